Background: an optimization exercise with open tools, aiming at a short achievable clock period and few clock cycles. Do not read the settings as production practice. At most, simulation tests tie the RTL to the original design; equivalence was not proved. Runs are listed by start time; runs that overlapped did not see each other's results, and the first one shown may already differ from the original design. Some runs may be left out. An edit can pass the tests and still lose a function that they never use. Only the layout flow was run in runs 2 and 3; the RTL was not checked for function there.

**flow/run.sh**
```bash
#!/bin/bash
# synth_recipe.tcl (not shown) runs the flow's synth.tcl, then flattens the netlist and writes it again
# the make line also repeats each setting of config.mk as NAME=value (left out here)
make -C /OpenROAD-flow-scripts/flow DESIGN_CONFIG=/design/flow/config.mk WORK_HOME=/design/flow/orfs CLKGATE_MAP_FILE= SYNTH_SCRIPT=/design/flow/synth_recipe.tcl finish
```
**flow/config.mk**
```make
export PLATFORM = sky130hd
export DESIGN_NAME = myCPU
export DESIGN_NICKNAME = myCPU
export VERILOG_FILES = /design/flow/design.v
export SDC_FILE = /design/flow/constraint.sdc
export NUM_CORES = 4
export LEC_CHECK = 0
export CAP_MARGIN = 20
export CORE_MARGIN = 2
export CORE_UTILIZATION = 30
export PLACE_DENSITY = 0.5
export SLEW_MARGIN = 20
```
**flow/constraint.sdc**
```tcl
create_clock -name core_clock -period 7.5 [get_ports {cpu_clk}]
set_input_delay 1.5000 -clock core_clock [delete_from_list [all_inputs] [get_ports {cpu_clk}]]
set_output_delay 1.5000 -clock core_clock [all_outputs]
set_load 0.01 [all_outputs]
```
**flow/design.v**
```verilog
`timescale 1ns / 1ps
module PC(
    input  wire        rst,
    input  wire        clk,
    input  wire [31:0] din,
    input  wire        stop,
    output reg  [31:0] pc
);
    wire rst_n = ~rst;
    always @(posedge clk or posedge rst) begin
        if(rst) begin
            pc <= 32'h0;
        end else if (stop)begin
            pc <= pc;
        end else begin
            pc <= din;            
        end
    end
endmodule
`timescale 1ns / 1ps
module NPC(
    input  wire [31:0] PC,
    input  wire [31:0] pc_jump,
    input  wire   op,
    output wire [31:0] npc,
    output wire [31:0] pc4
);
    assign pc4 = PC + 4;
    assign npc = op ? pc_jump : PC + 32'd4;
endmodule
`timescale 1ns / 1ps
module REG_IF_ID(
    input wire clk,
    input wire rst,
    input wire [31:0] inst_in,
    input wire [31:0] pc_in,
    input wire [31:0] pc4_in,
    input wire pipeline_stop,
    input wire flush,
    output reg [31:0] pc_out,
    output reg [31:0] pc4_out,
    output reg [31:0] inst_out
    );
    wire rst_n = ~rst;
    always @(posedge clk or posedge rst) begin
        if(rst)          pc_out <= 32'b0;
        else if (flush)     pc_out <= 32'b0;
        else if (pipeline_stop) pc_out <= pc_out;
        else                pc_out <= pc_in;
    end
    always @(posedge clk or posedge rst) begin
        if(rst)          pc4_out <= 32'b0;
        else if (flush)     pc4_out <= 32'b0;
        else if (pipeline_stop) pc4_out <= pc4_out;
        else                pc4_out <= pc4_in;
    end
    always @(posedge clk or posedge rst) begin
        if(rst)          inst_out <= 32'b0;
        else if (flush)     inst_out <= 32'b0;
        else if (pipeline_stop) inst_out <= inst_out;
        else                inst_out <= inst_in;
    end
endmodule
`timescale 1ns / 1ps
module SEXT(
    input  wire [24:0] imm,
    input  wire [2:0] op,
    output reg [31:0] ext
);
    always @(*) begin
        case (op)
            3'b000: ext = {{20{imm[24]}}, imm[24:13]};
            3'b001: ext = {{20{imm[24]}}, imm[24:18], imm[4:0]};
            3'b011: ext = {imm[24:5], 12'b0};
            3'b010: ext = {{20{imm[24]}},imm[0],imm[23:18],imm[4:1],1'b0};
            3'b100: ext = {{12{imm[24]}}, imm[12:5], imm[13], imm[23:14], 1'b0};
            default: ext = 32'b0;
        endcase
    end
endmodule
`timescale 1ns / 1ps
module RF(
    input  wire        clk,
    input  wire        rst,
    input  wire [4:0] rR1,
    output wire  [31:0] rD1,
    input  wire [4:0] rR2,
    output wire  [31:0] rD2,
    input  wire        we,
    input  wire [4:0] wR,
    input  wire [31:0] wD
);
    reg [31:0] rf[31:0];
    wire rst_n = ~rst;
    assign rD1 = rf[rR1];
    assign rD2 = rf[rR2];
    always @(posedge clk or posedge rst) begin
        if (rst) begin
            rf[0]  <= 32'b0;
            rf[1]  <= 32'b0;
            rf[2]  <= 32'b0;
            rf[3]  <= 32'b0;
            rf[4]  <= 32'b0;
            rf[5]  <= 32'b0;
            rf[6]  <= 32'b0;
            rf[7]  <= 32'b0;
            rf[8]  <= 32'b0;
            rf[9]  <= 32'b0;
            rf[10] <= 32'b0;
            rf[11] <= 32'b0;
            rf[12] <= 32'b0;
            rf[13] <= 32'b0;
            rf[14] <= 32'b0;
            rf[15] <= 32'b0;
            rf[16] <= 32'b0;
            rf[17] <= 32'b0;
            rf[18] <= 32'b0;
            rf[19] <= 32'b0;
            rf[20] <= 32'b0;
            rf[21] <= 32'b0;
            rf[22] <= 32'b0;
            rf[23] <= 32'b0;
            rf[24] <= 32'b0;
            rf[25] <= 32'b0;
            rf[26] <= 32'b0;
            rf[27] <= 32'b0;
            rf[28] <= 32'b0;
            rf[29] <= 32'b0;
            rf[30] <= 32'b0;
            rf[31] <= 32'b0;
        end else if(we && wR) begin
            rf[wR] <= wD;
        end else begin
            rf[0] <= 32'b0;
        end
    end
endmodule
`timescale 1ns / 1ps
module Ctrl(
    input  wire [6:0] opcode,
    input  wire [6:0] funct7,
    input  wire [2:0] funct3,
    output wire read_rD1,
    output wire read_rD2,
    output wire [2:0] branch,
    output reg have_inst,
    output reg       rf_we,
    output reg  [3:0] alu_op,
    output reg       alub_sel,
    output reg       ram_we,
    output reg [2:0] sext_op,
    output reg [1:0] rf_wsel
);
    assign read_rD1 = (opcode == 7'b0110011) | (opcode == 7'b0000011) | (opcode == 7'b1100111) | (opcode == 7'b0010011) | (opcode == 7'b0100011) | (opcode == 7'b1100011);
    assign read_rD2 = (opcode == 7'b0110011) | (opcode == 7'b0000011) | (opcode == 7'b1100111) | (opcode == 7'b0100011) | (opcode == 7'b1100011);
    wire is_B = (opcode == 7'b1100011)? 1'b1 : 1'b0;
    wire is_JAL = (opcode == 7'b1101111)? 1'b1 : 1'b0;
    wire is_JALR = (opcode == 7'b1100111)? 1'b1 : 1'b0;
    assign branch = {is_B, is_JAL, is_JALR};
    always @(*) begin
        case (opcode)
            7'b0110011,7'b0010011,7'b0000011,7'b0100011,7'b0110111,7'b1100011,7'b1101111,7'b1100111: 
                have_inst = 1'b1;
            default: have_inst = 1'b0;
        endcase
    end
    always @(*) begin
        case (opcode)
            7'b0110011,7'b0010011,7'b0000011,7'b0110111,7'b1101111,7'b1100111:
                rf_we = 1'b1;
            7'b0100011,7'b1100011: rf_we = 1'b0;
            default: rf_we = 1'b0;
        endcase
    end
    always @(*) begin
        case (opcode)
            7'b0110011,7'b0010011: rf_wsel = 2'b00;
            7'b0000011: rf_wsel = 2'b11;
            7'b0100011,7'b0110111: rf_wsel = 2'b01;
            7'b1101111,7'b1100111: rf_wsel = 2'b10;
            default: rf_wsel = 2'b00;
        endcase
    end
    always @(*) begin
        case (opcode)
            7'b0110011: sext_op = 3'b111;
            7'b0010011,7'b0000011,7'b1100111: sext_op = 3'b000;
            7'b0100011: sext_op = 3'b001;
            7'b1100011: sext_op = 3'b010;
            7'b0110111: sext_op = 3'b011;
            7'b1101111: sext_op = 3'b100;
            default: sext_op = 3'b111;
        endcase
    end
    always @(*) begin
        case (opcode)
            7'b0110011: begin
                case (funct3)
                    3'b000: alu_op = funct7[5] ? 4'b0001 : 4'b0000;
                    3'b001: alu_op = 4'b0101;
                    3'b100: alu_op = 4'b0100;
                    3'b101: alu_op = funct7[5] ? 4'b0111 : 4'b0110;
                    3'b110: alu_op = 4'b0011;
                    3'b111: alu_op = 4'b0010;
                    default: alu_op = 4'b0010;
                endcase
            end
            7'b0010011: begin
                case (funct3)
                    3'b000: alu_op = 4'b0000;
                    3'b001: alu_op = 4'b0101;
                    3'b100: alu_op = 4'b0100;
                    3'b101: alu_op = funct7[5] ? 4'b0111 : 4'b0110;
                    3'b110: alu_op = 4'b0011;
                    3'b111: alu_op = 4'b0010;
                    default: alu_op = 4'b0010;
                endcase
            end
            7'b0000011,7'b1100111,7'b0100011: alu_op = 4'b0000;
            7'b1100011: begin
                case (funct3)
                    3'b000: alu_op = 4'b1000;
                    3'b001: alu_op = 4'b1001;
                    3'b100: alu_op = 4'b1010;
                    3'b101: alu_op = 4'b1011;
                    default: alu_op = 4'b1000;
                endcase
            end
            default: alu_op = 4'b0010;
        endcase
    end
    always @(*) begin
        case (opcode)
            7'b0110011,7'b1100011: alub_sel = 1'b0;
            7'b0010011,7'b0000011,7'b1100111,7'b0100011: alub_sel = 1'b1;
            default: alub_sel = 1'b0;
        endcase
    end
    always @(*) begin
        if (opcode == 7'b0100011) begin
            ram_we = 1'b1;
        end else begin
            ram_we = 1'b0;
        end
    end
endmodule
`timescale 1ns / 1ps
module REG_ID_EX(
    input wire        clk,
    input wire        rst,  
    input wire [31:0] rD1_in,
    input wire [31:0] rD2_in,
    input wire [4 :0] wR_in,
    input wire [31:0] pc_in,
    input wire [31:0] pc4_in,
    input wire [31:0] imm_in,
    input wire        have_inst_in,
    output reg [31:0] rD1_out,
    output reg [31:0] rD2_out,
    output reg [4 :0] wR_out,
    output reg [31:0] pc_out,
    output reg [31:0] pc4_out,
    output reg [31:0] imm_out,
    output reg        have_inst_out,
    input wire        forward_op1,
    input wire        forward_op2,
    input wire [31:0] rD1_forward,
    input wire [31:0] rD2_forward,
    input wire        flush,
    input wire [1 :0] rf_wsel_in,
    input wire [2 :0] branch_in,
    input wire        rf_we_in,
    input wire [3 :0] alu_op_in,
    input wire        alub_sel_in,
    input wire        ram_we_in,
    output reg [1 :0] rf_wsel_out,
    output reg [2 :0] branch_out,
    output reg        rf_we_out,
    output reg [3 :0] alu_op_out,
    output reg        alub_sel_out,
    output reg        ram_we_out
    );
    wire rst_n = ~rst;
    always @(posedge clk or posedge rst) begin
        if(rst)         wR_out <= 5'b0;
        else if(flush)  wR_out <= 5'b0;
        else            wR_out <= wR_in;
    end
    always @(posedge clk or posedge rst) begin
        if(rst)         pc_out <= 32'b0;
        else if(flush)  pc_out <= 32'b0;
        else            pc_out <= pc_in;
    end
    always @(posedge clk or posedge rst) begin
        if(rst)         pc4_out <= 32'b0;
        else if(flush)  pc4_out <= 32'b0;
        else            pc4_out <= pc4_in;
    end
    always @(posedge clk or posedge rst) begin
        if(rst)         have_inst_out <= 1'b0;
        else if(flush)  have_inst_out <= 1'b0;
        else            have_inst_out <= have_inst_in;
    end
    always @(posedge clk or posedge rst) begin
        if(rst)         imm_out <= 32'b0;
        else if(flush)  imm_out <= 32'b0;
        else            imm_out <= imm_in;
    end
    always @(posedge clk or posedge rst) begin
        if(rst)         rD1_out <= 32'b0;
        else if(forward_op1)  rD1_out <= rD1_forward;
        else            rD1_out <= rD1_in;
    end
    always @(posedge clk or posedge rst) begin
        if(rst)         rD2_out <= 32'b0;
        else if(forward_op2)  rD2_out <= rD2_forward;
        else            rD2_out <= rD2_in;
    end
    always @(posedge clk or posedge rst) begin
        if(rst)         rf_wsel_out <= 2'b0;
        else if(flush)  rf_wsel_out <= 2'b0;
        else            rf_wsel_out <= rf_wsel_in;
    end
    always @(posedge clk or posedge rst) begin
        if(rst)         branch_out <= 3'b0;
        else if(flush)  branch_out <= 3'b0;
        else            branch_out <= branch_in;
    end
    always @(posedge clk or posedge rst) begin
        if(rst)         rf_we_out <= 1'b0;
        else if(flush)  rf_we_out <= 1'b0;
        else            rf_we_out <= rf_we_in;
    end
    always @(posedge clk or posedge rst) begin
        if(rst)         alu_op_out <= 4'b0;
        else if(flush)  alu_op_out <= 4'b0;
        else            alu_op_out <= alu_op_in;
    end
    always @(posedge clk or posedge rst) begin
        if(rst)         alub_sel_out <= 1'b0;
        else if(flush)  alub_sel_out <= 1'b0;
        else            alub_sel_out <= alub_sel_in;
    end
    always @(posedge clk or posedge rst) begin
        if(rst)         ram_we_out <= 1'b0;
        else if(flush)  ram_we_out <= 1'b0;
        else            ram_we_out <= ram_we_in;
    end
endmodule
`timescale 1ns / 1ps
module ALU(
    input  wire alub_sel,
    input  wire [3:0] alu_op,       
    input  wire [31:0] rD1,
    input  wire [31:0] rD2,
    input  wire [31:0] imm,
    output reg [31:0] C,
    output reg        f
);
    reg [31:0] B;
    wire [31:0] A = rD1;
    always @ (*) begin
        case (alub_sel)
            1'b0  : B = rD2;
            1'b1: B = imm;
            default        : B = rD2;
        endcase
    end
    wire [4 :0]shamt = B[4:0];
    always @(*) begin
        C = 32'b0;
        f = 1'b0;
        case (alu_op)
            4'b0000: C = A+B;
            4'b0010: C = A&B;
            4'b0011: C = A|B;
            4'b0100: C = A^B;
            4'b0101: C = A<<shamt;
            4'b0110: C = A>>shamt;
            4'b0111: C = $signed(A)>>>shamt;
            4'b0001: C = A-B;
            4'b1000: f = (A==B)? 1'b1 : 1'b0;
            4'b1001: f = (A!=B)? 1'b1 : 1'b0;
            4'b1010: begin
                C = A+(~B)+1;
                f = ($signed(A) < $signed(B))?  1'b1 : 1'b0;
            end
            4'b1011: begin
                C = A+(~B)+1;
                f = ($signed(A) >= $signed(B))?  1'b1 : 1'b0;
            end
            default: C = 32'b0;
        endcase
    end
endmodule
`timescale 1ns / 1ps
module Judge_Jump(
    input wire [2:0] branch,
    input wire bf,
    input wire [31:0] imm,
    input wire [31:0] PC,
    input wire [31:0] PC4,
    input wire [31:0] aluc,
    output reg npc_op,
    output reg [31:0] pc_jump
    );
    always @(*) begin
        if(branch[2] & bf)      pc_jump = PC+imm;       
        else if(branch[1])      pc_jump = PC+imm;       
        else if(branch[0])      pc_jump = aluc;         
        else                    pc_jump = PC+32'd4;
    end
    always @(*) begin
        if(branch[2] & bf)          npc_op = 1'b1;           
        else if(branch[2] & !bf)    npc_op = 1'b0;           
        else if(branch[1])          npc_op = 1'b1;           
        else if(branch[0])          npc_op = 1'b1;           
        else                        npc_op = 1'b0; 
    end
endmodule
`timescale 1ns / 1ps
module REG_EX_MEM(
    input wire clk,
    input wire rst,
    input wire [4:0] wR_in,
    input wire [31:0] rD2_in,
    input wire [31:0] aluc_in,
    input wire [31:0] wD_in,
    input wire [31:0] pc_in,
    input wire       have_inst_in,
    output reg [4:0] wR_out,
    output reg [31:0] rD2_out,
    output reg [31:0] aluc_out,
    output reg [31:0] wD_out,
    output reg [31:0] pc_out,
    output reg       have_inst_out,
    input wire [1 :0] rf_wsel_in,
    input wire        rf_we_in,
    input wire        ram_we_in,
    output reg [1 :0] rf_wsel_out,
    output reg        rf_we_out,
    output reg        ram_we_out
    );
    wire rst_n = ~rst;
    always @(posedge clk or posedge rst) begin
        if(rst)           wD_out <= 32'b0;
        else              wD_out <= wD_in;
    end
    always @(posedge clk or posedge rst) begin
        if(rst)           wR_out <= 5'b0;
        else              wR_out <= wR_in;
    end
    always @(posedge clk or posedge rst) begin
        if(rst)           rD2_out <= 32'b0;
        else              rD2_out <= rD2_in;
    end
    always @(posedge clk or posedge rst) begin
        if(rst)           pc_out <= 32'b0;
        else              pc_out <= pc_in;
    end
    always @(posedge clk or posedge rst) begin
        if(rst)           aluc_out <= 32'b0;
        else              aluc_out <= aluc_in;
    end
    always @(posedge clk or posedge rst) begin
        if(rst)           have_inst_out <= 1'b0;
        else              have_inst_out <= have_inst_in;
    end
    always @(posedge clk or posedge rst) begin
        if(rst)           rf_wsel_out <= 2'b0;
        else              rf_wsel_out <= rf_wsel_in;
    end
    always @(posedge clk or posedge rst) begin
        if(rst)           rf_we_out <= 1'b0;
        else              rf_we_out <= rf_we_in;
    end
    always @(posedge clk or posedge rst) begin
        if(rst)           ram_we_out <= 1'b0;
        else              ram_we_out <= ram_we_in;
    end
endmodule
`timescale 1ns / 1ps
module REG_MEM_WB(
    input wire        clk,
    input wire        rst,  
    input wire [4 :0] wR_in,
    input wire [31:0] wD_in,
    input wire [31:0] pc_in,
    input wire        have_inst_in,
    input wire        rf_we_in,
    output reg [4 :0] wR_out,
    output reg [31:0] wD_out,
    output reg [31:0] pc_out,
    output reg        have_inst_out,
    output reg        rf_we_out
    );
    wire rst_n = ~rst;
    always @ (posedge clk or posedge rst) begin
        if(rst)      wR_out <= 5'b0;
        else         wR_out <= wR_in;
    end
    always @ (posedge clk or posedge rst) begin
        if(rst)      wD_out <= 32'b0;
        else         wD_out <= wD_in;
    end
    always @ (posedge clk or posedge rst) begin
        if(rst)      pc_out <= 32'b0;
        else         pc_out <= pc_in;
    end
    always @(posedge clk or posedge rst) begin
        if(rst)      have_inst_out <= 1'b0;
        else         have_inst_out <= have_inst_in;
    end
    always @ (posedge clk or posedge rst) begin
        if(rst)      rf_we_out <= 1'b0;
        else         rf_we_out <= rf_we_in;
    end
endmodule
`timescale 1ns / 1ps
module Control_HazardDetection(
    input wire        is_control_hazard,
    output wire       flush_REG_ID_EX,
    output wire       flush_REG_IF_ID
    );
    assign flush_REG_ID_EX = is_control_hazard? 1'b1 :1'b0;
    assign flush_REG_IF_ID = is_control_hazard? 1'b1 :1'b0;
endmodule
`timescale 1ns / 1ps
module Data_HazardDetection(
    input wire [4 :0] rR1_ID,
    input wire [4 :0] rR2_ID,
    input wire        read_rD1,
    input wire        read_rD2,
    input wire [1 :0] rf_wsel,
    input wire [4 :0] wR_EX,
    input wire [4 :0] wR_MEM,
    input wire [4 :0] wR_WB,
    input wire [31:0] wD_EX,
    input wire [31:0] wD_MEM,
    input wire [31:0] wD_WB,
    input wire        rf_we_EX,
    input wire        rf_we_MEM,
    input wire        rf_we_WB,
    output wire       forward_op1,
    output wire       forward_op2,
    output reg [31:0] rD1_forward,
    output reg [31:0] rD2_forward,
    output reg        pipeline_stop_PC,
    output reg        pipeline_stop_REG_IF_ID,
    output reg        flush_REG_ID_EX
    );
    wire RAW_A_rR1 = (wR_EX == rR1_ID) && rf_we_EX && read_rD1 && (wR_EX != 5'b0);
    wire RAW_A_rR2 = (wR_EX == rR2_ID) && rf_we_EX && read_rD2 && (wR_EX != 5'b0);
    wire RAW_B_rR1 = (wR_MEM == rR1_ID) && rf_we_MEM && read_rD1 && (wR_MEM != 5'b0);
    wire RAW_B_rR2 = (wR_MEM == rR2_ID) && rf_we_MEM && read_rD2 && (wR_MEM != 5'b0);
    wire RAW_C_rR1 = (wR_WB == rR1_ID) && rf_we_WB && read_rD1 && (wR_WB != 5'b0);
    wire RAW_C_rR2 = (wR_WB == rR2_ID) && rf_we_WB && read_rD2 && (wR_WB != 5'b0);
    assign forward_op1 = RAW_A_rR1 | RAW_B_rR1 | RAW_C_rR1;
    assign forward_op2 = RAW_A_rR2 | RAW_B_rR2 | RAW_C_rR2;
    always @ (*) begin
        if (RAW_A_rR1)      rD1_forward = wD_EX;
        else if (RAW_B_rR1) rD1_forward = wD_MEM;
        else if (RAW_C_rR1) rD1_forward = wD_WB;
        else                rD1_forward = 32'b0;
    end
    always @ (*) begin
        if (RAW_A_rR2)      rD2_forward = wD_EX;
        else if (RAW_B_rR2) rD2_forward = wD_MEM;
        else if (RAW_C_rR2) rD2_forward = wD_WB;
        else                rD2_forward = 32'b0;
    end
    wire load_hazard = (RAW_A_rR1 || RAW_A_rR2) && (rf_wsel == 2'b11);
    always @ (*) begin
        if(load_hazard)  begin
            pipeline_stop_PC = 1'b1;
            pipeline_stop_REG_IF_ID = 1'b1;
            flush_REG_ID_EX = 1'b1;
        end
        else begin
            pipeline_stop_PC = 1'b0;
            pipeline_stop_REG_IF_ID = 1'b0;
            flush_REG_ID_EX = 1'b0;
        end
    end
endmodule
`timescale 1ns / 1ps
module myCPU (
    input  wire         cpu_rst,
    input  wire         cpu_clk,
    output wire [15:0]  inst_addr,
    input  wire [31:0]  inst,
    output wire [31:0]  Bus_addr,
    input  wire [31:0]  Bus_rdata,
    output wire         Bus_we,
    output wire [31:0]  Bus_wdata
    , 
    output wire         debug_wb_have_inst,
    output wire [31:0]  debug_wb_pc,
    output              debug_wb_ena,
    output wire [ 4:0]  debug_wb_reg,
    output wire [31:0]  debug_wb_value
);
    wire [31:0] PC4_IF;
    wire [31:0] PC_IF;
    wire [31:0] npc;
    wire [31:0] pc_jump;
    wire        npc_op;
    wire pipeline_stop_PC;
    wire pipeline_stop_REG_IF_ID;
    wire flush_REG_IF_ID;
    wire [31:0] PC4_ID;
    wire [31:0] PC_ID;
    wire [31:0] inst_ID;
    wire [31:0] imm_ID;
    wire [31:0] rD1_ID;
    wire [31:0] rD2_ID;
    wire have_inst_ID;
    wire        rf_we_ID;
    wire [3:0] alu_op_ID;
    wire        alub_sel_ID;
    wire        ram_we_ID;
    wire [2:0]    sext_op_ID;
    wire [1:0]    rf_wsel_ID;
    wire [2:0] branch_ID;
    wire read_rD1;
    wire read_rD2;
    wire [31:0] PC4_EX;
    wire [31:0] PC_EX;
    wire [31:0] imm_EX;
    wire [31:0] rD1_EX;
    wire [31:0] rD2_EX;
    wire [4:0] wR_EX;
    wire have_inst_EX;
    wire        rf_we_EX;
    wire [3:0] alu_op_EX;
    wire        alub_sel_EX;
    wire        ram_we_EX;
    wire [2:0]    sext_op_EX;
    wire [1:0]    rf_wsel_EX;
    wire [2:0] branch_EX;
    wire forward_op1;
    wire forward_op2;
    wire [31:0] rD1_forward;
    wire [31:0] rD2_forward;
    wire flush_REG_ID_EX;
    wire [31:0] aluc_EX;
    wire bf_EX ;
    reg [31:0] wD_EX;
    wire [4:0] wR_MEM;
    wire [31:0] rD2_MEM;
    wire [31:0] aluc_MEM;
    wire [31:0] wD_MEM;
    wire [31:0] PC_MEM;
    wire have_inst_MEM;
    wire        rf_we_MEM;
    wire        ram_we_MEM;
    wire [1:0]    rf_wsel_MEM;
    reg [31:0] wD;
    wire [31:0] DRAM_rdo;
    wire [4:0] wR_WB;
    wire [31:0] wD_WB;
    wire [31:0] PC_WB;
    wire have_inst_WB;
    wire        rf_we_WB;
    wire flush_REG_ID_EX_Control;
    wire flush_REG_ID_EX_Data;
    PC U_PC (
        .rst        (cpu_rst),               
        .clk        (cpu_clk),               
        .din        (npc),               
        .stop       (pipeline_stop_PC),
        .pc         (PC_IF)                  
    );
    NPC U_NPC (
        .PC         (PC_IF),                 
        .pc_jump     (pc_jump),                  
        .op         (npc_op),              
        .npc        (npc),                
        .pc4        (PC4_IF)                
    );
    REG_IF_ID U_REG_IF_ID (
        .clk    (cpu_clk),
        .rst    (cpu_rst),
        .inst_in   (inst),
        .pc_in      (PC_IF),
        .pc4_in     (PC4_IF),
        .pipeline_stop(pipeline_stop_REG_IF_ID),
        .flush(flush_REG_IF_ID),
        .pc_out(PC_ID),
        .pc4_out(PC4_ID),
        .inst_out(inst_ID)
    );
    SEXT U_SEXT (
        .op         (sext_op_ID),              
        .imm        (inst_ID[31:7]),   
        .ext        (imm_ID)               
    );
    RF U_RF (
        .clk        (cpu_clk),               
        .rst        (cpu_rst),               
        .rR1        (inst_ID[19:15]),      
        .rD1        (rD1_ID),                
        .rR2        (inst_ID[24:20]),      
        .rD2        (rD2_ID),                
        .we         (rf_we_WB),            
        .wR         (wR_WB),       
        .wD         (wD_WB)                  
    );
    Ctrl U_Ctrl (
        .opcode     (inst_ID[6:0]),        
        .funct7     (inst_ID[31:25]),      
        .funct3     (inst_ID[14:12]),      
        .read_rD1   (read_rD1),
        .read_rD2   (read_rD2),
        .rf_we      (rf_we_ID),            
        .alu_op     (alu_op_ID),           
        .alub_sel   (alub_sel_ID),         
        .ram_we     (ram_we_ID),            
        .sext_op    (sext_op_ID),      
        .rf_wsel    (rf_wsel_ID),        
        .have_inst  (have_inst_ID),
        .branch     (branch_ID)
    );
    REG_ID_EX U_REG_ID_EX (
        .clk    (cpu_clk),
        .rst    (cpu_rst),
        .rD1_in (rD1_ID),
        .rD2_in (rD2_ID),
        .wR_in  (inst_ID[11:7]),
        .pc_in      (PC_ID),
        .pc4_in     (PC4_ID),
        .imm_in     (imm_ID),
        .have_inst_in(have_inst_ID),
        .rD1_out(rD1_EX),
        .rD2_out(rD2_EX),
        .wR_out(wR_EX),
        .pc_out(PC_EX),
        .pc4_out(PC4_EX),
        .imm_out(imm_EX),
        .have_inst_out(have_inst_EX),
        .rf_wsel_in(rf_wsel_ID),
        .branch_in(branch_ID),
        .rf_we_in(rf_we_ID),
        .alu_op_in(alu_op_ID),
        .alub_sel_in(alub_sel_ID),
        .ram_we_in(ram_we_ID),
        .rf_wsel_out(rf_wsel_EX),
        .branch_out(branch_EX),
        .rf_we_out(rf_we_EX),
        .alu_op_out(alu_op_EX),
        .alub_sel_out(alub_sel_EX),
        .ram_we_out(ram_we_EX),
        .forward_op1(forward_op1),
        .forward_op2(forward_op2),
        .rD1_forward(rD1_forward),
        .rD2_forward(rD2_forward),
        .flush(flush_REG_ID_EX)
    );
    ALU U_ALU (
        .alub_sel   (alub_sel_EX),
        .alu_op         (alu_op_EX),           
        .rD1          (rD1_EX),                
        .rD2          (rD2_EX),      
        .imm          (imm_EX),      
        .C          (aluc_EX),                  
        .f          (bf_EX)                  
    );
    Judge_Jump U_Judge_Jump (
        .branch(branch_EX),
        .bf(bf_EX),
        .imm(imm_EX),
        .PC(PC_EX),
        .PC4(PC4_EX),
        .aluc(aluc_EX),
        .npc_op(npc_op),
        .pc_jump(pc_jump)
    );
    always @ (*) begin
        case (rf_wsel_EX)
            2'b00   : wD_EX = aluc_EX;
            2'b10 : wD_EX = PC4_EX;
            2'b01: wD_EX = imm_EX;
            default  : wD_EX = aluc_EX;
        endcase
    end
    REG_EX_MEM U_REG_EX_MEM (
        .clk    (cpu_clk),
        .rst    (cpu_rst),
        .wR_in  (wR_EX),
        .rD2_in (rD2_EX),
        .aluc_in(aluc_EX),
        .wD_in  (wD_EX),
        .pc_in  (PC_EX),
        .have_inst_in(have_inst_EX),
        .wR_out  (wR_MEM),
        .rD2_out (rD2_MEM),
        .aluc_out(aluc_MEM),
        .wD_out  (wD_MEM),
        .pc_out     (PC_MEM),
        .have_inst_out(have_inst_MEM),
        .ram_we_in  (ram_we_EX),
        .rf_wsel_in (rf_wsel_EX),
        .rf_we_in   (rf_we_EX),
        .ram_we_out  (ram_we_MEM),
        .rf_wsel_out (rf_wsel_MEM),
        .rf_we_out   (rf_we_MEM)
    );
    always @ (*) begin
        case (rf_wsel_MEM)
            2'b00   : wD = wD_MEM;
            2'b11 : wD = DRAM_rdo;
            2'b10 : wD = wD_MEM;
            2'b01: wD = wD_MEM;
            default  : wD = 32'h0;
        endcase
    end
    REG_MEM_WB U_REG_MEM_WB(
        .clk(cpu_clk),
        .rst(cpu_rst),
        .wR_in(wR_MEM),
        .wD_in(wD),
        .pc_in(PC_MEM),
        .have_inst_in(have_inst_MEM),
        .rf_we_in(rf_we_MEM),
        .wR_out(wR_WB),
        .wD_out(wD_WB),
        .pc_out(PC_WB),
        .have_inst_out(have_inst_WB),
        .rf_we_out(rf_we_WB)
    );
    assign inst_addr = PC_IF[17:2];
    assign Bus_addr = aluc_MEM;
    assign Bus_we = ram_we_MEM;
    assign Bus_wdata = rD2_MEM;
    assign DRAM_rdo = Bus_rdata;
    assign flush_REG_ID_EX = flush_REG_ID_EX_Control | flush_REG_ID_EX_Data;
    Control_HazardDetection U_Control_HazardDetection(
        .is_control_hazard(npc_op),       
        .flush_REG_ID_EX(flush_REG_ID_EX_Control),
        .flush_REG_IF_ID(flush_REG_IF_ID)
    );
    Data_HazardDetection U_Data_HazardDetection(
        .rR1_ID(inst_ID[19:15]),
        .rR2_ID(inst_ID[24:20]),
        .read_rD1(read_rD1),
        .read_rD2(read_rD2),
        .rf_wsel(rf_wsel_EX),
        .wR_EX(wR_EX),
        .wR_MEM(wR_MEM),
        .wR_WB(wR_WB),
        .wD_EX(wD_EX),
        .wD_MEM(wD),
        .wD_WB(wD_WB),
        .rf_we_EX(rf_we_EX),
        .rf_we_MEM(rf_we_MEM),
        .rf_we_WB(rf_we_WB),
        .forward_op1(forward_op1),
        .forward_op2(forward_op2),
        .rD1_forward(rD1_forward),
        .rD2_forward(rD2_forward),
        .pipeline_stop_PC(pipeline_stop_PC),
        .pipeline_stop_REG_IF_ID(pipeline_stop_REG_IF_ID),
        .flush_REG_ID_EX(flush_REG_ID_EX_Data)
    );
    assign debug_wb_have_inst = have_inst_WB ;
    assign debug_wb_pc        = PC_WB ;
    assign debug_wb_ena       = rf_we_WB ;
    assign debug_wb_reg       = wR_WB ;
    assign debug_wb_value     = wD_WB ;
endmodule
```
==> results.cfg, run 1 <==
[critical_path]
cp.required_ns = 8.19
path_class = reg -> reg
crit_path_frequent_cell = mux2i_1
r2r-end = U_PC.pc[11]$_DFFE_PP0N_
slowest_stage = nor4_1
arrival_ns = 6.45
cp_max_fo = 28
worstReg2RegStart = U_REG_ID_EX.alub_sel_out$_DFF_PP0_
path_cells = buf_4, mux2i_1, ha_1, nor4_1, nand4_1, nor4_2, mux2i_1, clkinv_1, and3_1, o21ai_4, nand2_1, a211oi_1, a311oi_1
r2r_setup_slack_ns = 1.74
crit_path_max_incr_delay_ns = 0.94
r2r_cells = 13
endpoint_kind = flip-flop
worstSetupStartpointType = flip-flop

[die]
initial_core_util = 0.302
die_x_um = 524
io_pins = 218
core.rowCount = 190
core_mm2 = 0.268
die_h_um = 524
dieArea_mm2 = 0.274

[global_routing]
grt_pass1_wl_um = 589000
top_usage_layer = met2
grt_pass1_vias = 69900
grt_start_max_net_pins = 164
antenna_found_initial = 35
grt_usage = 0.306
grt-ovfl-total = 0
use_met2 = 0.452
use_met3 = 0.101
grtUsageMet1 = 0.386

[yosys]
yosysUniqueCellTypes = 110
synth_async_sr_flop_share = 1.00
yosysWarnings = 13
netlist.area_leader.share = 0.474
syn_nets = 7634
synth_top_area_cell = dfrtp_1
synth_edf_count = 0
avgSynthCellArea_um2 = 10.9
syn_area_mm2 = 0.0810
synthesis.instances = 7429
yosysSeqAreaShare = 0.474
ys_seq_elements = 1535
synth_ff_type = dfrtp_1
synth_area_leaders = dfrtp_1 (47%), mux2_2 (14%), a22oi_1 (4.4%), a221oi_1 (3.3%), a22o_1 (2.9%)

[timing]
rsz0062_at_grt = no
finalSetupTns_ns = 0
max-slew-margin-rel = 0.162
report.final.slew_viol_count = 0
hold_violations = 0
finalCritPeriodShare = 0.768
fin_crit_ns = 5.76
skew_ns = 0.0537
setup_violations = 0
worstMarginPinSlew_ns = 1.25
worst_hold_slack_ns = 0.318
fmaxAchievable_mhz = 174

[hold_path]
hold_path_class = reg -> reg
holdPathEnd = U_REG_MEM_WB.pc_out[29]$_DFF_PP0_
hp-start = U_REG_EX_MEM.pc_out[29]$_DFF_PP0_
hold_depth = 0

[placed_design]
hpwl_um = 275000
gp_congestion = 1.01
port_buffers = 217

[route]
drtPass1Iterations = 8
drtAntennaViolNets = 0
drc = 0
via_count = 72300
post_drt_wl_per_cell_um = 38.6
routed_via_density = 6.47
drt_iter0_drc = 10300
wl_um = 431000

[clock_network]
cts_buffers = 173
cts_root_buf = clkbuf_16
holdBufCountCts = 0
clkSinkCount = 1535
postCtsSetupBuffers = 0
cts_buffer_depth = 3
clk_pin_slew_ns = 0.06
htreeDepth = 4
cts_tree = built
insertion_delay_ns = 0.87
post_cts_resized = 0

[layout]
final_nets = 7663
final_common_cell = dfrtp_1
flow.area_growth_from_synthesis_pct = 16.4
drive_gt1_frac = 0.239
mostFrequentLayoutCells = dfrtp_1 (1,532), mux2_2 (1,001), a22oi_1 (480)

[run]
maxCapViolCount = 0

[run_status]
outcome = timing/DRC/antenna clean
==> cells by family after synthesis <==
| kind of cell | share of synthesized area |
|---|---|
| buffers and inverters | 0.0414 |
| and+or+nand+nor | 0.0903 |
| adders and majority gates | 0.0217 |
| muxes | 0.171 |
| DFF | 0.474 |
| xor gates and xnor gates | 0.0120 |
| AOI/OAI and AO/OA | 0.190 |
==> sequential cells by signal, indices dropped and copies added, names as in the netlist, 32 cells and up <==
register / count
U_PC.pc: 32
U_REG_EX_MEM.aluc_out: 32
U_REG_MEM_WB.wD_out: 32
U_REG_ID_EX.rD1_out: 32
U_REG_IF_ID.pc_out: 32
U_REG_ID_EX.imm_out: 32
U_REG_MEM_WB.pc_out: 32
U_REG_EX_MEM.pc_out: 32
U_RF.rf: 1024
U_REG_ID_EX.rD2_out: 32
U_REG_EX_MEM.wD_out: 32
U_REG_EX_MEM.rD2_out: 32
U_REG_ID_EX.pc_out: 32
U_REG_IF_ID.inst_out: 32
==> final cells by class <==
class | instances | area, um^2
multi-input combinational | 5053 | 40100
sequential | 1535 | 38400
antenna | 10 | 25.0
inverter | 190 | 722
timing repair buffer | 505 | 4540
clock inverter | 71 | 961
clock buffer | 248 | 5080
tap | 3552 | 4440
fill | 26600 | 174000
==> worst max-delay path: cells and delay by family, from the launching register on <==
kind	cells	cell delay [ns]
muxes	2	0.58
DFF	1	0.74
adders and majority gates	1	0.47
and+or+nand+nor	5	2.15
AOI/OAI and AO/OA	3	1.11
buffers and inverters	2	0.54
==> cells in the mapped netlist, types with 19 or more instances <==
library cell and instances:
nor2_1 352, mux4_2 48, a221oi_1 307, nand3_1 192, nor3_1 107, o31ai_1 24
nand4_1 132, a21o_1 38, or4_1 26, o21ai_0 227, buf_1 91, a221o_1 19
nand2_1 393, a31oi_1 26, o211ai_1 57, dfrtp_1 1535, mux2i_1 120, a21oi_1 387
o221ai_1 25, buf_2 36, a22o_1 271, nand2b_1 24, ha_1 136, buf_4 22
xor2_1 45, xnor2_1 66, mux2_2 1001, nor4_1 21, clkbuf_1 491, a22oi_1 480
nor2b_1 22, o22ai_1 29, and3_1 30, a211oi_1 66, inv_1 180, and2_1 113
==> per-layer routing <==
metal,vias up,wire (um)
li1,28100,-
met1,37000,165000
met2,5414,182000
met3,1680,50200
met4,32,33400
met5,-,322
==> per-stage QoR <==
step,util,setup slack (ns),std cells,instance area (um^2)
after CTS,0.351,1.80,11200,94300
after detailed placement,0.329,1.81,10800,88200
final,0.351,1.74,11200,94300
after global placement,0.328,1.76,10800,88200
after global routing,0.351,1.54,11200,94300
after floorplan,-,-15.26,7429,81000
==> worst max path at each step <==
stage | start | endpoint | slack [ns] | cells after the start
final | U_REG_ID_EX.alub_sel_out$_DFF_PP0_ | U_PC.pc[11]$_DFFE_PP0N_ | 1.74 | 13
after floorplan | cpu_rst | U_PC.pc[0]$_DFFE_PP0P_ | -15.26 | 1
after CTS | U_REG_ID_EX.alub_sel_out$_DFF_PP0_ | U_PC.pc[11]$_DFFE_PP0N_ | 1.80 | 13
after global routing | U_REG_ID_EX.alub_sel_out$_DFF_PP0_ | U_PC.pc[11]$_DFFE_PP0N_ | 1.54 | 13
after detailed placement | U_REG_ID_EX.alub_sel_out$_DFF_PP0_ | U_PC.pc[11]$_DFFE_PP0N_ | 1.81 | 13
after global placement | U_REG_ID_EX.alub_sel_out$_DFF_PP0_ | U_PC.pc[11]$_DFFE_PP0N_ | 1.76 | 13
Testbench counts, summed over its fixed seeds: cycles 31,139.
Power of run 1 is not shown: the default activity estimate is doubtful for this run.
==> inputs of run 2 (changes only) <==
==> flow/design.v (replaced) <==
`timescale 1ns / 1ps
module myCPU (
    input  wire         cpu_rst,
    input  wire         cpu_clk,
    output wire [15:0]  inst_addr,
    input  wire [31:0]  inst,
    output wire [31:0]  Bus_addr,
    input  wire [31:0]  Bus_rdata,
    output wire         Bus_we,
    output wire [31:0]  Bus_wdata,
    output wire         debug_wb_have_inst,
    output wire [31:0]  debug_wb_pc,
    output wire         debug_wb_ena,
    output wire [ 4:0]  debug_wb_reg,
    output wire [31:0]  debug_wb_value
);
    localparam BTB_N = 16;
    reg  [31:0] pc_f;
    reg         e_valid;         
    reg         e_have;          
    reg  [31:0] e_pc, e_pc4, e_imm;
    reg  [31:0] e_a_rf, e_b_rf;
    reg         e_aM, e_aW, e_aX, e_bM, e_bW, e_bX;
    reg         e_ld_dep;
    reg         e_wen, e_is_ld, e_is_st, e_is_br, e_is_jal, e_is_jalr;
    reg  [4:0]  e_rd;
    reg         e_use_imm;
    reg         e_r_add, e_r_sub, e_r_sll, e_r_srl, e_r_sra, e_r_xor, e_r_or, e_r_and, e_r_imm, e_r_link;
    reg         e_beq, e_bne, e_blt, e_bge;
    reg         e_pred;
    reg         m_have, m_wen, m_is_ld, m_st;
    reg  [4:0]  m_rd;
    reg  [31:0] m_res, m_sdata, m_pc;
    reg         w_have, w_wen;
    reg  [4:0]  w_rd;
    reg  [31:0] w_val, w_pc;
    reg  [31:0] x_val;
    reg  [31:0] rf [1:31];
    reg         btb_v   [0:BTB_N-1];
    reg  [1:0]  btb_c   [0:BTB_N-1];
    reg  [25:0] btb_tag [0:BTB_N-1];
    reg  [31:0] btb_tgt [0:BTB_N-1];
    wire [6:0] op  = inst[6:0];
    wire [2:0] f3  = inst[14:12];
    wire [4:0] rd  = inst[11:7];
    wire [4:0] rs1 = inst[19:15];
    wire [4:0] rs2 = inst[24:20];
    wire is_r    = (op == 7'b0110011);
    wire is_i    = (op == 7'b0010011);
    wire is_ld   = (op == 7'b0000011);
    wire is_st   = (op == 7'b0100011);
    wire is_br   = (op == 7'b1100011);
    wire is_lui  = (op == 7'b0110111);
    wire is_jal  = (op == 7'b1101111);
    wire is_jalr = (op == 7'b1100111);
    wire known   = is_r | is_i | is_ld | is_st | is_br | is_lui | is_jal | is_jalr;
    wire use1 = is_r | is_i | is_ld | is_st | is_br | is_jalr;
    wire use2 = is_r | is_st | is_br;
    wire wen  = is_r | is_i | is_ld | is_lui | is_jal | is_jalr;
    wire [31:0] imm_i = {{20{inst[31]}}, inst[31:20]};
    wire [31:0] imm_s = {{20{inst[31]}}, inst[31:25], inst[11:7]};
    wire [31:0] imm_b = {{20{inst[31]}}, inst[7], inst[30:25], inst[11:8], 1'b0};
    wire [31:0] imm_u = {inst[31:12], 12'b0};
    wire [31:0] imm_j = {{12{inst[31]}}, inst[19:12], inst[20], inst[30:21], 1'b0};
    wire [31:0] imm   = ({32{is_i | is_ld | is_jalr}} & imm_i) |
                        ({32{is_st}}  & imm_s) |
                        ({32{is_br}}  & imm_b) |
                        ({32{is_lui}} & imm_u) |
                        ({32{is_jal}} & imm_j);
    wire ri   = is_r | is_i;
    wire f_add = (ri & f3 == 3'b000 & ~(is_r & inst[30])) | is_ld | is_st;
    wire f_sub = is_r & f3 == 3'b000 & inst[30];
    wire f_sll = ri & f3 == 3'b001;
    wire f_srl = ri & f3 == 3'b101 & ~inst[30];
    wire f_sra = ri & f3 == 3'b101 & inst[30];
    wire f_xor = ri & f3 == 3'b100;
    wire f_or  = ri & f3 == 3'b110;
    wire f_and = ri & (f3 == 3'b111 | f3 == 3'b010 | f3 == 3'b011);
    wire f_bne = f3 == 3'b001;
    wire f_blt = f3 == 3'b100;
    wire f_bge = f3 == 3'b101;
    wire f_beq = ~(f_bne | f_blt | f_bge);
    wire [31:0] rf_a = (rs1 == 5'd0) ? 32'd0 : rf[rs1];
    wire [31:0] rf_b = (rs2 == 5'd0) ? 32'd0 : rf[rs2];
    wire e_w = e_valid & e_wen & (e_rd != 5'd0);
    wire m_w = m_wen & (m_rd != 5'd0);
    wire hitE_a = e_w & (e_rd == rs1);
    wire hitE_b = e_w & (e_rd == rs2);
    wire hitM_a = m_w & (m_rd == rs1);
    wire hitM_b = m_w & (m_rd == rs2);
    wire ld_dep = e_is_ld & ((hitE_a & use1) | (hitE_b & use2));
    wire [3:0]  fi = pc_f[5:2];
    wire        f_pred = btb_v[fi] & (btb_tag[fi] == pc_f[31:6]) & btb_c[fi][1];
    wire [31:0] pc_f4 = pc_f + 32'd4;
    wire [31:0] srcA = ({32{e_aM}} & m_res) | ({32{e_aW}} & w_val) | ({32{e_aX}} & x_val) |
                       ({32{~(e_aM | e_aW | e_aX)}} & e_a_rf);
    wire [31:0] srcB = ({32{e_bM}} & m_res) | ({32{e_bW}} & w_val) | ({32{e_bX}} & x_val) |
                       ({32{~(e_bM | e_bW | e_bX)}} & e_b_rf);
    wire [31:0] opB  = e_use_imm ? e_imm : srcB;
    wire [4:0]  sh   = opB[4:0];
    wire [31:0] sra_v = $signed(srcA) >>> sh;
    wire [31:0] sum  = srcA + opB;
    wire [31:0] dif  = srcA - srcB;
    wire [31:0] res  = ({32{e_r_add}}  & sum) |
                       ({32{e_r_sub}}  & dif) |
                       ({32{e_r_sll}}  & (srcA << sh)) |
                       ({32{e_r_srl}}  & (srcA >> sh)) |
                       ({32{e_r_sra}}  & sra_v) |
                       ({32{e_r_xor}}  & (srcA ^ opB)) |
                       ({32{e_r_or}}   & (srcA | opB)) |
                       ({32{e_r_and}}  & (srcA & opB)) |
                       ({32{e_r_imm}}  & e_imm) |
                       ({32{e_r_link}} & e_pc4);
    wire eq = (srcA == srcB);
    wire lt = ($signed(srcA) < $signed(srcB));
    wire br_taken = (e_beq & eq) | (e_bne & ~eq) | (e_blt & lt) | (e_bge & ~lt);
    wire stall = e_valid & e_ld_dep;
    wire go    = e_valid & ~e_ld_dep;
    wire taken = e_is_jal | e_is_jalr | (e_is_br & br_taken);
    wire mispredict = go & (e_is_jalr | (taken ^ e_pred));
    wire [31:0] btgt = e_pc + e_imm;
    wire [31:0] redirect_pc = e_is_jalr ? sum : (taken ? btgt : e_pc4);
    wire [31:0] npc = mispredict ? redirect_pc :
                      stall      ? pc_f :
                      f_pred     ? btb_tgt[fi] : pc_f4;
    wire [3:0] ei = e_pc[5:2];
    wire       e_btb_hit = btb_v[ei] & (btb_tag[ei] == e_pc[31:6]);
    wire [1:0] e_c = btb_c[ei];
    wire [31:0] m_val = m_is_ld ? Bus_rdata : m_res;
    always @(posedge cpu_clk or posedge cpu_rst) begin
        if (cpu_rst) pc_f <= 32'd0;
        else         pc_f <= npc;
    end
    always @(posedge cpu_clk or posedge cpu_rst) begin
        if (cpu_rst) begin
            e_valid <= 1'b0; e_have <= 1'b0; e_wen <= 1'b0; e_pred <= 1'b0;
            e_is_ld <= 1'b0; e_is_st <= 1'b0; e_is_br <= 1'b0; e_is_jal <= 1'b0; e_is_jalr <= 1'b0;
            e_ld_dep <= 1'b0;
            e_aM <= 1'b0; e_aW <= 1'b0; e_aX <= 1'b0;
            e_bM <= 1'b0; e_bW <= 1'b0; e_bX <= 1'b0;
        end else if (mispredict) begin
            e_valid <= 1'b0; e_have <= 1'b0; e_wen <= 1'b0; e_pred <= 1'b0;
            e_is_ld <= 1'b0; e_is_st <= 1'b0; e_is_br <= 1'b0; e_is_jal <= 1'b0; e_is_jalr <= 1'b0;
            e_ld_dep <= 1'b0;
        end else if (stall) begin
            e_ld_dep <= 1'b0;
            e_aM <= 1'b0; e_aW <= e_aM; e_aX <= e_aW;
            e_bM <= 1'b0; e_bW <= e_bM; e_bX <= e_bW;
        end else begin
            e_valid   <= 1'b1;
            e_have    <= known;
            e_wen     <= wen;
            e_pred    <= f_pred;
            e_is_ld   <= is_ld;
            e_is_st   <= is_st;
            e_is_br   <= is_br;
            e_is_jal  <= is_jal;
            e_is_jalr <= is_jalr;
            e_ld_dep  <= ld_dep;
            e_aM <= hitE_a; e_aW <= ~hitE_a & hitM_a; e_aX <= 1'b0;
            e_bM <= hitE_b; e_bW <= ~hitE_b & hitM_b; e_bX <= 1'b0;
        end
    end
    always @(posedge cpu_clk) begin
        if (~stall) begin
            e_pc      <= pc_f;
            e_pc4     <= pc_f4;
            e_imm     <= imm;
            e_a_rf    <= rf_a;
            e_b_rf    <= rf_b;
            e_rd      <= rd;
            e_use_imm <= is_i | is_ld | is_st | is_jalr;
            e_r_add   <= f_add;
            e_r_sub   <= f_sub;
            e_r_sll   <= f_sll;
            e_r_srl   <= f_srl;
            e_r_sra   <= f_sra;
            e_r_xor   <= f_xor;
            e_r_or    <= f_or;
            e_r_and   <= f_and;
            e_r_imm   <= is_lui;
            e_r_link  <= is_jal | is_jalr;
            e_beq     <= f_beq;
            e_bne     <= f_bne;
            e_blt     <= f_blt;
            e_bge     <= f_bge;
        end
    end
    always @(posedge cpu_clk or posedge cpu_rst) begin
        if (cpu_rst) begin
            m_have <= 1'b0; m_wen <= 1'b0; m_is_ld <= 1'b0; m_st <= 1'b0;
        end else begin
            m_have  <= go & e_have;
            m_wen   <= go & e_wen;
            m_is_ld <= e_is_ld;
            m_st    <= go & e_is_st;
        end
    end
    always @(posedge cpu_clk) begin
        m_rd    <= e_rd;
        m_res   <= res;
        m_sdata <= srcB;
        m_pc    <= e_pc;
    end
    always @(posedge cpu_clk or posedge cpu_rst) begin
        if (cpu_rst) begin
            w_have <= 1'b0; w_wen <= 1'b0;
        end else begin
            w_have <= m_have;
            w_wen  <= m_wen;
        end
    end
    always @(posedge cpu_clk) begin
        w_rd  <= m_rd;
        w_val <= m_val;
        w_pc  <= m_pc;
        x_val <= w_val;
    end
    integer i;
    always @(posedge cpu_clk or posedge cpu_rst) begin
        if (cpu_rst) begin
            for (i = 1; i < 32; i = i + 1) rf[i] <= 32'd0;
        end else if (m_w) begin
            rf[m_rd] <= m_val;
        end
    end
    integer j;
    always @(posedge cpu_clk or posedge cpu_rst) begin
        if (cpu_rst) begin
            for (j = 0; j < BTB_N; j = j + 1) btb_v[j] <= 1'b0;
        end else if (go & taken & ~e_is_jalr) begin
            btb_v[ei] <= 1'b1;
        end
    end
    always @(posedge cpu_clk) begin
        if (go & (e_is_br | e_is_jal)) begin
            if (taken) begin
                btb_tag[ei] <= e_pc[31:6];
                btb_tgt[ei] <= btgt;
                btb_c[ei]   <= ~e_btb_hit ? 2'b10 : (e_c == 2'b11 ? 2'b11 : e_c + 2'b01);
            end else if (e_btb_hit) begin
                btb_c[ei]   <= (e_c == 2'b00) ? 2'b00 : e_c - 2'b01;
            end
        end
    end
    assign inst_addr = pc_f[17:2];
    assign Bus_addr  = m_res;
    assign Bus_we    = m_st;
    assign Bus_wdata = m_sdata;
    assign debug_wb_have_inst = w_have;
    assign debug_wb_pc        = w_pc;
    assign debug_wb_ena       = w_wen;
    assign debug_wb_reg       = w_rd;
    assign debug_wb_value     = w_val;
endmodule
==> results.cfg, run 2 <==
[yosys]
synth_async_sr_flop_share = 0.441
synth_compound_area_frac = 0.169
synth_edf_count = 1138
syn_nets = 9782
synth.most_common_cell = edfxtp_1
yosys-top-cells-count = edfxtp_1 (1,138), dfrtp_1 (1,062), a21oi_1 (912), nor2_1 (874), nand2_1 (813)
synthMuxAreaShare = 0.108
yosysUniqueCellTypes = 86
synthesis.instances = 9581
synthAdderAreaFrac = 0.0151
ys_seq_elements = 2406
syn_area_mm2 = 0.113
yosysWarnings = 3
synth_area_leaders = edfxtp_1 (30%), dfrtp_1 (23%), mux4_2 (8.4%), a21oi_1 (4.0%), dfxtp_1 (3.6%)
synth_top_area_cell = edfxtp_1
synth_xor_area_frac = 0.0145
avgSynthCellArea_um2 = 11.8
netlist.area_leader.share = 0.301
synth_ff_type = edfxtp_1
yosysSeqAreaShare = 0.572
synth_top_family_by_area = compound AO/OA/AOI/OAI gates
yosys.area_share.simple = 0.0873

[clock_network]
clkSinkCount = 2406
insertion_delay_ns = 0.94
cts_buffers = 275
cts_buffer_depth = 4
clk_pin_slew_ns = 0.06
htreeDepth = 5
cts_root_buf = clkbuf_16
post_cts_resized = 0
holdBufCountCts = 0
cts_tree = built
postCtsSetupBuffers = 0

[route]
post_drt_wl_per_cell_um = 35.8
drc = 0
drtPass1Iterations = 11
wl_um = 533000
drt_iter0_drc = 14800
drtAntennaViolNets = 0
via_count = 90900
routed_via_density = 6.12

[critical_path]
worstReg2RegStart = e_bM$_DFFE_PP0P_
path_class = reg -> reg
cp.required_ns = 8.01
crit_path_max_incr_delay_ns = 0.97
arrival_ns = 7.18
setup.worst_path.start = e_bM$_DFFE_PP0P_
cp_max_fo = 39
endpoint_kind = flip-flop
r2r_cells = 12
slowest_stage = nor2_4
crit_buf_inv = 1
worstSetupStartpointType = flip-flop
path_cells = or4b_2, and2_1, fa_1, nand3_1, a21oi_1, o31a_1, o311a_1, o221a_1, nor3_2, nand2_1, nor2_4, buf_4
critPathTopFamily = simple AND/OR/NAND/NOR gates
critical_path_depth = 12

[timing]
fmaxAchievable_mhz = 150
skew_ns = 0.0658
finalWorstSetupSlack_ns = 0.828
worstMarginPinSlew_ns = 1.32
rsz0062_at_grt = no
finalCritPeriodShare = 0.890
fin_crit_ns = 6.67
hold_violations = 0
setup_violations = 0
max-slew-margin-rel = 0.112
report.final.slew_viol_count = 0

[placed_design]
port_buffers = 217
hpwl_um = 352000
pre_cts_ws_ns = 0.884
placed_cells = 14300
gp_congestion = 0.970

[global_routing]
grt-ovfl-total = 0
grt_pass1_wl_um = 730000
use_met2 = 0.434
grt_start_max_net_pins = 168
grtUsageMet1 = 0.325
use_met3 = 0.0667
grt_pass1_vias = 87800
top_usage_layer = met2
antenna_found_initial = 32
grt_usage = 0.271

[hold_path]
hold_path_class = reg -> reg
hp-start = m_pc[8]$_DFF_P_
hold_depth = 0

[layout]
mostFrequentLayoutCells = edfxtp_1 (1,138), dfrtp_1 (1,054), a21oi_1 (912)
largest_register_ffs = 992
final_common_cell = edfxtp_1
regArea_mm2 = 0.0649
final_nets = 9841
fin_cells = 14900
fillers = 37000
flow.area_growth_from_synthesis_pct = 16.9
multiInputGateArea_mm2 = 0.0461
reg.largest.list = rf x992, btb_tgt x512, btb_tag x416
max_flop_register = rf
drive_gt1_frac = 0.148

[run]
maxCapViolCount = 0

[die]
core.rowCount = 225
die_x_um = 619
core_mm2 = 0.376
dieArea_mm2 = 0.383
initial_core_util = 0.302
io_pins = 218
die_h_um = 619

[run_status]
outcome = timing/DRC/antenna clean
run 2: logic make-up (layout without fill, tap and decap cells):
logic type | after synthesis | after routing
xor+xnor | 188 | 188
flops | 2406 | 2406
fa+ha+maj | 135 | 135
compound gates | 2875 | 2875
mux | 690 | 690
buf+inv | 987 | 1260
simple gates | 2300 | 2300
other cells | 0 | 14
run 2: path summary, 6_finish.rpt:
check	to	slack [ns]
max	btb_tgt[7][30]$_DFFE_PP_	0.83
max reg2reg	btb_tgt[7][30]$_DFFE_PP_	0.83
min in group asynchronous	rf[12][18]$_DFFE_PP0P_	1.12
min	w_pc[8]$_DFF_P_	0.32
min reg2reg	w_pc[8]$_DFF_P_	0.32
max in group asynchronous	rf[21][22]$_DFFE_PP0P_	4.68
run 2: layer usage:
layer	wire length (um)	share of wire
met3	52700	0.099
met4	42000	0.079
met2	244000	0.46
met5	148	0.00028
met1	194000	0.36
run 2: through the flow:
stage | area, um^2 | util | TNS, ns | hold slack, ns
2_1_floorplan | 113000 | - | -9181.48 | 0.310
3_3_place_gp | 123000 | 0.327 | 0 | 0.310
3_5_place_dp | 123000 | 0.328 | 0 | 0.312
4_1_cts | 132000 | 0.352 | 0 | 0.325
5_1_grt | 133000 | 0.353 | 0 | 0.329
6_report | 133000 | 0.353 | 0 | 0.325
run 2: worst register-to-register path, delay by kind of cell, from the launching register on:
kind	cells	cell delay (ns)
AO/OA/AOI/OAI	4	1.18
adder cells (fa/ha/maj)	1	0.47
buffers and inverters	1	0.77
flip-flops	1	0.82
AND/OR/NAND/NOR	6	2.97
run 2: layout make-up:
cell class | count | area share
Sequential cell | 2406 | 0.489
Multi-Input combinational cell | 6188 | 0.347
Clock buffer | 378 | 0.0585
Tap cell | 4994 | 0.0471
Timing Repair Buffer | 593 | 0.0441
Clock inverter | 113 | 0.00841
Inverter | 176 | 0.00508
Antenna cell | 14 | 0.000264
Power of run 2 is not shown: the default activity estimate is doubtful for this run.
==> inputs of run 3 (changes only) <==
--- a/flow/config.mk
+++ b/flow/config.mk
@@ -7,2 +7,3 @@
 export LEC_CHECK = 0
+export ABC_CLOCK_PERIOD_IN_PS = 3000
 export CAP_MARGIN = 20
@@ -11,2 +12,3 @@
 export PLACE_DENSITY = 0.5
+export SETUP_SLACK_MARGIN = 4.5
 export SLEW_MARGIN = 20
==> results.cfg, run 3 <==
[clock_network]
insertion_delay_ns = 0.95
clkSinkCount = 2406
clk_pin_slew_ns = 0.06
cts_root_buf = clkbuf_16
cts_buffer_depth = 4
htreeDepth = 5
cts_tree = built
cts_buffers = 274

[yosys]
yosys-top-cells-count = edfxtp_1 (1,138), dfrtp_1 (1,062), a21oi_1 (912), nor2_1 (874), nand2_1 (813)
yosysWarnings = 3
synth_async_sr_flop_share = 0.441
synth_compound_area_frac = 0.169
avgSynthCellArea_um2 = 11.8
netlist.area_leader.share = 0.301
synthAdderAreaFrac = 0.0151
synth_edf_count = 1138
syn_nets = 9782
yosysUniqueCellTypes = 86
synth.most_common_cell = edfxtp_1
synthMuxAreaShare = 0.108
synth_top_family_by_area = compound AO/OA/AOI/OAI gates
synth_ff_type = edfxtp_1
syn_area_mm2 = 0.113
synth_xor_area_frac = 0.0145
synth_top_area_cell = edfxtp_1
yosys.area_share.simple = 0.0873
yosysSeqAreaShare = 0.572
synth_area_leaders = edfxtp_1 (30%), dfrtp_1 (23%), mux4_2 (8.4%), a21oi_1 (4.0%), dfxtp_1 (3.6%)
ys_seq_elements = 2406
synthesis.instances = 9581

[critical_path]
worstReg2RegStart = e_bM$_DFFE_PP0P_
path_class = reg -> reg
critPathTopFamily = buffers and inverters
r2r_setup_slack_ns = 2.61
slowest_stage = dfrtp_4
crit_buf_inv = 11
cp_max_fo = 6
crit_path_max_incr_delay_ns = 0.55
r2r_cells = 22
worstSetupStartpointType = flip-flop
endpoint_kind = flip-flop
arrival_ns = 5.57
r2r-end = btb_tgt[14][14]$_DFFE_PP_
path_cells = buf_12, buf_6, or4b_4, and2_4, buf_4, ha_4, nand4_1, nor3_4, a31o_2, nand3_1, a2111oi_4, buf_4, nor3_4, buf_12, nand2_8, buf_12, buf_8, nor2_4, buf_12, buf_12, buf_12, buf_16
cp.required_ns = 8.18
crit_path_frequent_cell = buf_12
critical_path_depth = 22

[die]
core.rowCount = 225
initial_core_util = 0.302
io_pins = 218
core_mm2 = 0.376
die_h_um = 619
dieArea_mm2 = 0.383
die_x_um = 619

[global_routing]
grt_pass1_wl_um = 792000
grt_usage = 0.297
grt_pass1_vias = 93300
grt_start_max_net_pins = 134
grt-ovfl-total = 0
antenna_found_initial = 33

[run]
maxCapViolCount = 0

[route]
post_drt_wl_per_cell_um = 38.2
routed_via_density = 6.26
drt_iter0_drc = 17100
wl_um = 601000
via_count = 98500
drc = 0
drtPass1Iterations = 13
drtAntennaViolNets = 0

[placed_design]
placed_cells = 14400
gp_congestion = 0.967
port_buffers = 217
hpwl_um = 349000

[layout]
final_nets = 10700
mostFrequentLayoutCells = edfxtp_1 (1,138), dfrtp_1 (1,040), a21oi_1 (874)
largest_register_ffs = 992
flow.area_growth_from_synthesis_pct = 31.2
drive_gt1_frac = 0.285
max_flop_register = rf
final_common_cell = edfxtp_1
fin_cells = 15700
reg.largest.list = rf x992, btb_tgt x512, btb_tag x416

[timing]
hold_violations = 0
worstMarginPinSlew_ns = 1.26
fmaxAchievable_mhz = 205
max-slew-margin-rel = 0.159
fin_crit_ns = 4.89
finalCritPeriodShare = 0.652
worst_hold_slack_ns = 0.324
rsz0062_at_grt = yes
setup_violations = 0
skew_ns = 0.0564
report.final.slew_viol_count = 0

[hold_path]
hold_path_class = reg -> reg
holdPathEnd = w_pc[31]$_DFF_P_
hp-start = m_pc[31]$_DFF_P_
hold_depth = 0

[run_status]
outcome = timing/DRC/antenna clean
==> run 3: cell counts after synthesis <==
No cell type changed its count.
==> run 3: kinds of logic (layout without fill, tap and decap cells) <==
| logic type | Yosys count | count (layout) |
|---|---|---|
| AO/OA/AOI/OAI | 2875 | 2875 |
| adder cells (fa/ha/maj) | 135 | 135 |
| flip-flops | 2406 | 2406 |
| AND/OR/NAND/NOR | 2300 | 2314 |
| multiplexers | 690 | 699 |
| other | 0 | 23 |
| XOR/XNOR | 188 | 188 |
| buffers and inverters | 987 | 2096 |
==> run 3: layout make-up <==
| class | instances | area (um^2) |
|---|---|---|
| Inverter | 176 | 698 |
| Sequential cell | 2406 | 65300 |
| Tap cell | 4994 | 6250 |
| Clock inverter | 125 | 1550 |
| Timing Repair Buffer | 1430 | 17500 |
| Multi-Input combinational cell | 6211 | 49900 |
| Timing Repair inverter | 3 | 47.5 |
| Clock buffer | 362 | 7580 |
| Fill cell | 35300 | 227000 |
| Antenna cell | 23 | 57.6 |
==> run 3: worst reg2reg max path, delay by kind of cell, from the launching register on <==
family                     cells  cell delay, ns
and+or+nand+nor                8            1.55
adders and majority gates      1            0.25
AOI/OAI and AO/OA              2            0.64
DFF                            1            0.55
buffers and inverters         11            1.62
==> run 3: through the flow <==
step / setup TNS, ns / utilization / cell area [um^2] / setup WS (ns)
global route: 0 / 0.396 / 149000 / 2.56
finish: 0 / 0.396 / 149000 / 2.61
global placement: 0 / 0.328 / 123000 / 1.42
CTS: 0 / 0.382 / 144000 / 2.70
floorplan: -9181.48 / - / 114000 / -8.65
detailed placement: 0 / 0.329 / 124000 / 1.34
==> run 3: layer usage <==
metal / global-route usage / wire length (um) / vias up
met1: 0.353 / 208000 / 49500
met3: 0.0905 / 70000 / 2461
met5: 0.00303 / 271 / -
met4: 0.200 / 55800 / 20
met2: 0.463 / 267000 / 7951
li1: - / - / 38600
==> run 3: how the worst max path moves through the flow <==
stage                                 from                         to
after floorplan                    cpu_rst       btb_v[0]$_DFFE_PP0P_
after global placement    e_bX$_DFFE_PP0P_   btb_tgt[0][31]$_DFFE_PP_
after detailed placement  e_bX$_DFFE_PP0P_   btb_tgt[0][25]$_DFFE_PP_
after CTS                 e_bM$_DFFE_PP0P_   btb_tgt[3][27]$_DFFE_PP_
after global routing      e_bM$_DFFE_PP0P_    btb_tgt[4][9]$_DFFE_PP_
final                     e_bM$_DFFE_PP0P_  btb_tgt[14][14]$_DFFE_PP_
==> run 3: repair_timing <==
action                                   CTS  global route
resized for setup                       1756           504
endpoints found under the setup margin  2113          1780
pin swaps                                212           207
hold buffers                               0             0
setup buffers                            489           208
cloned                                   109            45
Power of run 3 is not shown: the default activity estimate is doubtful for this run.
==> inputs of run 4 (changes only) <==
--- a/flow/design.v
+++ b/flow/design.v
@@ -16,3 +16,3 @@
 );
-    localparam BTB_N = 16;
+    localparam BHT_N = 64;
     reg  [31:0] pc_f;
@@ -20,3 +20,3 @@
     reg         e_have;          
-    reg  [31:0] e_pc, e_pc4, e_imm;
+    reg  [31:0] e_pc, e_pc4, e_imm, e_alt;
     reg  [31:0] e_a_rf, e_b_rf;
@@ -24,3 +24,3 @@
     reg         e_ld_dep;
-    reg         e_wen, e_is_ld, e_is_st, e_is_br, e_is_jal, e_is_jalr;
+    reg         e_wen, e_is_ld, e_is_st, e_is_br, e_is_jalr;
     reg  [4:0]  e_rd;
@@ -38,6 +38,7 @@
     reg  [31:0] rf [1:31];
-    reg         btb_v   [0:BTB_N-1];
-    reg  [1:0]  btb_c   [0:BTB_N-1];
-    reg  [25:0] btb_tag [0:BTB_N-1];
-    reg  [31:0] btb_tgt [0:BTB_N-1];
+    reg         bht_v   [0:BHT_N-1];
+    reg  [1:0]  bht_c   [0:BHT_N-1];
+    reg  [3:0]  bht_tag [0:BHT_N-1];
+    reg         u_en, u_taken;
+    reg  [9:0]  u_pc;
     wire [6:0] op  = inst[6:0];
@@ -66,5 +67,3 @@
                         ({32{is_st}}  & imm_s) |
-                        ({32{is_br}}  & imm_b) |
-                        ({32{is_lui}} & imm_u) |
-                        ({32{is_jal}} & imm_j);
+                        ({32{is_lui}} & imm_u);
     wire ri   = is_r | is_i;
@@ -82,2 +81,4 @@
     wire f_beq = ~(f_bne | f_blt | f_bge);
+    wire br_eff  = is_br & (imm_b != 32'd4);
+    wire br_same = (rs1 == rs2);
     wire [31:0] rf_a = (rs1 == 5'd0) ? 32'd0 : rf[rs1];
@@ -91,5 +92,12 @@
     wire ld_dep = e_is_ld & ((hitE_a & use1) | (hitE_b & use2));
-    wire [3:0]  fi = pc_f[5:2];
-    wire        f_pred = btb_v[fi] & (btb_tag[fi] == pc_f[31:6]) & btb_c[fi][1];
-    wire [31:0] pc_f4 = pc_f + 32'd4;
+    wire [5:0]  fi = pc_f[7:2];
+    wire        bht_hit = bht_v[fi] & (bht_tag[fi] == pc_f[11:8]);
+    wire        bht_taken = bht_c[fi][1];
+    wire        br_pred = br_same ? (f_beq | f_bge) :
+                          bht_hit ? bht_taken : inst[31];      
+    wire        f_pred = is_jal | (br_eff & br_pred);
+    wire [31:0] pc_f4  = pc_f + 32'd4;
+    wire [31:0] tgt_b  = pc_f + imm_b;
+    wire [31:0] tgt_j  = pc_f + imm_j;
+    wire [31:0] f_tgt  = is_jal ? tgt_j : tgt_b;
     wire [31:0] srcA = ({32{e_aM}} & m_res) | ({32{e_aW}} & w_val) | ({32{e_aX}} & x_val) |
@@ -118,12 +126,7 @@
     wire go    = e_valid & ~e_ld_dep;
-    wire taken = e_is_jal | e_is_jalr | (e_is_br & br_taken);
-    wire mispredict = go & (e_is_jalr | (taken ^ e_pred));
-    wire [31:0] btgt = e_pc + e_imm;
-    wire [31:0] redirect_pc = e_is_jalr ? sum : (taken ? btgt : e_pc4);
+    wire mispredict = go & (e_is_jalr | (e_is_br & (br_taken ^ e_pred)));
+    wire [31:0] redirect_pc = e_is_jalr ? sum : e_alt;
     wire [31:0] npc = mispredict ? redirect_pc :
                       stall      ? pc_f :
-                      f_pred     ? btb_tgt[fi] : pc_f4;
-    wire [3:0] ei = e_pc[5:2];
-    wire       e_btb_hit = btb_v[ei] & (btb_tag[ei] == e_pc[31:6]);
-    wire [1:0] e_c = btb_c[ei];
+                      f_pred     ? f_tgt : pc_f4;
     wire [31:0] m_val = m_is_ld ? Bus_rdata : m_res;
@@ -136,3 +139,3 @@
             e_valid <= 1'b0; e_have <= 1'b0; e_wen <= 1'b0; e_pred <= 1'b0;
-            e_is_ld <= 1'b0; e_is_st <= 1'b0; e_is_br <= 1'b0; e_is_jal <= 1'b0; e_is_jalr <= 1'b0;
+            e_is_ld <= 1'b0; e_is_st <= 1'b0; e_is_br <= 1'b0; e_is_jalr <= 1'b0;
             e_ld_dep <= 1'b0;
@@ -142,3 +145,3 @@
             e_valid <= 1'b0; e_have <= 1'b0; e_wen <= 1'b0; e_pred <= 1'b0;
-            e_is_ld <= 1'b0; e_is_st <= 1'b0; e_is_br <= 1'b0; e_is_jal <= 1'b0; e_is_jalr <= 1'b0;
+            e_is_ld <= 1'b0; e_is_st <= 1'b0; e_is_br <= 1'b0; e_is_jalr <= 1'b0;
             e_ld_dep <= 1'b0;
@@ -155,4 +158,3 @@
             e_is_st   <= is_st;
-            e_is_br   <= is_br;
-            e_is_jal  <= is_jal;
+            e_is_br   <= br_eff;
             e_is_jalr <= is_jalr;
@@ -168,2 +170,3 @@
             e_imm     <= imm;
+            e_alt     <= f_pred ? pc_f4 : f_tgt;
             e_a_rf    <= rf_a;
@@ -226,2 +229,16 @@
     end
+    always @(posedge cpu_clk or posedge cpu_rst) begin
+        if (cpu_rst) begin
+            u_en <= 1'b0;
+        end else begin
+            u_en <= go & e_is_br;
+        end
+    end
+    always @(posedge cpu_clk) begin
+        u_taken <= br_taken;
+        u_pc    <= e_pc[11:2];
+    end
+    wire [5:0] ui = u_pc[5:0];
+    wire       u_hit = bht_v[ui] & (bht_tag[ui] == u_pc[9:6]);
+    wire [1:0] u_c = bht_c[ui];
     integer j;
@@ -229,16 +246,16 @@
         if (cpu_rst) begin
-            for (j = 0; j < BTB_N; j = j + 1) btb_v[j] <= 1'b0;
-        end else if (go & taken & ~e_is_jalr) begin
-            btb_v[ei] <= 1'b1;
-        end
-    end
-    always @(posedge cpu_clk) begin
-        if (go & (e_is_br | e_is_jal)) begin
-            if (taken) begin
-                btb_tag[ei] <= e_pc[31:6];
-                btb_tgt[ei] <= btgt;
-                btb_c[ei]   <= ~e_btb_hit ? 2'b10 : (e_c == 2'b11 ? 2'b11 : e_c + 2'b01);
-            end else if (e_btb_hit) begin
-                btb_c[ei]   <= (e_c == 2'b00) ? 2'b00 : e_c - 2'b01;
-            end
+            for (j = 0; j < BHT_N; j = j + 1) bht_v[j] <= 1'b0;
+        end else if (u_en) begin
+            bht_v[ui] <= 1'b1;
+        end
+    end
+    always @(posedge cpu_clk) begin
+        if (u_en) begin
+            bht_tag[ui] <= u_pc[9:6];
+            if (~u_hit)
+                bht_c[ui] <= u_taken ? 2'b10 : 2'b01;
+            else if (u_taken)
+                bht_c[ui] <= (u_c == 2'b11) ? 2'b11 : u_c + 2'b01;
+            else
+                bht_c[ui] <= (u_c == 2'b00) ? 2'b00 : u_c - 2'b01;
         end
==> results.cfg, run 4 <==
[layout]
fillers = 30000
final_nets = 10400
drive_gt1_frac = 0.307
max_flop_register = rf
reg.largest.list = rf x992, bht_tag x256, bht_c x128
flow.area_growth_from_synthesis_pct = 35.2
mostFrequentLayoutCells = dfrtp_1 (1,093), nor2_1 (904), a21oi_1 (871)
final_common_cell = dfrtp_1
largest_register_ffs = 992

[die]
core.rowCount = 206
die_x_um = 567
core_mm2 = 0.315
initial_core_util = 0.302
dieArea_mm2 = 0.321
die_h_um = 567
io_pins = 218

[yosys]
synth_edf_count = 593
yosys-top-cells-count = dfrtp_1 (1,110), nor2_1 (1,044), a21oi_1 (975), nand2_1 (815), clkbuf_1 (697)
syn_nets = 9480
synthesis.instances = 9280
synth_async_sr_flop_share = 0.582
yosysWarnings = 3
avgSynthCellArea_um2 = 10.2
synth.most_common_cell = dfrtp_1
ys_seq_elements = 1906
syn_area_mm2 = 0.0951
synth_area_leaders = dfrtp_1 (29%), edfxtp_1 (19%), a21oi_1 (5.1%), mux4_2 (4.3%), dfxtp_1 (4.3%)
synth_top_area_cell = dfrtp_1
netlist.area_leader.share = 0.292
synth_ff_type = dfrtp_1
yosysUniqueCellTypes = 89
yosysSeqAreaShare = 0.522

[global_routing]
grt_pass1_wl_um = 718000
grt_usage = 0.316
antenna_found_initial = 31
grt-ovfl-total = 0
grt_start_max_net_pins = 135
grt_pass1_vias = 86500

[clock_network]
cts_buffer_depth = 4
cts_buffers = 212
holdBufCountCts = 0
insertion_delay_ns = 0.95
clkSinkCount = 1906
htreeDepth = 4
clk_pin_slew_ns = 0.07
cts_tree = built
cts_root_buf = clkbuf_16

[timing]
report.final.slew_viol_count = 0
max-slew-margin-rel = 0.176
rsz0062_at_grt = yes
fmaxAchievable_mhz = 212
fin_crit_ns = 4.72
setup_violations = 0
finalSetupTns_ns = 0
skew_ns = 0.125
worstMarginPinSlew_ns = 1.21
hold_violations = 0
finalCritPeriodShare = 0.629

[critical_path]
cp_max_fo = 7
arrival_ns = 5.47
worstSetupStartpointType = flip-flop
path_class = reg -> reg
r2r_cells = 18
endpoint_kind = flip-flop
worstReg2RegStart = e_bM$_DFFE_PP0P_
r2r_setup_slack_ns = 2.78
cp.required_ns = 8.25
r2r-end = m_res[23]$_DFF_P_

[route]
post_drt_wl_per_cell_um = 36.8
wl_um = 534000
routed_via_density = 6.34
via_count = 92000
drtPass1Iterations = 15
drt_iter0_drc = 16800
drc = 0
drtAntennaViolNets = 0

[placed_design]
hpwl_um = 320000
gp_congestion = 0.987
port_buffers = 217

[hold_path]
hold_depth = 0
hp-start = m_pc[15]$_DFF_P_
hold_path_class = reg -> reg
holdPathEnd = w_pc[15]$_DFF_P_

[run_status]
outcome = timing/DRC/antenna clean

[run]
maxCapViolCount = 0
==> run 4: changes by cell type after synthesis, moves of 48 or more <==
cell,previous run,this run
mux4_2,421,182
or2_2,17,75
nor2_1,874,1044
mux2i_1,225,176
dfrtp_1,1062,1110
edfxtp_1,1138,593
a21oi_1,912,975
==> run 4: metal layers <==
metal,share of wire,up-vias,GRT usage
met5,0.00060,-,0.00119
met4,0.085,20,0.210
met3,0.13,2054,0.103
met2,0.41,7573,0.446
met1,0.37,45700,0.411
li1,-,36600,-
==> run 4: worst max-delay path by stage <==
stage | from | end
floorplan | cpu_rst | bht_v[0]$_DFFE_PP0P_
global placement | inst[5] | pc_f[30]$_DFFE_PP0P_
detailed placement | inst[5] | pc_f[30]$_DFFE_PP0P_
CTS | e_bM$_DFFE_PP0P_ | pc_f[30]$_DFFE_PP0P_
global route | e_aM$_DFFE_PP0P_ | pc_f[24]$_DFFE_PP0P_
finish | e_bM$_DFFE_PP0P_ | m_res[23]$_DFF_P_
==> run 4: final cells by class <==
cell class                 instances  area (um^2)  area share
clock inverter                    94         1090     0.00846
timing repair buffer            1461        16700       0.130
sequential                      1906        50000       0.389
tap                             4160         5200      0.0405
inverter                         192          766     0.00596
multi-input combinational       6381        48600       0.378
antenna                           26         65.1    0.000506
clock buffer                     290         6110      0.0475
==> run 4: worst max-delay path, stage by stage (launching register included) <==
cell and delay (ns):
dfrtp_4 0.56, buf_12 0.18, a222oi_1 0.38, nand2_1 0.21
mux2i_4 0.36, buf_12 0.16, ha_4 0.15, o21ai_0 0.10
o21bai_2 0.25, o211ai_1 0.13, buf_4 0.17, o211a_4 0.25
a2111o_1 0.44, o211a_4 0.21, buf_4 0.14, buf_6 0.13
xnor2_4 0.20, a221oi_4 0.41, o21ai_1 0.14
==> run 4: per-stage QoR <==
step / hold WS, ns / util / cell area (um^2) / instances / setup WS [ns]
4_1_cts: 0.324 / 0.391 / 123000 / 14200 / 2.89
5_1_grt: 0.326 / 0.408 / 128000 / 14500 / 2.69
3_3_place_gp: 0.313 / 0.328 / 103000 / 13200 / 0.822
3_5_place_dp: 0.312 / 0.328 / 103000 / 13200 / 0.911
6_report: 0.321 / 0.408 / 129000 / 14500 / 2.78
2_1_floorplan: 0.310 / - / 95200 / 9280 / -9.32
==> run 4: cells by family (layout without fill, tap and decap cells) <==
group | after synthesis | after routing | synth area share
compound gates | 3071 | 3074 | 0.216
xor+xnor | 140 | 140 | 0.0129
fa+ha+maj | 134 | 134 | 0.0179
buf+inv | 1008 | 2037 | 0.0416
flops | 1906 | 1906 | 0.522
mux | 416 | 416 | 0.0693
other cells | 0 | 26 | 0
simple gates | 2605 | 2617 | 0.120
==> run 4: repair_timing <==
action,4_1_cts,5_1_grt
pin swaps,343,384
gates resized for setup,2103,678
setup endpoints to repair,995,580
setup buffers,619,223
gates cloned,59,13
Testbench counts for the RTL of run 4, summed over its fixed seeds: cycles 24,309.
Power of run 4 is not shown: the default activity estimate is doubtful for this run.
==> inputs of run 5 (changes only) <==
--- a/flow/design.v
+++ b/flow/design.v
@@ -1 +1,26 @@
+`timescale 1ns / 1ps
+module ks_add #(parameter W = 32) (
+    input  wire [W-1:0] a,
+    input  wire [W-1:0] b,
+    input  wire         cin,
+    output reg  [W-1:0] s,
+    output reg          cout
+);
+    reg [W-1:0] g, p, p0;
+    integer k, n;
+    always @(*) begin
+        p0 = a ^ b;
+        p  = p0;
+        g  = a & b;
+        g[0] = g[0] | (p0[0] & cin);
+        for (k = 1; k < W; k = k * 2) begin
+            for (n = W - 1; n >= k; n = n - 1) begin
+                g[n] = g[n] | (p[n] & g[n-k]);
+                p[n] = p[n] & p[n-k];
+            end
+        end
+        s    = p0 ^ {g[W-2:0], cin};
+        cout = g[W-1];
+    end
+endmodule
 `timescale 1ns / 1ps
@@ -20,10 +45,8 @@
     reg         e_have;          
-    reg  [31:0] e_pc, e_pc4, e_imm, e_alt;
-    reg  [31:0] e_a_rf, e_b_rf;
-    reg         e_aM, e_aW, e_aX, e_bM, e_bW, e_bX;
-    reg         e_ld_dep;
+    reg  [31:0] e_pc, e_pc4, e_const, e_tgt;
+    reg  [31:0] e_a, e_b, e_bo;  
+    reg         e_aM, e_bM, e_boM;   
     reg         e_wen, e_is_ld, e_is_st, e_is_br, e_is_jalr;
     reg  [4:0]  e_rd;
-    reg         e_use_imm;
-    reg         e_r_add, e_r_sub, e_r_sll, e_r_srl, e_r_sra, e_r_xor, e_r_or, e_r_and, e_r_imm, e_r_link;
+    reg         e_r_add, e_r_sub, e_r_sll, e_r_srl, e_r_sra, e_r_xor, e_r_or, e_r_and, e_r_const;
     reg         e_beq, e_bne, e_blt, e_bge;
@@ -36,3 +59,2 @@
     reg  [31:0] w_val, w_pc;
-    reg  [31:0] x_val;
     reg  [31:0] rf [1:31];
@@ -43,2 +65,4 @@
     reg  [9:0]  u_pc;
+    wire [31:0] m_val = m_is_ld ? Bus_rdata : m_res;
+    wire        m_w   = m_wen & (m_rd != 5'd0);
     wire [6:0] op  = inst[6:0];
@@ -57,5 +81,6 @@
     wire known   = is_r | is_i | is_ld | is_st | is_br | is_lui | is_jal | is_jalr;
-    wire use1 = is_r | is_i | is_ld | is_st | is_br | is_jalr;
-    wire use2 = is_r | is_st | is_br;
-    wire wen  = is_r | is_i | is_ld | is_lui | is_jal | is_jalr;
+    wire use1    = is_r | is_i | is_ld | is_st | is_br | is_jalr;
+    wire use2    = is_r | is_st | is_br;
+    wire wen     = is_r | is_i | is_ld | is_lui | is_jal | is_jalr;
+    wire use_imm = is_i | is_ld | is_st | is_jalr;
     wire [31:0] imm_i = {{20{inst[31]}}, inst[31:20]};
@@ -65,5 +90,3 @@
     wire [31:0] imm_j = {{12{inst[31]}}, inst[19:12], inst[20], inst[30:21], 1'b0};
-    wire [31:0] imm   = ({32{is_i | is_ld | is_jalr}} & imm_i) |
-                        ({32{is_st}}  & imm_s) |
-                        ({32{is_lui}} & imm_u);
+    wire [31:0] imm   = is_st ? imm_s : imm_i;
     wire ri   = is_r | is_i;
@@ -83,11 +106,10 @@
     wire br_same = (rs1 == rs2);
-    wire [31:0] rf_a = (rs1 == 5'd0) ? 32'd0 : rf[rs1];
-    wire [31:0] rf_b = (rs2 == 5'd0) ? 32'd0 : rf[rs2];
-    wire e_w = e_valid & e_wen & (e_rd != 5'd0);
-    wire m_w = m_wen & (m_rd != 5'd0);
+    wire hitM_a = m_w & (m_rd == rs1);
+    wire hitM_b = m_w & (m_rd == rs2);
+    wire [31:0] rf_a = (rs1 == 5'd0) ? 32'd0 : hitM_a ? m_val : rf[rs1];
+    wire [31:0] rf_b = (rs2 == 5'd0) ? 32'd0 : hitM_b ? m_val : rf[rs2];
+    wire e_w    = e_valid & e_wen & (e_rd != 5'd0);
     wire hitE_a = e_w & (e_rd == rs1);
     wire hitE_b = e_w & (e_rd == rs2);
-    wire hitM_a = m_w & (m_rd == rs1);
-    wire hitM_b = m_w & (m_rd == rs2);
-    wire ld_dep = e_is_ld & ((hitE_a & use1) | (hitE_b & use2));
+    wire ld_stall = e_is_ld & ((hitE_a & use1) | (hitE_b & use2));
     wire [5:0]  fi = pc_f[7:2];
@@ -99,10 +121,24 @@
     wire [31:0] pc_f4  = pc_f + 32'd4;
-    wire [31:0] tgt_b  = pc_f + imm_b;
-    wire [31:0] tgt_j  = pc_f + imm_j;
+    wire [18:0] hi13   = pc_f[31:13];
+    wire [18:0] hi13p  = hi13 + 19'd1;
+    wire [18:0] hi13m  = hi13 - 19'd1;
+    wire [13:0] lo_b;
+    ks_add #(13) u_add_b (.a(pc_f[12:0]), .b(imm_b[12:0]), .cin(1'b0), .s(lo_b[12:0]), .cout(lo_b[13]));
+    wire [18:0] hi_b   = ({19{lo_b[13] == inst[31]}} & hi13) |
+                         ({19{lo_b[13] & ~inst[31]}} & hi13p) |
+                         ({19{~lo_b[13] & inst[31]}} & hi13m);
+    wire [31:0] tgt_b  = {hi_b, lo_b[12:0]};
+    wire [10:0] hi21   = pc_f[31:21];
+    wire [10:0] hi21p  = hi21 + 11'd1;
+    wire [10:0] hi21m  = hi21 - 11'd1;
+    wire [21:0] lo_j;
+    ks_add #(21) u_add_j (.a(pc_f[20:0]), .b(imm_j[20:0]), .cin(1'b0), .s(lo_j[20:0]), .cout(lo_j[21]));
+    wire [10:0] hi_j   = ({11{lo_j[21] == inst[31]}} & hi21) |
+                         ({11{lo_j[21] & ~inst[31]}} & hi21p) |
+                         ({11{~lo_j[21] & inst[31]}} & hi21m);
+    wire [31:0] tgt_j  = {hi_j, lo_j[20:0]};
     wire [31:0] f_tgt  = is_jal ? tgt_j : tgt_b;
-    wire [31:0] srcA = ({32{e_aM}} & m_res) | ({32{e_aW}} & w_val) | ({32{e_aX}} & x_val) |
-                       ({32{~(e_aM | e_aW | e_aX)}} & e_a_rf);
-    wire [31:0] srcB = ({32{e_bM}} & m_res) | ({32{e_bW}} & w_val) | ({32{e_bX}} & x_val) |
-                       ({32{~(e_bM | e_bW | e_bX)}} & e_b_rf);
-    wire [31:0] opB  = e_use_imm ? e_imm : srcB;
+    wire [31:0] srcA = e_aM  ? m_res : e_a;
+    wire [31:0] srcB = e_bM  ? m_res : e_b;
+    wire [31:0] opB  = e_boM ? m_res : e_bo;
     wire [4:0]  sh   = opB[4:0];
@@ -110,13 +146,12 @@
     wire [31:0] sum  = srcA + opB;
-    wire [31:0] dif  = srcA - srcB;
-    wire [31:0] res  = ({32{e_r_add}}  & sum) |
-                       ({32{e_r_sub}}  & dif) |
-                       ({32{e_r_sll}}  & (srcA << sh)) |
-                       ({32{e_r_srl}}  & (srcA >> sh)) |
-                       ({32{e_r_sra}}  & sra_v) |
-                       ({32{e_r_xor}}  & (srcA ^ opB)) |
-                       ({32{e_r_or}}   & (srcA | opB)) |
-                       ({32{e_r_and}}  & (srcA & opB)) |
-                       ({32{e_r_imm}}  & e_imm) |
-                       ({32{e_r_link}} & e_pc4);
+    wire [31:0] dif  = srcA - opB;
+    wire [31:0] res  = ({32{e_r_add}}   & sum) |
+                       ({32{e_r_sub}}   & dif) |
+                       ({32{e_r_sll}}   & (srcA << sh)) |
+                       ({32{e_r_srl}}   & (srcA >> sh)) |
+                       ({32{e_r_sra}}   & sra_v) |
+                       ({32{e_r_xor}}   & (srcA ^ opB)) |
+                       ({32{e_r_or}}    & (srcA | opB)) |
+                       ({32{e_r_and}}   & (srcA & opB)) |
+                       ({32{e_r_const}} & e_const);
     wire eq = (srcA == srcB);
@@ -124,10 +159,8 @@
     wire br_taken = (e_beq & eq) | (e_bne & ~eq) | (e_blt & lt) | (e_bge & ~lt);
-    wire stall = e_valid & e_ld_dep;
-    wire go    = e_valid & ~e_ld_dep;
+    wire go = e_valid;
     wire mispredict = go & (e_is_jalr | (e_is_br & (br_taken ^ e_pred)));
-    wire [31:0] redirect_pc = e_is_jalr ? sum : e_alt;
+    wire [31:0] redirect_pc = e_is_jalr ? sum : (e_pred ? e_pc4 : e_tgt);
     wire [31:0] npc = mispredict ? redirect_pc :
-                      stall      ? pc_f :
+                      ld_stall   ? pc_f :
                       f_pred     ? f_tgt : pc_f4;
-    wire [31:0] m_val = m_is_ld ? Bus_rdata : m_res;
     always @(posedge cpu_clk or posedge cpu_rst) begin
@@ -137,18 +170,7 @@
     always @(posedge cpu_clk or posedge cpu_rst) begin
-        if (cpu_rst) begin
-            e_valid <= 1'b0; e_have <= 1'b0; e_wen <= 1'b0; e_pred <= 1'b0;
-            e_is_ld <= 1'b0; e_is_st <= 1'b0; e_is_br <= 1'b0; e_is_jalr <= 1'b0;
-            e_ld_dep <= 1'b0;
-            e_aM <= 1'b0; e_aW <= 1'b0; e_aX <= 1'b0;
-            e_bM <= 1'b0; e_bW <= 1'b0; e_bX <= 1'b0;
-        end else if (mispredict) begin
-            e_valid <= 1'b0; e_have <= 1'b0; e_wen <= 1'b0; e_pred <= 1'b0;
-            e_is_ld <= 1'b0; e_is_st <= 1'b0; e_is_br <= 1'b0; e_is_jalr <= 1'b0;
-            e_ld_dep <= 1'b0;
-        end else if (stall) begin
-            e_ld_dep <= 1'b0;
-            e_aM <= 1'b0; e_aW <= e_aM; e_aX <= e_aW;
-            e_bM <= 1'b0; e_bW <= e_bM; e_bX <= e_bW;
-        end else begin
-            e_valid   <= 1'b1;
+        if (cpu_rst)         e_valid <= 1'b0;
+        else                 e_valid <= ~mispredict & ~ld_stall;
+    end
+    always @(posedge cpu_clk) begin
+        begin
             e_have    <= known;
@@ -160,17 +182,13 @@
             e_is_jalr <= is_jalr;
-            e_ld_dep  <= ld_dep;
-            e_aM <= hitE_a; e_aW <= ~hitE_a & hitM_a; e_aX <= 1'b0;
-            e_bM <= hitE_b; e_bW <= ~hitE_b & hitM_b; e_bX <= 1'b0;
-        end
-    end
-    always @(posedge cpu_clk) begin
-        if (~stall) begin
+            e_aM      <= hitE_a;
+            e_bM      <= hitE_b;
+            e_boM     <= hitE_b & ~use_imm;
+            e_a       <= rf_a;
+            e_b       <= rf_b;
+            e_bo      <= use_imm ? imm : rf_b;
             e_pc      <= pc_f;
+            e_const   <= is_lui ? imm_u : pc_f4;
             e_pc4     <= pc_f4;
-            e_imm     <= imm;
-            e_alt     <= f_pred ? pc_f4 : f_tgt;
-            e_a_rf    <= rf_a;
-            e_b_rf    <= rf_b;
+            e_tgt     <= f_tgt;
             e_rd      <= rd;
-            e_use_imm <= is_i | is_ld | is_st | is_jalr;
             e_r_add   <= f_add;
@@ -183,4 +201,3 @@
             e_r_and   <= f_and;
-            e_r_imm   <= is_lui;
-            e_r_link  <= is_jal | is_jalr;
+            e_r_const <= is_lui | is_jal | is_jalr;
             e_beq     <= f_beq;
@@ -193,11 +210,11 @@
         if (cpu_rst) begin
-            m_have <= 1'b0; m_wen <= 1'b0; m_is_ld <= 1'b0; m_st <= 1'b0;
+            m_have <= 1'b0; m_wen <= 1'b0; m_st <= 1'b0;
         end else begin
-            m_have  <= go & e_have;
-            m_wen   <= go & e_wen;
-            m_is_ld <= e_is_ld;
-            m_st    <= go & e_is_st;
-        end
-    end
-    always @(posedge cpu_clk) begin
+            m_have <= go & e_have;
+            m_wen  <= go & e_wen;
+            m_st   <= go & e_is_st;
+        end
+    end
+    always @(posedge cpu_clk) begin
+        m_is_ld <= e_is_ld;
         m_rd    <= e_rd;
@@ -219,3 +236,2 @@
         w_pc  <= m_pc;
-        x_val <= w_val;
     end
@@ -230,7 +246,4 @@
     always @(posedge cpu_clk or posedge cpu_rst) begin
-        if (cpu_rst) begin
-            u_en <= 1'b0;
-        end else begin
-            u_en <= go & e_is_br;
-        end
+        if (cpu_rst) u_en <= 1'b0;
+        else         u_en <= go & e_is_br;
     end
==> results.cfg, run 5 <==
[critical_path]
slowest_stage = o211ai_1
critPathTopFamily = compound AO/OA/AOI/OAI gates
endpoint_kind = flip-flop
crit_path_max_incr_delay_ns = 0.70
crit_path_frequent_cell = buf_12
crit_buf_inv = 9
worstSetupStartpointType = flip-flop
cp_max_fo = 5
cp.required_ns = 8.23
path_cells = buf_12, buf_6, buf_12, buf_16, mux2i_4, inv_2, ha_4, nand4_1, or2_4, o211ai_1, mux2i_1, mux2_4, a21o_1, a32oi_4, buf_12, buf_12, buf_12, buf_8, a211oi_1, a221o_1
path_class = reg -> reg
arrival_ns = 5.42

[yosys]
avgSynthCellArea_um2 = 9.88
ys_seq_elements = 1900
synth_async_sr_flop_share = 0.576
netlist.area_leader.share = 0.290
yosysUniqueCellTypes = 88
yosysWarnings = 5
syn_nets = 9782
yosys-top-cells-count = dfrtp_1 (1,095), nor2_1 (1,036), a21oi_1 (853), nand2_1 (800), o21ai_0 (736)
synth.most_common_cell = dfrtp_1
synth_ff_type = dfrtp_1
synthesis.instances = 9546
syn_area_mm2 = 0.0943
synth_top_area_cell = dfrtp_1
synth_edf_count = 384
synth_area_leaders = dfrtp_1 (29%), edfxtp_1 (12%), dfxtp_1 (8.9%), a22oi_1 (5.1%), mux4_2 (4.6%)
yosysSeqAreaShare = 0.502

[layout]
mostFrequentLayoutCells = dfrtp_1 (1,080), nor2_1 (930), a21oi_1 (801)
final_nets = 10600
fillers = 29500
fin_cells = 14700
final_common_cell = dfrtp_1
flow.area_growth_from_synthesis_pct = 35.1
reg.largest.list = rf x992, bht_tag x256, bht_c x128
largest_register_ffs = 992
max_flop_register = rf
drive_gt1_frac = 0.288

[clock_network]
holdBufCountCts = 0
cts_root_buf = clkbuf_16
clkSinkCount = 1900
cts_buffers = 211
cts_tree = built
cts_buffer_depth = 4
insertion_delay_ns = 0.91
htreeDepth = 4
clk_pin_slew_ns = 0.07

[placed_design]
gp_congestion = 0.979
port_buffers = 217
placed_cells = 13300
hpwl_um = 305000

[run]
maxCapViolCount = 0

[timing]
max-slew-margin-rel = 0.164
fmaxAchievable_mhz = 213
report.final.slew_viol_count = 0
hold_violations = 0
worstMarginPinSlew_ns = 1.23
worst_hold_slack_ns = 0.317
finalCritPeriodShare = 0.625
fin_crit_ns = 4.69
rsz0062_at_grt = yes
skew_ns = 0.117
setup_violations = 0

[die]
die_h_um = 565
core_mm2 = 0.312
initial_core_util = 0.302
die_x_um = 565
io_pins = 218
core.rowCount = 205
dieArea_mm2 = 0.319

[global_routing]
grt_usage = 0.318
grt_pass1_vias = 87100
grt_pass1_wl_um = 716000
grt-ovfl-total = 0
grt_start_max_net_pins = 171
antenna_found_initial = 43

[route]
routed_via_density = 6.35
drc = 0
drtAntennaViolNets = 0
wl_um = 535000
via_count = 93400
drt_iter0_drc = 16900
drtPass1Iterations = 14
post_drt_wl_per_cell_um = 36.4

[hold_path]
hold_path_class = reg -> reg

[run_status]
outcome = timing/DRC/antenna clean
[run 5: cell count changes after synthesis, sizes merged, moves of 55 or more]
cell and change:
mux2i +113, o21ai +167, a22oi +230, a222oi -55
a21oi -122, a221oi -66, a22o -159, edfxtp -209
dfxtp +218
[run 5: kinds of logic (layout without fill, tap and decap cells)]
logic type	Yosys count	count (layout)	synth area share
compound gates	3073	3078	0.210
simple gates	2640	2646	0.124
flops	1900	1900	0.502
buf+inv	1088	2048	0.0450
mux	548	552	0.0846
fa+ha+maj	170	170	0.0229
xor+xnor	127	127	0.0118
other cells	0	36	0
[run 5: what timing repair did]
item                                    4_1_cts  5_1_grt
endpoints found under the hold margin         0        0
gates cloned                                 62       20
gates resized for setup                    2082      491
buffers inserted                            629      228
endpoints found under the setup margin     1044      968
pin swaps                                   389      327
[run 5: worst paths after layout]
kind | from | to | slack (ns) | cells after the start
max in group asynchronous | cpu_rst | rf[6][30]$_DFFE_PP0P_ | 4.79 | 4
setup reg to reg | e_aM$_DFF_P_ | pc_f[29]$_DFFE_PP0P_ | 2.81 | 20
setup / recovery | e_aM$_DFF_P_ | pc_f[29]$_DFFE_PP0P_ | 2.81 | 20
hold / removal | e_pc[30]$_DFF_P_ | m_pc[30]$_DFF_P_ | 0.32 | 0
hold reg to reg | e_pc[30]$_DFF_P_ | m_pc[30]$_DFF_P_ | 0.32 | 0
min in group asynchronous | cpu_rst | rf[4][7]$_DFFE_PP0P_ | 1.07 | 2
[run 5: final cells by class]
type | instances | area, um^2 | area share
clock inverters | 86 | 898 | 0.00705
repair inverters | 1 | 11.3 | 0.0000883
inverters | 230 | 945 | 0.00741
repair buffers | 1436 | 17200 | 0.135
multi-input cells | 6573 | 49500 | 0.388
well taps | 4140 | 5180 | 0.0406
diodes | 36 | 90.1 | 0.000707
clock buffers | 295 | 6040 | 0.0474
flip-flops and latches | 1900 | 47600 | 0.374
[run 5: metrics by stage]
step                      utilization  instance area, um^2  setup WS (ns)  setup TNS (ns)
after global placement          0.327               102000          0.426               0
after floorplan                     -                94500          -9.11        -9972.22
final                           0.408               127000           2.81               0
after CTS                       0.392               123000           2.88               0
after detailed placement        0.327               102000          0.610               0
after global routing            0.408               127000           2.79               0
[run 5: routing by layer]
metal	share of wire	track usage	vias up
met3	0.14	0.116	2291
met2	0.40	0.445	7941
met4	0.085	0.209	25
met1	0.38	0.409	46100
met5	0.00067	0.00565	-
li1	-	-	37000
Testbench counts for the RTL of run 5, summed over its fixed seeds: cycles 24,309.
Power of run 5 is not shown: the default activity estimate is doubtful for this run.
==> inputs of run 6 (changes only) <==
--- a/flow/design.v
+++ b/flow/design.v
@@ -47,3 +47,3 @@
     reg  [31:0] e_a, e_b, e_bo;  
-    reg         e_aM, e_bM, e_boM;   
+    reg         e_aR, e_aM, e_aF, e_bR, e_bM, e_bF, e_boR, e_boM, e_boF;
     reg         e_wen, e_is_ld, e_is_st, e_is_br, e_is_jalr;
@@ -113,3 +113,2 @@
     wire hitE_b = e_w & (e_rd == rs2);
-    wire ld_stall = e_is_ld & ((hitE_a & use1) | (hitE_b & use2));
     wire [5:0]  fi = pc_f[7:2];
@@ -140,5 +139,5 @@
     wire [31:0] f_tgt  = is_jal ? tgt_j : tgt_b;
-    wire [31:0] srcA = e_aM  ? m_res : e_a;
-    wire [31:0] srcB = e_bM  ? m_res : e_b;
-    wire [31:0] opB  = e_boM ? m_res : e_bo;
+    wire [31:0] srcA = ({32{e_aR}}  & Bus_rdata) | ({32{e_aM}}  & m_res) | ({32{e_aF}}  & e_a);
+    wire [31:0] srcB = ({32{e_bR}}  & Bus_rdata) | ({32{e_bM}}  & m_res) | ({32{e_bF}}  & e_b);
+    wire [31:0] opB  = ({32{e_boR}} & Bus_rdata) | ({32{e_boM}} & m_res) | ({32{e_boF}} & e_bo);
     wire [4:0]  sh   = opB[4:0];
@@ -163,3 +162,2 @@
     wire [31:0] npc = mispredict ? redirect_pc :
-                      ld_stall   ? pc_f :
                       f_pred     ? f_tgt : pc_f4;
@@ -171,3 +169,3 @@
         if (cpu_rst)         e_valid <= 1'b0;
-        else                 e_valid <= ~mispredict & ~ld_stall;
+        else                 e_valid <= ~mispredict;
     end
@@ -182,5 +180,11 @@
             e_is_jalr <= is_jalr;
-            e_aM      <= hitE_a;
-            e_bM      <= hitE_b;
-            e_boM     <= hitE_b & ~use_imm;
+            e_aR      <= hitE_a & e_is_ld;
+            e_aM      <= hitE_a & ~e_is_ld;
+            e_aF      <= ~hitE_a;
+            e_bR      <= hitE_b & e_is_ld;
+            e_bM      <= hitE_b & ~e_is_ld;
+            e_bF      <= ~hitE_b;
+            e_boR     <= hitE_b & ~use_imm & e_is_ld;
+            e_boM     <= hitE_b & ~use_imm & ~e_is_ld;
+            e_boF     <= ~(hitE_b & ~use_imm);
             e_a       <= rf_a;
==> results.cfg, run 6 <==
[global_routing]
grt_start_max_net_pins = 161
grt_pass1_vias = 88900
antenna_found_initial = 43
grt-ovfl-total = 0
grt_pass1_wl_um = 734000
grt_usage = 0.326

[critical_path]
cp_max_fo = 7
setup.worst_path.start = Bus_rdata[2]
worstSetupEndpoint = pc_f[12]$_DFF_PP0_
r2r_setup_slack_ns = 2.78
worstSetupStartpointType = primary input
worstReg2RegStart = e_bR$_DFF_P_
r2r-end = pc_f[12]$_DFF_PP0_
cp.required_ns = 8.25
r2r_cells = 17
arrival_ns = 5.52
path_class = in -> reg
endpoint_kind = flip-flop

[timing]
fmaxAchievable_mhz = 210
skew_ns = 0.102
hold_violations = 0
setup_violations = 0
worstMarginPinSlew_ns = 1.27
rsz0062_at_grt = yes
max-slew-margin-rel = 0.152
report.final.slew_viol_count = 0
fin_crit_ns = 4.76
finalCritPeriodShare = 0.635

[yosys]
netlist.area_leader.share = 0.290
syn_area_mm2 = 0.0946
synth_async_sr_flop_share = 0.575
yosysSeqAreaShare = 0.502
synth_edf_count = 384
synth_top_area_cell = dfrtp_1
synth.most_common_cell = nor2_1
yosysUniqueCellTypes = 91
synth_ff_type = dfrtp_1
ys_seq_elements = 1906
avgSynthCellArea_um2 = 9.86
yosys-top-cells-count = nor2_1 (1,138), dfrtp_1 (1,095), a21oi_1 (892), nand2_1 (763), clkbuf_1 (729)
syn_nets = 9830
synthesis.instances = 9594
synth_area_leaders = dfrtp_1 (29%), edfxtp_1 (12%), dfxtp_1 (9.0%), a22oi_1 (5.2%), mux4_2 (5.2%)
yosysWarnings = 5

[route]
drt_iter0_drc = 16800
drtAntennaViolNets = 0
wl_um = 545000
drc = 0
drtPass1Iterations = 22
via_count = 94800
routed_via_density = 6.34
post_drt_wl_per_cell_um = 36.4

[die]
core_mm2 = 0.314
die_h_um = 566
io_pins = 218
die_x_um = 566
initial_core_util = 0.301
core.rowCount = 206
dieArea_mm2 = 0.320

[run]
maxCapViolCount = 0

[placed_design]
hpwl_um = 324000
gp_congestion = 0.976
port_buffers = 217
placed_cells = 13500

[layout]
mostFrequentLayoutCells = dfrtp_1 (1,078), nor2_1 (1,041), a21oi_1 (809)
reg.largest.list = rf x992, bht_tag x256, bht_c x128
fillers = 30000
final_nets = 10800
drive_gt1_frac = 0.306
flow.area_growth_from_synthesis_pct = 36.5
fin_cells = 14900
largest_register_ffs = 992
final_common_cell = dfrtp_1
max_flop_register = rf

[clock_network]
cts_tree = built
htreeDepth = 4
cts_root_buf = clkbuf_16
cts_buffer_depth = 4
clkSinkCount = 1906
insertion_delay_ns = 0.91
holdBufCountCts = 0
cts_buffers = 214
clk_pin_slew_ns = 0.07

[hold_path]
hold_path_class = reg -> reg
hp-start = e_pc[13]$_DFF_P_

[run_status]
outcome = timing/DRC/antenna clean
[run 6: how the worst min path moves through the flow]
stage	to	slack [ns]	depth (start not counted)
2_1_floorplan	m_pc[2]$_DFF_P_	0.31	0
3_3_place_gp	m_pc[10]$_DFF_P_	0.31	0
3_5_place_dp	m_pc[11]$_DFF_P_	0.31	0
4_1_cts	m_pc[13]$_DFF_P_	0.32	0
5_1_grt	m_pc[5]$_DFF_P_	0.33	0
6_report	m_pc[13]$_DFF_P_	0.32	0
[run 6: cell families (layout without fill, tap and decap cells)]
kind of cell             count (synthesis)  after routing  synth area share
AO/OA/AOI/OAI                         3175           3181             0.220
AND/OR/NAND/NOR                       2708           2716             0.126
flip-flops                            1906           1906             0.502
buffers and inverters                 1104           2244            0.0451
multiplexers                           407            414            0.0726
adder cells (fa/ha/maj)                170            170            0.0228
XOR/XNOR                               124            124            0.0115
other                                    0             29                 0
[run 6: final cells by class]
type	count	area, um^2	area share
inverter	237	956	0.00740
timing repair buffer	1607	17900	0.139
antenna	29	72.6	0.000562
clock inverter	91	1160	0.00898
sequential	1906	47800	0.370
tap	4160	5200	0.0403
clock buffer	307	6270	0.0486
multi-input combinational	6605	49700	0.385
timing repair inverter	2	12.5	0.0000969
[run 6: per-layer routing]
layer	routed length (um)	up-vias	GRT usage	part of all wire
met5	601	-	0.00670	0.0011
met4	45600	32	0.219	0.084
met3	72400	2157	0.110	0.13
met2	224000	7808	0.464	0.41
met1	202000	47000	0.417	0.37
li1	-	37800	-	-
[run 6: critical path, stage by stage]
cell	delay, ns
buf_12	0.11
a222oi_1	0.70
ha_4	0.24
nand4_1	0.27
or4_4	0.51
nor3_4	0.16
mux2i_2	0.28
nand2_1	0.11
a211oi_2	0.28
o211ai_1	0.17
buf_4	0.19
and3b_2	0.28
buf_12	0.17
buf_16	0.13
a211o_1	0.24
nand2_1	0.07
o211ai_1	0.10
[run 6: repair_timing]
| item | 4_1_cts | 5_1_grt |
|---|---|---|
| gates resized for setup | 2165 | 587 |
| pin swaps | 497 | 377 |
| endpoints found under the setup margin | 931 | 772 |
| buffers inserted | 747 | 225 |
| gates cloned | 57 | 17 |
[run 6: stage by stage]
stage / TNS [ns] / hold WS [ns] / util / cell area, um^2 / setup slack [ns]
floorplan: -9972.22 / 0.310 / - / 94700 / -9.11
global placement: 0 / 0.310 / 0.327 / 103000 / 0.603
CTS: 0 / 0.317 / 0.395 / 124000 / 2.98
detailed placement: 0 / 0.312 / 0.327 / 103000 / 0.605
finish: 0 / 0.322 / 0.411 / 129000 / 2.74
global route: 0 / 0.327 / 0.410 / 129000 / 2.62
Testbench counts for the RTL of run 6, summed over its fixed seeds: cycles 23,719.
Power of run 6 is not shown: the default activity estimate is doubtful for this run.
==> inputs of run 7 (changes only) <==
--- a/flow/design.v
+++ b/flow/design.v
@@ -41,3 +41,3 @@
 );
-    localparam BHT_N = 64;
+    localparam BHT_N = 16;
     reg  [31:0] pc_f;
@@ -48,2 +48,5 @@
     reg         e_aR, e_aM, e_aF, e_bR, e_bM, e_bF, e_boR, e_boM, e_boF;
+    reg         e_aR_h, e_aM_h, e_aF_h, e_boR_h, e_boM_h, e_boF_h;
+    reg         e_caM, e_cbM;
+    reg         k_force, k_eq, k_ne, k_lt, k_ge, k_ret;
     reg         e_wen, e_is_ld, e_is_st, e_is_br, e_is_jalr;
@@ -53,2 +56,6 @@
     reg         e_pred;
+    reg  [31:0] ras [0:7];
+    reg  [2:0]  ras_sp;
+    reg         e_rd0, e_is_link, e_is_jal, e_hiwrong, nopred;
+    reg  [31:0] e_imm_bj;
     reg         m_have, m_wen, m_is_ld, m_st;
@@ -64,3 +71,3 @@
     reg         u_en, u_taken;
-    reg  [9:0]  u_pc;
+    reg  [7:0]  u_pc;
     wire [31:0] m_val = m_is_ld ? Bus_rdata : m_res;
@@ -113,4 +120,5 @@
     wire hitE_b = e_w & (e_rd == rs2);
-    wire [5:0]  fi = pc_f[7:2];
-    wire        bht_hit = bht_v[fi] & (bht_tag[fi] == pc_f[11:8]);
+    wire ld_stall = e_is_ld & ((hitE_a & (is_br | is_jalr)) | (hitE_b & is_br));
+    wire [3:0]  fi = pc_f[5:2];
+    wire        bht_hit = bht_v[fi] & (bht_tag[fi] == pc_f[9:6]);
     wire        bht_taken = bht_c[fi][1];
@@ -118,26 +126,20 @@
                           bht_hit ? bht_taken : inst[31];      
-    wire        f_pred = is_jal | (br_eff & br_pred);
+    wire        f_ret  = is_jalr & (rd == 5'd0) & (inst[31:20] == 12'd0);
+    wire        f_pred = ~nopred & (is_jal | f_ret | (br_eff & br_pred));
+    wire [31:0] ras_top = ras[ras_sp];
     wire [31:0] pc_f4  = pc_f + 32'd4;
-    wire [18:0] hi13   = pc_f[31:13];
-    wire [18:0] hi13p  = hi13 + 19'd1;
-    wire [18:0] hi13m  = hi13 - 19'd1;
     wire [13:0] lo_b;
     ks_add #(13) u_add_b (.a(pc_f[12:0]), .b(imm_b[12:0]), .cin(1'b0), .s(lo_b[12:0]), .cout(lo_b[13]));
-    wire [18:0] hi_b   = ({19{lo_b[13] == inst[31]}} & hi13) |
-                         ({19{lo_b[13] & ~inst[31]}} & hi13p) |
-                         ({19{~lo_b[13] & inst[31]}} & hi13m);
-    wire [31:0] tgt_b  = {hi_b, lo_b[12:0]};
-    wire [10:0] hi21   = pc_f[31:21];
-    wire [10:0] hi21p  = hi21 + 11'd1;
-    wire [10:0] hi21m  = hi21 - 11'd1;
     wire [21:0] lo_j;
     ks_add #(21) u_add_j (.a(pc_f[20:0]), .b(imm_j[20:0]), .cin(1'b0), .s(lo_j[20:0]), .cout(lo_j[21]));
-    wire [10:0] hi_j   = ({11{lo_j[21] == inst[31]}} & hi21) |
-                         ({11{lo_j[21] & ~inst[31]}} & hi21p) |
-                         ({11{~lo_j[21] & inst[31]}} & hi21m);
-    wire [31:0] tgt_j  = {hi_j, lo_j[20:0]};
-    wire [31:0] f_tgt  = is_jal ? tgt_j : tgt_b;
-    wire [31:0] srcA = ({32{e_aR}}  & Bus_rdata) | ({32{e_aM}}  & m_res) | ({32{e_aF}}  & e_a);
+    wire [31:0] tgt_b  = {pc_f[31:13], lo_b[12:0]};
+    wire [31:0] tgt_j  = {pc_f[31:21], lo_j[20:0]};
+    wire        f_hiwrong = is_jal ? (lo_j[21] != inst[31]) : (is_br & (lo_b[13] != inst[31]));
+    wire [31:0] f_tgt  = ({32{is_jal}} & tgt_j) | ({32{f_ret}} & ras_top) |
+                         ({32{~is_jal & ~f_ret}} & tgt_b);
+    wire [31:0] srcA = {({16{e_aR_h}} & Bus_rdata[31:16]) | ({16{e_aM_h}} & m_res[31:16]) | ({16{e_aF_h}} & e_a[31:16]),
+                        ({16{e_aR}}   & Bus_rdata[15:0])  | ({16{e_aM}}   & m_res[15:0])  | ({16{e_aF}}   & e_a[15:0])};
     wire [31:0] srcB = ({32{e_bR}}  & Bus_rdata) | ({32{e_bM}}  & m_res) | ({32{e_bF}}  & e_b);
-    wire [31:0] opB  = ({32{e_boR}} & Bus_rdata) | ({32{e_boM}} & m_res) | ({32{e_boF}} & e_bo);
+    wire [31:0] opB  = {({16{e_boR_h}} & Bus_rdata[31:16]) | ({16{e_boM_h}} & m_res[31:16]) | ({16{e_boF_h}} & e_bo[31:16]),
+                        ({16{e_boR}}   & Bus_rdata[15:0])  | ({16{e_boM}}   & m_res[15:0])  | ({16{e_boF}}   & e_bo[15:0])};
     wire [4:0]  sh   = opB[4:0];
@@ -155,9 +157,17 @@
                        ({32{e_r_const}} & e_const);
-    wire eq = (srcA == srcB);
-    wire lt = ($signed(srcA) < $signed(srcB));
+    wire [31:0] cmpA = e_caM ? m_res : e_a;
+    wire [31:0] cmpB = e_cbM ? m_res : e_b;
+    wire [31:0] jtgt = cmpA + e_bo;
+    wire eq = (cmpA == cmpB);
+    wire lt = ($signed(cmpA) < $signed(cmpB));
     wire br_taken = (e_beq & eq) | (e_bne & ~eq) | (e_blt & lt) | (e_bge & ~lt);
-    wire go = e_valid;
-    wire mispredict = go & (e_is_jalr | (e_is_br & (br_taken ^ e_pred)));
-    wire [31:0] redirect_pc = e_is_jalr ? sum : (e_pred ? e_pc4 : e_tgt);
+    wire go = e_valid & ~(e_pred & e_hiwrong);
+    wire ret_ok = e_pred & (cmpA == e_tgt);
+    wire mispredict = k_force | (k_eq & eq) | (k_ne & ~eq) | (k_lt & lt) | (k_ge & ~lt) |
+                      (k_ret & (cmpA != e_tgt));
+    wire [31:0] btgt = e_pc + e_imm_bj;
+    wire [31:0] redirect_pc = e_is_jalr ? jtgt :
+                              e_pred    ? (e_hiwrong ? e_pc : e_pc4) : btgt;
     wire [31:0] npc = mispredict ? redirect_pc :
+                      ld_stall   ? pc_f :
                       f_pred     ? f_tgt : pc_f4;
@@ -168,4 +178,20 @@
     always @(posedge cpu_clk or posedge cpu_rst) begin
-        if (cpu_rst)         e_valid <= 1'b0;
-        else                 e_valid <= ~mispredict;
+        if (cpu_rst) nopred <= 1'b0;
+        else         nopred <= e_valid & e_pred & e_hiwrong;
+    end
+    wire f_enter = ~mispredict & ~ld_stall;
+    wire f_hw    = f_pred & f_hiwrong;
+    always @(posedge cpu_clk or posedge cpu_rst) begin
+        if (cpu_rst) begin
+            e_valid <= 1'b0;
+            k_force <= 1'b0; k_eq <= 1'b0; k_ne <= 1'b0; k_lt <= 1'b0; k_ge <= 1'b0; k_ret <= 1'b0;
+        end else begin
+            e_valid <= f_enter;
+            k_force <= f_enter & (f_hw | (is_jal & ~f_pred) | (is_jalr & ~f_pred));
+            k_eq    <= f_enter & ~f_hw & br_eff & ((f_beq & ~f_pred) | (f_bne & f_pred));
+            k_ne    <= f_enter & ~f_hw & br_eff & ((f_bne & ~f_pred) | (f_beq & f_pred));
+            k_lt    <= f_enter & ~f_hw & br_eff & ((f_blt & ~f_pred) | (f_bge & f_pred));
+            k_ge    <= f_enter & ~f_hw & br_eff & ((f_bge & ~f_pred) | (f_blt & f_pred));
+            k_ret   <= f_enter & is_jalr & f_pred;
+        end
     end
@@ -180,2 +206,7 @@
             e_is_jalr <= is_jalr;
+            e_rd0     <= (rd == 5'd0);
+            e_is_jal  <= is_jal;
+            e_hiwrong <= f_hiwrong;
+            e_imm_bj  <= is_jal ? imm_j : imm_b;
+            e_is_link <= is_jal | is_jalr;
             e_aR      <= hitE_a & e_is_ld;
@@ -183,2 +214,7 @@
             e_aF      <= ~hitE_a;
+            e_aR_h    <= hitE_a & e_is_ld & use1;
+            e_aM_h    <= hitE_a & ~e_is_ld & use1;
+            e_aF_h    <= ~(hitE_a & use1);
+            e_caM     <= hitE_a & (is_br | is_jalr);
+            e_cbM     <= hitE_b & is_br;
             e_bR      <= hitE_b & e_is_ld;
@@ -189,2 +225,5 @@
             e_boF     <= ~(hitE_b & ~use_imm);
+            e_boR_h   <= hitE_b & (is_r | is_br) & e_is_ld;
+            e_boM_h   <= hitE_b & (is_r | is_br) & ~e_is_ld;
+            e_boF_h   <= ~(hitE_b & (is_r | is_br));
             e_a       <= rf_a;
@@ -241,2 +280,19 @@
     end
+    always @(posedge cpu_clk or posedge cpu_rst) begin
+        if (cpu_rst) begin
+            ras_sp <= 3'd0;
+        end else if (go & e_is_jalr & e_rd0) begin
+            ras_sp <= ras_sp - 3'd1;
+        end else if (go & e_is_link & ~e_rd0) begin
+            ras_sp <= ras_sp + 3'd1;
+        end
+    end
+    integer r;
+    always @(posedge cpu_clk or posedge cpu_rst) begin
+        if (cpu_rst) begin
+            for (r = 0; r < 8; r = r + 1) ras[r] <= 32'd0;
+        end else if (go & e_is_link & ~e_rd0) begin
+            ras[ras_sp + 3'd1] <= e_pc4;
+        end
+    end
     integer i;
@@ -255,6 +311,6 @@
         u_taken <= br_taken;
-        u_pc    <= e_pc[11:2];
+        u_pc    <= e_pc[9:2];
     end
-    wire [5:0] ui = u_pc[5:0];
-    wire       u_hit = bht_v[ui] & (bht_tag[ui] == u_pc[9:6]);
+    wire [3:0] ui = u_pc[3:0];
+    wire       u_hit = bht_v[ui] & (bht_tag[ui] == u_pc[7:4]);
     wire [1:0] u_c = bht_c[ui];
@@ -270,3 +326,3 @@
         if (u_en) begin
-            bht_tag[ui] <= u_pc[9:6];
+            bht_tag[ui] <= u_pc[7:4];
             if (~u_hit)
==> results.cfg, run 7 <==
[layout]
fillers = 30200
largest_register_ffs = 992
reg.largest.list = rf x992, ras x256, bht_tag x64
flow.area_growth_from_synthesis_pct = 33.2
multiInputGateArea_mm2 = 0.0519
drive_gt1_frac = 0.290
max_flop_register = rf
utilization = 0.402
mostFrequentLayoutCells = dfrtp_1 (1,295), nor2_1 (859), nand2_1 (850)
final_common_cell = dfrtp_1
regArea_mm2 = 0.0451
final_nets = 10900

[route]
via_count = 94000
drt_iter0_drc = 16100
wl_um = 542000
routed_via_density = 6.28
post_drt_wl_per_cell_um = 36.2
drtPass1Iterations = 14
drtAntennaViolNets = 0
drc = 0

[placed_design]
hpwl_um = 339000
port_buffers = 217
pre_cts_ws_ns = 0.847
gp_congestion = 0.987

[critical_path]
cp_max_fo = 4
r2r_setup_slack_ns = 3.37
path_class = in -> reg
cp.required_ns = 8.31
arrival_ns = 5.06
endpoint_kind = flip-flop
crit_path_max_incr_delay_ns = 0.41
slowest_stage = a222oi_1
path_cells = buf_8, a222oi_1, buf_4, clkinvlp_4, ha_4, buf_4, nor2b_4, o31ai_4, a21oi_4, a41oi_4, o21ai_4, a31oi_4, o2bb2ai_4, o41a_1, o31a_1, nor3b_1, a211o_1
crit_path_frequent_cell = buf_4
worstSetupStartpointType = primary input

[run]
maxCapViolCount = 0

[timing]
report.final.slew_viol_count = 0
rsz0062_at_grt = yes
hold_violations = 0
worstMarginPinSlew_ns = 1.33
fin_crit_ns = 4.26
fmaxAchievable_mhz = 235
finalWorstSetupSlack_ns = 3.24
setup_violations = 0
finalSetupTns_ns = 0
finalCritPeriodShare = 0.567
skew_ns = 0.0915
max-slew-margin-rel = 0.111

[yosys]
ys_seq_elements = 1868
syn_nets = 10200
synth_ff_type = dfrtp_1
synth_top_area_cell = dfrtp_1
yosysWarnings = 6
synth_edf_count = 96
synth_area_leaders = dfrtp_1 (35%), dfxtp_1 (9.7%), mux2_2 (4.6%), a21oi_1 (4.5%), o21ai_0 (4.1%)
synth_async_sr_flop_share = 0.703
avgSynthCellArea_um2 = 9.57
yosys-top-cells-count = dfrtp_1 (1,313), nor2_1 (963), nand2_1 (887), a21oi_1 (847), o21ai_0 (774)
synthesis.instances = 9858
yosysSeqAreaShare = 0.476
netlist.area_leader.share = 0.348
yosysUniqueCellTypes = 90
syn_area_mm2 = 0.0943
synth.most_common_cell = dfrtp_1

[global_routing]
antenna_found_initial = 44
grt_start_max_net_pins = 159
grt_pass1_vias = 88600
grt-ovfl-total = 0
grt_usage = 0.322
grt_pass1_wl_um = 726000

[clock_network]
cts_tree = built
cts_buffer_depth = 4
cts_root_buf = clkbuf_16
htreeDepth = 4
cts_buffers = 216
clk_pin_slew_ns = 0.06
clkSinkCount = 1868
insertion_delay_ns = 0.95

[die]
core_mm2 = 0.312
die_h_um = 565
die_x_um = 565
io_pins = 218
initial_core_util = 0.302
dieArea_mm2 = 0.319
core.rowCount = 205

[hold_path]
hold_path_class = reg -> reg

[run_status]
outcome = timing/DRC/antenna clean
run 7: cell types whose count changed after synthesis, moves of 53 or more:
cell | before | now
mux2_2 | 56 | 388
edfxtp_1 | 384 | 96
dfrtp_1 | 1095 | 1313
a22oi_1 | 658 | 481
nor2_1 | 1138 | 963
mux4_2 | 217 | 50
a221oi_1 | 183 | 329
nand2_1 | 763 | 887
a22o_1 | 125 | 220
o21ai_0 | 709 | 774
ha_1 | 166 | 227
mux2i_1 | 131 | 184
run 7: path summary, 6_finish.rpt:
check	from	endpoint	cells after the start
worst min-delay path	m_pc[17]$_DFF_P_	w_pc[17]$_DFF_P_	0
min in group asynchronous	cpu_rst	rf[17][25]$_DFFE_PP0P_	2
worst max register to register	e_a[1]$_SDFF_PN0_	m_res[29]$_DFF_P_	16
worst max-delay path	Bus_rdata[1]	m_res[29]$_DFF_P_	17
worst min register to register	m_pc[17]$_DFF_P_	w_pc[17]$_DFF_P_	0
max in group asynchronous	cpu_rst	rf[9][13]$_DFFE_PP0P_	5
run 7: what timing repair did:
action / in CTS / in global routing
setup buffers: 540 / 200
hold buffers: 0 / 0
pin swaps: 388 / 378
resized for setup: 1981 / 529
endpoints found under the setup margin: 747 / 693
hold endpoints to repair: 0 / 0
gates cloned: 24 / 19
run 7: cell type report:
cell class,instances,share of cell area
antenna,18,0.000358
clock buffer,307,0.0496
clock inverter,95,0.00982
inverter,227,0.00727
multi-input combinational,6921,0.413
sequential,1868,0.359
tap,4140,0.0412
timing repair buffer,1397,0.120
timing repair inverter,2,0.000129
run 7: critical path: cells and delay by family:
| kind | cells | cell delay (ns) |
|---|---|---|
| buffers and inverters | 4 | 0.55 |
| AO/OA/AOI/OAI | 10 | 2.42 |
| adder cells (fa/ha/maj) | 1 | 0.29 |
| AND/OR/NAND/NOR | 2 | 0.30 |
run 7: cells by family (layout without fill, tap and decap cells):
family          after synthesis  in the layout  synth area share
flops                      1868           1868             0.476
mux                         622            622            0.0778
compound gates             3297           3297             0.233
other cells                   0             18                 0
xor+xnor                    184            184            0.0171
simple gates               2578           2585             0.120
buf+inv                    1076           2028            0.0446
fa+ha+maj                   233            233            0.0314
run 7: per-stage QoR:
step	hold WS (ns)	std cells	area, um^2
5_1_grt	0.336	15000	126000
6_report	0.325	15000	126000
4_1_cts	0.327	14700	121000
2_1_floorplan	0.310	9858	94300
3_3_place_gp	0.310	13700	103000
3_5_place_dp	0.312	13800	103000
run 7: metal layers:
| layer | vias up | global-route usage | routed length (um) |
|---|---|---|---|
| met2 | 7058 | 0.486 | 231000 |
| met1 | 46600 | 0.399 | 200000 |
| met4 | 34 | 0.206 | 43700 |
| met3 | 2084 | 0.0993 | 66200 |
| met5 | - | 0.00446 | 394 |
| li1 | 38200 | - | - |
Testbench counts for the RTL of run 7, summed over its fixed seeds: cycles 23,536.
Power of run 7 is not shown: the default activity estimate is doubtful for this run.
==> inputs of run 8 (changes only) <==
--- a/flow/design.v
+++ b/flow/design.v
@@ -63,2 +63,3 @@
     reg  [31:0] m_res, m_sdata, m_pc;
+    reg  [31:0] m_addr;          
     reg         w_have, w_wen;
@@ -264,2 +265,3 @@
         m_res   <= res;
+        m_addr  <= sum;
         m_sdata <= srcB;
@@ -336,3 +338,3 @@
     assign inst_addr = pc_f[17:2];
-    assign Bus_addr  = m_res;
+    assign Bus_addr  = m_addr;
     assign Bus_we    = m_st;
==> results.cfg, run 8 <==
[critical_path]
path_cells = buf_12, a222oi_1, inv_1, ha_4, o21bai_4, a21oi_4, o21ai_4, a2111oi_4, or3_4, o31ai_4, o21ai_4, buf_4, buf_6, o21bai_4, o21ai_2, mux2i_1, a221o_1
path_class = in -> reg
slowest_stage = a222oi_1
worstSetupStartpointType = primary input
crit_path_max_incr_delay_ns = 0.44
critPathTopFamily = compound AO/OA/AOI/OAI gates
cp_max_fo = 3
arrival_ns = 4.87
cp.required_ns = 8.29
endpoint_kind = flip-flop
crit_buf_inv = 4

[clock_network]
cts_root_buf = clkbuf_16
insertion_delay_ns = 0.91
clk_pin_slew_ns = 0.07
cts_buffer_depth = 4
htreeDepth = 4
cts_tree = built
clkSinkCount = 1900
cts_buffers = 211

[timing]
finalSetupTns_ns = 0
rsz0062_at_grt = yes
worstMarginPinSlew_ns = 1.29
fin_crit_ns = 4.08
fmaxAchievable_mhz = 245
setup_violations = 0
finalCritPeriodShare = 0.544
max-slew-margin-rel = 0.136
skew_ns = 0.0999
hold_violations = 0
report.final.slew_viol_count = 0

[yosys]
synthesis.instances = 9989
ys_seq_elements = 1900
synth_top_area_cell = dfrtp_1
yosysWarnings = 6
yosys-top-cells-count = dfrtp_1 (1,313), nor2_1 (1,101), a21oi_1 (979), nand2_1 (831), clkbuf_1 (723)
synth_ff_type = dfrtp_1
synth_async_sr_flop_share = 0.691
synth_area_leaders = dfrtp_1 (35%), dfxtp_1 (10%), a22oi_1 (5.2%), a21oi_1 (5.2%), nor2_1 (4.4%)
syn_nets = 10300
syn_area_mm2 = 0.0948
yosysSeqAreaShare = 0.481
netlist.area_leader.share = 0.346
yosysUniqueCellTypes = 85
avgSynthCellArea_um2 = 9.49
synth_edf_count = 96
synth.most_common_cell = dfrtp_1

[hold_path]
hold_path_class = reg -> reg

[global_routing]
antenna_found_initial = 27
grt_pass1_wl_um = 735000
grt_usage = 0.322
grt-ovfl-total = 0
grt_pass1_vias = 89600
grt_start_max_net_pins = 149

[layout]
largest_register_ffs = 992
drive_gt1_frac = 0.293
final_common_cell = dfrtp_1
max_flop_register = rf
mostFrequentLayoutCells = dfrtp_1 (1,298), nor2_1 (983), a21oi_1 (882)
reg.largest.list = rf x992, ras x256, bht_tag x64
flow.area_growth_from_synthesis_pct = 34.5
final_nets = 11100
fillers = 30200

[route]
drtPass1Iterations = 15
drtAntennaViolNets = 0
wl_um = 549000
via_count = 95800
routed_via_density = 6.31
drt_iter0_drc = 17000
drc = 0
post_drt_wl_per_cell_um = 36.2

[placed_design]
hpwl_um = 328000
gp_congestion = 1.01
port_buffers = 217

[die]
io_pins = 218
core.rowCount = 206
core_mm2 = 0.315
die_x_um = 566
dieArea_mm2 = 0.321
initial_core_util = 0.301
die_h_um = 566

[run_status]
outcome = timing/DRC/antenna clean

[run]
maxCapViolCount = 0
run 8: changes by cell type in the layout (fill, tap and decap cells not counted), sizes merged, moves of 23 or more:
cell,previous run,this run
a22oi,481,661
a221oi,331,184
nor2,966,1106
a21oi,849,980
a22o,220,116
o21ai,785,698
nand2,888,833
clkdlybuf4s15,31,74
mux2,388,349
dfxtp,459,491
clkbuf,332,303
nand3,150,178
nor4,40,63
run 8: metrics by stage:
stage / hold slack (ns) / std cells / util / cell area, um^2 / setup WS [ns]
2_1_floorplan: 0.310 / 9989 / - / 94800 / -12.16
3_3_place_gp: 0.310 / 13900 / 0.327 / 103000 / 0.872
3_5_place_dp: 0.312 / 13900 / 0.327 / 103000 / 0.720
6_report: 0.324 / 15200 / 0.405 / 128000 / 3.42
5_1_grt: 0.332 / 15200 / 0.405 / 127000 / 3.32
4_1_cts: 0.324 / 14900 / 0.387 / 122000 / 3.54
run 8: final cells by class:
type | count | area, um^2 | share of cell area
sequential | 1900 | 45800 | 0.359
clock inverter | 98 | 1130 | 0.00883
timing repair buffer | 1446 | 16000 | 0.125
tap | 4160 | 5200 | 0.0408
clock buffer | 283 | 5950 | 0.0467
timing repair inverter | 1 | 16.3 | 0.000128
antenna | 23 | 57.6 | 0.000451
multi-input combinational | 7036 | 52500 | 0.412
inverter | 226 | 918 | 0.00720
run 8: metal layers:
| layer | routed length, um | part of all wire | GRT usage | vias to the layer above |
|---|---|---|---|---|
| met5 | 287 | 0.00052 | 0.00476 | - |
| met4 | 53200 | 0.097 | 0.239 | 20 |
| met3 | 65600 | 0.12 | 0.101 | 2405 |
| met2 | 228000 | 0.42 | 0.473 | 7420 |
| met1 | 202000 | 0.37 | 0.394 | 47400 |
| li1 | - | - | - | 38600 |
run 8: worst paths after layout:
check | from | end | slack (ns) | depth (start not counted)
worst min register to register | m_pc[27]$_DFF_P_ | w_pc[27]$_DFF_P_ | 0.32 | 0
worst max-delay path | Bus_rdata[2] | m_res[26]$_DFF_P_ | 3.42 | 17
max in group asynchronous | cpu_rst | ras_sp[2]$_DFFE_PP0P_ | 4.67 | 4
worst min-delay path | m_pc[27]$_DFF_P_ | w_pc[27]$_DFF_P_ | 0.32 | 0
min in group asynchronous | cpu_rst | rf[1][22]$_DFFE_PP0P_ | 1.10 | 2
worst max register to register | e_caM$_DFF_P_ | pc_f[17]$_DFFE_PP0P_ | 3.53 | 19
run 8: timing repair:
item / CTS / global route
setup buffers: 583 / 254
pin swaps: 425 / 446
resized for setup: 1919 / 639
endpoints found under the hold margin: 0 / 0
hold buffers: 0 / 0
setup endpoints to repair: 800 / 658
cloned: 49 / 18
run 8: cells by family after synthesis:
family          after synthesis  synth area share
flops                      1900             0.481
mux                         573            0.0719
xor+xnor                    196            0.0181
fa+ha+maj                   233            0.0312
simple gates               2683             0.123
compound gates             3336             0.231
buf+inv                    1068            0.0435
Testbench counts for the RTL of run 8, summed over its fixed seeds: cycles 23,536.
Power of run 8 is not shown: the default activity estimate is doubtful for this run.

## afterwards: timing with drivers on the ports
How much do the figures lean on ideal ports? The routed layouts below were timed once more, with nothing changed but the port constraints.
Step 1: set_driving_cell puts a clkbuf_16 on cpu_clk and a buf_2 on each other input, an assumption about the parent block.
Step 2, shift: input delay + t, output delay - t, t = (earliest + latest rising clock arrival at the registers) / 2. This alone moves slack from input paths to output paths.
Three values: ideal, step 1, step 2; two values: the first two.
run	t, ns	slack for setup (ns)	worst register clock-pin slew, ns	worst slew at a driven data input, ns	cell pins on the clock port's net
run 1	0.938	1.742 / 1.742 / 1.742	0.07 / 0.07	0.07	1
run 2	0.996	0.828 / 0.828 / 0.828	0.07 / 0.07	0.20	1
run 3	1.035	2.611 / 2.611 / 2.611	0.07 / 0.07	0.27	1
run 4	0.990	2.779 / 2.779 / 2.282	0.08 / 0.08	0.31	1
run 5	0.970	2.811 / 2.811 / 2.029	0.08 / 0.08	0.31	1
run 6	0.996	2.735 / 2.777 / 1.786	0.08 / 0.08	0.33	1
run 7	1.004	3.244 / 3.260 / 2.256	0.08 / 0.08	0.34	1
run 8	0.974	3.422 / 3.394 / 2.420	0.07 / 0.07	0.17	1
After both steps setup and hold are still met in every run listed. For run 8, which loses most, drivers alone change the setup slack by -0.028 ns; drivers and shift together by -1.002 ns.
